This is an optimization exercise on Yosys and OpenROAD, whose aim is small area, a short achievable clock period and few clock cycles, not a production implementation.
The RTL was checked by simulation tests, not by an equivalence proof against the original design.
Order is by start time. A run may have started before the one above it ended, and the first run may already hold edits.
The series may have gaps, and a smaller design here may also do less where the tests do not look.
Power and IR drop assume default switching activity.

==> design/flow/design.v <==
module CHIP (	clk,
                rst_n,
                mem_read_D,
                mem_write_D,
                mem_addr_D,
                mem_wdata_D,
                mem_rdata_D,
                mem_ready_D,
                mem_read_I,
                mem_write_I,
                mem_addr_I,
                mem_wdata_I,
                mem_rdata_I,
                mem_ready_I,
                DCACHE_addr,
                DCACHE_wdata,
                DCACHE_wen
            );
input			clk, rst_n;
output			mem_read_D;
output			mem_write_D;
output	[31:4]	mem_addr_D;
output	[127:0]	mem_wdata_D;
input	[127:0]	mem_rdata_D;
input			mem_ready_D;
output			mem_read_I;
output			mem_write_I;
output	[31:4]	mem_addr_I;
output	[127:0]	mem_wdata_I;
input	[127:0]	mem_rdata_I;
input			mem_ready_I;
output	[29:0]	DCACHE_addr;
output	[31:0]	DCACHE_wdata;
output			DCACHE_wen;
    integer i;
    function [31:0] swap;
        input [31:0] v;
        swap = {v[7:0], v[15:8], v[23:16], v[31:24]};
    endfunction
    reg  [29:0] pc;                  
    reg         d_valid;
    reg  [29:0] d_pc;
    reg  [31:0] d_ins;
    reg         e_we, e_load, e_store, e_br, e_bne, e_pred, e_jalr, e_link;
    reg  [4:0]  e_rd;
    reg  [31:0] e_a, e_b, e_sd;
    reg         e_fm1, e_fw1, e_fm2, e_fw2, e_sfm, e_sfw;
    reg         e_sub, e_sra;
    reg  [5:0]  e_fsel;              
    reg         e_sl;                
    reg  [29:0] e_alt;               
    reg  [29:0] e_pc4;               
    reg         m_we, m_load, m_store;
    reg  [4:0]  m_rd;
    reg  [31:0] m_res, m_sd;
    reg         w_we;
    reg  [4:0]  w_rd;
    reg  [31:0] w_data;
    reg  [31:0] regs [1:31];
    wire        freeze;              
    wire        ex_redirect;
    wire [29:0] ex_target;
    reg  [1:0]   iv [0:3];           
    reg  [25:0]  it0 [0:3], it1 [0:3];
    reg  [127:0] id0 [0:3], id1 [0:3];
    reg  [3:0]   ilru;               
    reg          ibusy;
    reg  [27:0]  ireq;
    wire [27:0] pc_line = pc[29:2];
    wire [1:0]  pset    = pc[3:2];
    wire        ih0 = iv[pset][0] & (it0[pset] == pc[29:4]);
    wire        ih1 = iv[pset][1] & (it1[pset] == pc[29:4]);
    wire        ifwd = mem_ready_I & (ireq == pc_line);
    wire [127:0] iline = ih0 ? id0[pset] : ih1 ? id1[pset] : mem_rdata_I;
    wire        if_ok = ih0 | ih1 | ifwd;
    wire [31:0] if_ins = swap(iline[pc[1:0]*32 +: 32]);
    wire [27:0] nl1 = pc_line + 28'd1;
    wire [27:0] nl2 = pc_line + 28'd2;
    wire        p1 = (iv[nl1[1:0]][0] & (it0[nl1[1:0]] == nl1[27:2])) |
                     (iv[nl1[1:0]][1] & (it1[nl1[1:0]] == nl1[27:2]));
    wire        p2 = (iv[nl2[1:0]][0] & (it0[nl2[1:0]] == nl2[27:2])) |
                     (iv[nl2[1:0]][1] & (it1[nl2[1:0]] == nl2[27:2]));
    wire        id_redirect;
    assign mem_read_I  = ibusy;
    assign mem_write_I = 1'b0;
    assign mem_addr_I  = ireq;
    assign mem_wdata_I = 128'b0;
    wire [1:0] fset = ireq[1:0];
    wire       fway = ~iv[fset][0] ? 1'b0 : ~iv[fset][1] ? 1'b1 : ilru[fset];
    always @(posedge clk) begin
        if (!rst_n) begin
            ibusy <= 1'b0;
            ilru  <= 4'b0;
            for (i = 0; i < 4; i = i + 1) iv[i] <= 2'b00;
        end else begin
            if (ibusy) begin
                if (mem_ready_I) begin
                    ibusy <= 1'b0;
                    if (fway) begin
                        iv[fset][1] <= 1'b1;
                        it1[fset]   <= ireq[27:2];
                        id1[fset]   <= mem_rdata_I;
                    end else begin
                        iv[fset][0] <= 1'b1;
                        it0[fset]   <= ireq[27:2];
                        id0[fset]   <= mem_rdata_I;
                    end
                    ilru[fset] <= ~fway;
                end
            end else if (!if_ok && !ex_redirect && !id_redirect) begin
                ibusy <= 1'b1;
                ireq  <= pc_line;
            end else if (!p1) begin
                ibusy <= 1'b1;
                ireq  <= nl1;
            end else if (!p2) begin
                ibusy <= 1'b1;
                ireq  <= nl2;
            end
            if (ih0 | ih1) ilru[pset] <= ih0;
        end
    end
    wire [4:0]  op  = d_ins[6:2];
    wire [2:0]  f3  = d_ins[14:12];
    wire [4:0]  rs1 = d_ins[19:15];
    wire [4:0]  rs2 = d_ins[24:20];
    wire [4:0]  rd  = d_ins[11:7];
    wire is_r   = op == 5'b01100;
    wire is_i   = op == 5'b00100;
    wire is_ld  = op == 5'b00000;
    wire is_st  = op == 5'b01000;
    wire is_br  = op == 5'b11000;
    wire is_jal = op == 5'b11011;
    wire is_jr  = op == 5'b11001;
    wire use1   = ~is_jal;
    wire use2   = is_r | is_st | is_br;
    wire wr     = is_r | is_i | is_ld | is_jal | is_jr;
    wire [31:0] imm_i = {{20{d_ins[31]}}, d_ins[31:20]};
    wire [31:0] imm_s = {{20{d_ins[31]}}, d_ins[31:25], d_ins[11:7]};
    wire [29:0] imm_b = {{20{d_ins[31]}}, d_ins[7], d_ins[30:25], d_ins[11:9]};
    wire [29:0] imm_j = {{12{d_ins[31]}}, d_ins[19:12], d_ins[20], d_ins[30:22]};
    wire [29:0] br_tgt = d_pc + imm_b;
    wire [29:0] j_tgt  = d_pc + imm_j;
    wire [29:0] pc4    = d_pc + 30'd1;
    wire [31:0] r1 = (rs1 == 5'd0) ? 32'd0 : (w_we && w_rd == rs1) ? w_data : regs[rs1];
    wire [31:0] r2 = (rs2 == 5'd0) ? 32'd0 : (w_we && w_rd == rs2) ? w_data : regs[rs2];
    wire ld_use = d_valid & e_load & (e_rd != 5'd0) &
                  ((use1 & (rs1 == e_rd)) | (use2 & (rs2 == e_rd)));
    wire pred   = is_br & d_ins[31];     
    assign id_redirect = d_valid & (is_jal | pred) & ~ld_use & ~freeze & ~ex_redirect;
    wire [29:0] id_target = is_jal ? j_tgt : br_tgt;
    wire m1 = e_we & (e_rd != 5'd0) & (e_rd == rs1);
    wire w1 = m_we & (m_rd != 5'd0) & (m_rd == rs1);
    wire m2 = e_we & (e_rd != 5'd0) & (e_rd == rs2);
    wire w2 = m_we & (m_rd != 5'd0) & (m_rd == rs2);
    wire useimm = is_i | is_ld | is_st | is_jr;
    wire [3:0] fn = is_r ? {d_ins[30], f3} : (is_i ? {f3 == 3'b101 && d_ins[30], f3} : 4'b0000);
    always @(posedge clk) begin
        if (!rst_n) begin
            e_we <= 1'b0; e_load <= 1'b0; e_store <= 1'b0; e_br <= 1'b0;
            e_jalr <= 1'b0; e_link <= 1'b0;
        end else if (!freeze) begin
            if (ex_redirect || ld_use || !d_valid) begin
                e_we <= 1'b0; e_load <= 1'b0; e_store <= 1'b0; e_br <= 1'b0;
                e_jalr <= 1'b0; e_link <= 1'b0;
            end else begin
                e_we <= wr; e_load <= is_ld; e_store <= is_st; e_br <= is_br;
                e_jalr <= is_jr; e_link <= is_jal | is_jr;
            end
            e_rd   <= rd;
            e_bne  <= f3[0];
            e_pred <= pred;
            e_a    <= r1;
            e_b    <= useimm ? (is_st ? imm_s : imm_i) : r2;
            e_sd   <= r2;
            e_fm1  <= m1;
            e_fw1  <= w1 & ~m1;
            e_fm2  <= m2 & ~useimm;
            e_fw2  <= w2 & ~m2 & ~useimm;
            e_sfm  <= m2;
            e_sfw  <= w2 & ~m2;
            e_sub  <= (fn == 4'b1000) | (fn[2:0] == 3'b010) | is_br;
            e_sra  <= fn[3];
            e_sl   <= fn[2:0] == 3'b001;
            e_fsel <= {fn[1:0] == 2'b01,                
                       fn[2:0] == 3'b010,               
                       fn[2:0] == 3'b100,               
                       fn[2:0] == 3'b110,               
                       fn[2:0] == 3'b111,               
                       fn[2:0] == 3'b000};              
            e_alt  <= pred ? pc4 : br_tgt;
            e_pc4  <= pc4;
        end
    end
    wire [31:0] opa = e_fm1 ? m_res : e_fw1 ? w_data : e_a;
    wire [31:0] opb = e_fm2 ? m_res : e_fw2 ? w_data : e_b;
    wire [31:0] sdv = e_sfm ? m_res : e_sfw ? w_data : e_sd;
    wire [31:0] sum = opa + (e_sub ? ~opb : opb) + {31'd0, e_sub};
    wire        lt  = (opa[31] ^ opb[31]) ? opa[31] : sum[31];
    wire [31:0] shr = $signed({e_sra & opa[31], opa}) >>> opb[4:0];
    wire [31:0] shl = opa << opb[4:0];
    wire [31:0] alu = ({32{e_fsel[0]}} & sum) |
                      ({32{e_fsel[1]}} & (opa & opb)) |
                      ({32{e_fsel[2]}} & (opa | opb)) |
                      ({32{e_fsel[3]}} & (opa ^ opb)) |
                      ({32{e_fsel[4]}} & {31'd0, lt}) |
                      ({32{e_fsel[5]}} & (e_sl ? shl : shr));
    wire        eq  = (opa == opb);
    assign ex_redirect = (e_br & ((eq ^ e_bne) ^ e_pred)) | e_jalr;
    assign ex_target   = e_jalr ? sum[31:2] : e_alt;
    always @(posedge clk) begin
        if (!rst_n) begin
            m_we <= 1'b0; m_load <= 1'b0; m_store <= 1'b0;
        end else if (!freeze) begin
            m_we    <= e_we;
            m_load  <= e_load;
            m_store <= e_store;
            m_rd    <= e_rd;
            m_res   <= e_link ? {e_pc4, 2'b00} : alu;
            m_sd    <= sdv;
        end
    end
    localparam ND = 8;
    localparam NB = 3;
    reg  [ND-1:0] dv, dd;
    reg  [3:0]    dm   [0:ND-1];
    reg  [27:0]   dtag [0:ND-1];
    reg  [127:0]  ddat [0:ND-1];
    reg  [NB-1:0] vptr;
    reg  [1:0]    est;               
    reg  [NB-1:0] eline;
    wire [27:0]   m_line = m_res[31:4];
    wire [1:0]    m_word = m_res[3:2];
    reg  [ND-1:0] dh, dwv;
    always @(*) for (i = 0; i < ND; i = i + 1) begin
        dh[i]  = dv[i] & (dtag[i] == m_line);
        dwv[i] = dm[i][m_word];
    end
    wire          taghit = |dh;
    wire          wvalid = |(dh & dwv);
    reg  [NB-1:0] hidx;
    always @(*) begin
        hidx = {NB{1'b0}};
        for (i = 0; i < ND; i = i + 1) if (dh[i]) hidx = hidx | i[NB-1:0];
    end
    wire          eng_idle  = est == 2'd0;
    wire          vdirty    = dv[vptr] & dd[vptr];
    wire          alloc_ok  = ~vdirty & (eng_idle | (eline != vptr));
    wire          st_wbhit  = (est == 2'd2) & dh[eline];
    assign freeze = (m_load & ~(taghit & wvalid)) |
                    (m_store & (taghit ? st_wbhit : ~alloc_ok));
    wire          st_hit    = m_store & taghit & ~st_wbhit;
    wire          st_alloc  = m_store & ~taghit & alloc_ok;
    wire          ld_alloc  = m_load & ~taghit & alloc_ok & eng_idle;
    wire          ld_fill   = m_load & taghit & ~wvalid & eng_idle;
    reg  [127:0] dline;
    always @(*) begin
        dline = 128'd0;
        for (i = 0; i < ND; i = i + 1) dline = dline | ({128{dh[i]}} & ddat[i]);
    end
    wire [31:0] ld_val = swap(dline[m_word*32 +: 32]);
    wire [31:0] st_val = swap(m_sd);
    assign mem_read_D  = est == 2'd1;
    assign mem_write_D = est == 2'd2;
    assign mem_addr_D  = dtag[eline];
    assign mem_wdata_D = ddat[eline];
    assign DCACHE_wen   = m_store;
    assign DCACHE_addr  = m_res[31:2];
    assign DCACHE_wdata = st_val;
    integer k;
    always @(posedge clk) begin
        if (!rst_n) begin
            dv <= {ND{1'b0}};
            dd <= {ND{1'b0}};
            vptr <= {NB{1'b0}};
            est <= 2'd0;
            eline <= {NB{1'b0}};
        end else begin
            case (est)
            2'd0: begin
                if (ld_fill) begin
                    est <= 2'd1; eline <= hidx;
                end else if (ld_alloc) begin
                    est <= 2'd1; eline <= vptr;
                end else if (vdirty) begin
                    est   <= (dm[vptr] == 4'hf) ? 2'd2 : 2'd1;
                    eline <= vptr;
                end
            end
            2'd1: if (mem_ready_D) begin
                est <= 2'd0;
                dm[eline] <= 4'hf;
                for (k = 0; k < 4; k = k + 1)
                    if (!dm[eline][k]) ddat[eline][k*32 +: 32] <= mem_rdata_D[k*32 +: 32];
            end
            default: if (mem_ready_D) begin
                est <= 2'd0;
                dd[eline] <= 1'b0;
            end
            endcase
            if (ld_alloc | st_alloc) begin
                dv[vptr]   <= 1'b1;
                dtag[vptr] <= m_line;
                dm[vptr]   <= st_alloc ? (4'b0001 << m_word) : 4'b0000;
                dd[vptr]   <= st_alloc;
                vptr <= vptr + 1'b1;
            end
            if (st_alloc) ddat[vptr][m_word*32 +: 32] <= st_val;
            if (st_hit) begin
                dd[hidx] <= 1'b1;
                dm[hidx][m_word] <= 1'b1;
                ddat[hidx][m_word*32 +: 32] <= st_val;
            end
        end
    end
    always @(posedge clk) begin
        if (!rst_n) begin
            w_we <= 1'b0;
        end else if (!freeze) begin
            w_we   <= m_we;
            w_rd   <= m_rd;
            w_data <= m_load ? ld_val : m_res;
        end
    end
    always @(posedge clk) begin
        if (!rst_n) begin
            for (i = 1; i < 32; i = i + 1) regs[i] <= 32'd0;
        end else if (w_we && w_rd != 5'd0) begin
            regs[w_rd] <= w_data;
        end
    end
    always @(posedge clk) begin
        if (!rst_n) begin
            pc <= 30'd0;
            d_valid <= 1'b0;
        end else if (!freeze) begin
            if (ex_redirect) begin
                pc <= ex_target;
                d_valid <= 1'b0;
            end else if (ld_use) begin
            end else if (id_redirect) begin
                pc <= id_target;
                d_valid <= 1'b0;
            end else begin
                d_valid <= if_ok;
                d_pc    <= pc;
                d_ins   <= if_ins;
                if (if_ok) pc <= pc + 30'd1;
            end
        end
    end
endmodule
==> design/flow/run.sh <==
#!/bin/bash
# synth_recipe.tcl (not shown) runs the flow's synth.tcl, then flattens the netlist and writes it again
# the make line also repeats each setting of config.mk as NAME=value (left out here)
make -C /OpenROAD-flow-scripts/flow DESIGN_CONFIG=/design/flow/config.mk WORK_HOME=/design/flow/orfs CLKGATE_MAP_FILE= SYNTH_SCRIPT=/design/flow/synth_recipe.tcl finish
==> design/flow/config.mk <==
export PLATFORM = sky130hd
export DESIGN_NAME = CHIP
export DESIGN_NICKNAME = CHIP
export VERILOG_FILES = /design/flow/design.v
export SDC_FILE = /design/flow/constraint.sdc
export NUM_CORES = 4
export LEC_CHECK = 0
export CAP_MARGIN = 20
export CORE_MARGIN = 2
export CORE_UTILIZATION = 45
export PLACE_DENSITY = 0.6
export SETUP_SLACK_MARGIN = 5
export SLEW_MARGIN = 20
==> design/flow/constraint.sdc <==
create_clock -name core_clock -period 12.0 [get_ports {clk}]
set_input_delay 2.4000 -clock core_clock [delete_from_list [all_inputs] [get_ports {clk}]]
set_output_delay 2.4000 -clock core_clock [all_outputs]
set_load 0.01 [all_outputs]
==> metrics.cfg, run 1 <==
[status]
outcome = finished clean

[finish]
design_area_um2 = 238000
area_delta_synth_final_pct = 12.55
fill_cells = 39280
fin_nets = 15160
drive_above_1_share_pct = 25.51

[timing]
clock-skew-final_ns = 0.1840
slew_violations = 0
tightest_slew_ns = 1.303
finalSetupViolations = 0
rsz0062_at_grt = yes
finalCritPeriodShare_pct = 58.11
timing.fmax_mhz = 143.4
period_minus_slack_ns = 6.973
slew_headroom_pct = 13.12
final_hold_viol_count = 0
setup_tns_ns = 0

[worst_setup_path]
crit_buf_inv = 5
crit_cells = 15
ff2ff_setup_slack_ns = 5.03
cp.required_ns = 12.65
crit_fanout = 48
arrival_ns = 7.62
crit_start = m_res[23]$_DFFE_PP_
worstSetupPathType = flop to flop
crit_family = simple AND/OR/NAND/NOR gates
reg2reg_from = m_res[23]$_DFFE_PP_
setup.worst_path.end = ddat[4][27]$_DFFE_PP_
cpMaxStageDelayCell = edfxtp_1
cpPeakStageDelay_ns = 0.71
r2r_cells = 15
critPathLaunchType = flop
crit_path_cell_trace = buf_4 > xor2_1 > nand4b_1 > nor2_2 > and3_4 > buf_6 > nor4_1 > nand2_1 > a31oi_2 > nor4_4 > buf_12 > buf_12 > nand2_4 > o21ai_4 > buf_4
worst_setup_path_end_kind = flop
r2r-end = ddat[4][27]$_DFFE_PP_

[cts]
clockBufferDepth = 4
numCtsBuffers = 435
clock_latency_ns = 1.09
cts_tree = done
cts_htree_levels = 5
clk_pin_slew_ns = 0.06
root_buffer = clkbuf_16
clock_sinks = 3937
cts_hold_buf = 0

[route]
routed_wl_um = 747000
firstDrtPassIters = 9
antenna_left = 0
viasPerCell = 6.538
drcViolationCount = 0
met1Wirelength_um = 294600
routed.top_layer = met5
wl_per_cell_um = 34.99
route.met2.wl_um = 337300
met3_length_um = 79010
vias = 139600
drtIter0Drc = 19490

[die]
io_pins = 639
dieArea_um2 = 475500
row_count = 251
die_h_um = 689.6
start_util_pct = 45.23
core_area_um2 = 467600
die_x_um = 689.6

[yosys]
netlist_area_um2 = 211500
synth_edf_count = 3852
synth.yosys.seq_area_share_pct = 55.50
synth.distinct_cells = 98
netlist_instances = 14630
yosysWarnings = 1
synth_ff_type = edfxtp_1
async_flop_share_pct = 0
syn_avg_cell_area_um2 = 14.46
yosys_register_bits = 3937

[run]
max-cap-violations = 0

[power]
powerDensity_nw_per_um2 = 142.5
p_leak_nw = 79.09
ir_worst_vdd_uv = 153.4

[global_routing]
antenna_found_initial = 107
overflow = 0
grt_pass1_wl_um = 1041000
grt_max_degree = 154
grt_use_total_pct = 30.62
grt_pass1_vias = 136100

[hold_path]
hold_class = flop to flop

[place]
gp_congestion = 0.9712
place_area_um2 = 223300
port_buffers = 501
place.detailed.hpwl_um = 460500

==> cells by family (layout without fill, tap and decap cells) <==
logic type | after synthesis | in the layout | synth area share [%]
simple gates | 3060 | 3062 | 7.752
fa+ha+maj | 165 | 165 | 0.9868
compound gates | 2050 | 2050 | 6.544
xor+xnor | 646 | 646 | 2.858
mux | 3158 | 3158 | 23.02
buf+inv | 1610 | 1926 | 3.341
flops | 3937 | 3937 | 55.50
other cells | 1 | 205 | 0.001773
==> where the power goes <==
group          leakage, nW  internal [W]  switching, W
clock                 6.94       0.00771       0.00586
combinational         35.1       0.00161       0.00298
sequential            37.1        0.0155      0.000252
==> Yosys cell counts (85+ instances only) <==
master	instances	area, um2
a211oi_1	130	975.9
a21oi_1	408	2042
a221oi_1	92	805.8
a222oi_1	124	1241
a22oi_1	346	2597
and2_1	964	6031
and3_1	104	650.6
buf_1	191	716.9
buf_2	110	550.5
buf_4	188	1411
clkbuf_1	944	3543
dfxtp_1	85	1702
edfxtp_1	3852	115700
ha_1	162	2027
inv_1	145	544.3
mux2_2	1251	14090
mux2_4	88	1321
mux2i_1	580	5806
mux4_2	1200	27030
nand2_1	655	2459
nand3_1	153	765.7
nand4_1	269	1683
nor2_1	439	1648
nor2b_1	92	575.6
nor3_1	85	425.4
o211ai_1	149	1119
o21ai_0	420	2102
xnor2_1	468	4099
xor2_1	150	1314
==> final cells by class <==
cell class	instances	area [um2]	area share [%]
clock inverter	293	2990	1.256
sequential	3937	117400	49.33
timing repair buffer	962	8931	3.752
antenna	44	110.1	0.04626
inverter	153	581.8	0.2444
clock buffer	518	11300	4.747
tap	6198	7755	3.258
multi-input combinational	9242	88940	37.36
==> worst register-to-register path, delay by kind of cell, from the launching register on <==
| family | cells | cell delay (ns) |
|---|---|---|
| AOI/OAI and AO/OA | 2 | 0.94 |
| buffers and inverters | 5 | 1.92 |
| xor gates and xnor gates | 1 | 0.22 |
| and+or+nand+nor | 7 | 2.84 |
| DFF | 1 | 0.71 |
==> cell usage in the layout (no fill, tap or decap), drive strengths merged, types with 162 or more instances in the layout <==
master,instances
nor2,439
clkdlybuf4s50,500
xnor2,468
nand4,271
a22oi,346
a21oi,408
clkinv,228
buf,461
mux4,1200
mux2,1375
mux2i,583
and2,966
o21ai,455
ha,162
clkbuf,518
nand2,663
edfxtp,3852
==> per-stage QoR <==
step / cells / hold slack, ns / utilization [%] / setup slack [ns] / power [W]
floorplan: 14790 / 0.4029 / - / 3.985 / 0.01872
global placement: 20480 / 0.4733 / 47.76 / 4.278 / 0.02048
detailed placement: 20480 / 0.4691 / 47.76 / 4.222 / 0.02050
CTS: 21300 / 0.4059 / 50.86 / 5.049 / 0.03393
global route: 21320 / 0.4059 / 50.89 / 4.952 / 0.03481
finish: 21350 / 0.4273 / 50.90 / 5.027 / 0.03391
==> how the worst min path moves through the flow <==
| stage | start | endpoint | slack (ns) | cells past startpoint |
|---|---|---|---|---|
| floorplan | pc[10]$_SDFFE_PN0N_ | d_pc[10]$_DFFE_PN_ | 0.40 | 0 |
| finish | m_we$_SDFFE_PN0N_ | w_we$_SDFFE_PN0N_ | 0.43 | 2 |
| global route | m_we$_SDFFE_PN0N_ | w_we$_SDFFE_PN0N_ | 0.41 | 2 |
| CTS | m_we$_SDFFE_PN0N_ | w_we$_SDFFE_PN0N_ | 0.41 | 2 |
| detailed placement | m_we$_SDFFE_PN0N_ | w_we$_SDFFE_PN0N_ | 0.47 | 2 |
| global placement | m_we$_SDFFE_PN0N_ | w_we$_SDFFE_PN0N_ | 0.47 | 2 |
==> metal layers <==
metal / GRT usage [%] / vias to the layer above
li1: - / 57700
met1: 42.40 / 72270
met2: 46.88 / 8026
met3: 6.575 / 1504
met4: 12.93 / 60
met5: 0 / -
==> sequential cells by signal, summed over array words and instances, names as in the netlist, 104 cells and up, named ones only <==
signal and count:
id1 480, regs 1024, dtag 224, it1 104
it0 104, id0 480, ddat 1024
==> repair_timing <==
item / 4_1_cts / 5_1_grt
cloned: 2 / 1
pin swaps: 1 / 3
setup buffers: 8 / 3
gates resized for setup: 10 / 8
endpoints found under the setup margin: 759 / 269
Testbench counts, summed over its fixed seeds: cycles 188,594.
==> inputs of run 2 (changes only) <==
--- a/design/flow/design.v
+++ b/design/flow/design.v
@@ -53,6 +53,7 @@
     reg         m_we, m_load, m_store;
     reg  [4:0]  m_rd;
     reg  [31:0] m_res, m_sd;
+    reg  [29:0] st_addr;             
     reg         w_we;
     reg  [4:0]  w_rd;
     reg  [31:0] w_data;
@@ -66,58 +67,72 @@
     reg  [3:0]   ilru;               
     reg          ibusy;
     reg  [27:0]  ireq;
+    reg          sbv;
+    reg  [27:0]  sbtag;
+    reg  [127:0] sbdat;
     wire [27:0] pc_line = pc[29:2];
     wire [1:0]  pset    = pc[3:2];
     wire        ih0 = iv[pset][0] & (it0[pset] == pc[29:4]);
     wire        ih1 = iv[pset][1] & (it1[pset] == pc[29:4]);
+    wire        ihs = sbv & (sbtag == pc_line);
     wire        ifwd = mem_ready_I & (ireq == pc_line);
-    wire [127:0] iline = ih0 ? id0[pset] : ih1 ? id1[pset] : mem_rdata_I;
-    wire        if_ok = ih0 | ih1 | ifwd;
+    wire [127:0] iline = ih0 ? id0[pset] : ih1 ? id1[pset] : ihs ? sbdat : mem_rdata_I;
+    wire        if_ok = ih0 | ih1 | ihs | ifwd;
     wire [31:0] if_ins = swap(iline[pc[1:0]*32 +: 32]);
     wire [27:0] nl1 = pc_line + 28'd1;
     wire [27:0] nl2 = pc_line + 28'd2;
-    wire        p1 = (iv[nl1[1:0]][0] & (it0[nl1[1:0]] == nl1[27:2])) |
+    wire        c1 = (iv[nl1[1:0]][0] & (it0[nl1[1:0]] == nl1[27:2])) |
                      (iv[nl1[1:0]][1] & (it1[nl1[1:0]] == nl1[27:2]));
-    wire        p2 = (iv[nl2[1:0]][0] & (it0[nl2[1:0]] == nl2[27:2])) |
+    wire        c2 = (iv[nl2[1:0]][0] & (it0[nl2[1:0]] == nl2[27:2])) |
                      (iv[nl2[1:0]][1] & (it1[nl2[1:0]] == nl2[27:2]));
+    wire        s1 = sbv & (sbtag == nl1);
+    wire        s2 = sbv & (sbtag == nl2);
     wire        id_redirect;
+    wire        id_jump;             
     assign mem_read_I  = ibusy;
     assign mem_write_I = 1'b0;
     assign mem_addr_I  = ireq;
     assign mem_wdata_I = 128'b0;
-    wire [1:0] fset = ireq[1:0];
-    wire       fway = ~iv[fset][0] ? 1'b0 : ~iv[fset][1] ? 1'b1 : ilru[fset];
+    wire        promote = (ihs & ~ih0 & ~ih1) | (ibusy & mem_ready_I & s1);
+    wire [1:0]  sset = sbtag[1:0];
+    wire        sway = ~iv[sset][0] ? 1'b0 : ~iv[sset][1] ? 1'b1 : ilru[sset];
     always @(posedge clk) begin
         if (!rst_n) begin
             ibusy <= 1'b0;
             ilru  <= 4'b0;
+            sbv   <= 1'b0;
             for (i = 0; i < 4; i = i + 1) iv[i] <= 2'b00;
         end else begin
+            if (ih0 | ih1) ilru[pset] <= ih0;
+            if (promote) begin
+                if (sway) begin
+                    iv[sset][1] <= 1'b1;
+                    it1[sset]   <= sbtag[27:2];
+                    id1[sset]   <= sbdat;
+                end else begin
+                    iv[sset][0] <= 1'b1;
+                    it0[sset]   <= sbtag[27:2];
+                    id0[sset]   <= sbdat;
+                end
+                ilru[sset] <= ~sway;
+            end
             if (ibusy) begin
                 if (mem_ready_I) begin
                     ibusy <= 1'b0;
-                    if (fway) begin
-                        iv[fset][1] <= 1'b1;
-                        it1[fset]   <= ireq[27:2];
-                        id1[fset]   <= mem_rdata_I;
-                    end else begin
-                        iv[fset][0] <= 1'b1;
-                        it0[fset]   <= ireq[27:2];
-                        id0[fset]   <= mem_rdata_I;
-                    end
-                    ilru[fset] <= ~fway;
+                    sbv   <= 1'b1;
+                    sbtag <= ireq;
+                    sbdat <= mem_rdata_I;
                 end
-            end else if (!if_ok && !ex_redirect && !id_redirect) begin
+            end else if (!if_ok && !e_br && !e_jalr && !id_jump) begin
                 ibusy <= 1'b1;
                 ireq  <= pc_line;
-            end else if (!p1) begin
+            end else if (!c1 && !s1) begin
                 ibusy <= 1'b1;
                 ireq  <= nl1;
-            end else if (!p2) begin
+            end else if ((c1 || s1) && !c2 && !s2) begin
                 ibusy <= 1'b1;
                 ireq  <= nl2;
             end
-            if (ih0 | ih1) ilru[pset] <= ih0;
         end
     end
     wire [4:0]  op  = d_ins[6:2];
@@ -147,6 +162,7 @@
     wire ld_use = d_valid & e_load & (e_rd != 5'd0) &
                   ((use1 & (rs1 == e_rd)) | (use2 & (rs2 == e_rd)));
     wire pred   = is_br & d_ins[31];     
+    assign id_jump = d_valid & (is_jal | pred);
     assign id_redirect = d_valid & (is_jal | pred) & ~ld_use & ~freeze & ~ex_redirect;
     wire [29:0] id_target = is_jal ? j_tgt : br_tgt;
     wire m1 = e_we & (e_rd != 5'd0) & (e_rd == rs1);
@@ -218,6 +234,7 @@
             m_rd    <= e_rd;
             m_res   <= e_link ? {e_pc4, 2'b00} : alu;
             m_sd    <= sdv;
+            if (e_store) st_addr <= sum[31:2];
         end
     end
     localparam ND = 8;
@@ -245,9 +262,21 @@
     end
     wire          eng_idle  = est == 2'd0;
     wire          vdirty    = dv[vptr] & dd[vptr];
+    wire [NB-1:0] vptr1     = vptr + 1'b1;
+    wire          cln_sel   = ~vdirty;
+    reg  [NB-1:0] cptr;
+    integer j;
+    always @(*) begin
+        cptr = vptr;
+        for (j = ND-1; j >= 0; j = j - 1)
+            if (dv[vptr + j[NB-1:0]] & dd[vptr + j[NB-1:0]]) cptr = vptr + j[NB-1:0];
+    end
+    wire          cdirty    = dv[cptr] & dd[cptr];
     wire          alloc_ok  = ~vdirty & (eng_idle | (eline != vptr));
-    wire          st_wbhit  = (est == 2'd2) & dh[eline];
-    assign freeze = (m_load & ~(taghit & wvalid)) |
+    wire          fill_now  = (est == 2'd1) & mem_ready_D;
+    wire          st_wbhit  = ((est == 2'd2) | fill_now) & dh[eline];
+    wire          ld_fwd    = (est == 2'd1) & mem_ready_D & dh[eline] & ~wvalid;
+    assign freeze = (m_load & ~(taghit & wvalid) & ~ld_fwd) |
                     (m_store & (taghit ? st_wbhit : ~alloc_ok));
     wire          st_hit    = m_store & taghit & ~st_wbhit;
     wire          st_alloc  = m_store & ~taghit & alloc_ok;
@@ -258,14 +287,16 @@
         dline = 128'd0;
         for (i = 0; i < ND; i = i + 1) dline = dline | ({128{dh[i]}} & ddat[i]);
     end
-    wire [31:0] ld_val = swap(dline[m_word*32 +: 32]);
+    wire [31:0] ld_val = swap(ld_fwd ? mem_rdata_D[m_word*32 +: 32] : dline[m_word*32 +: 32]);
     wire [31:0] st_val = swap(m_sd);
     assign mem_read_D  = est == 2'd1;
     assign mem_write_D = est == 2'd2;
-    assign mem_addr_D  = dtag[eline];
-    assign mem_wdata_D = ddat[eline];
+    reg  [27:0]  eaddr;
+    reg  [127:0] ewdata;
+    assign mem_addr_D  = eaddr;
+    assign mem_wdata_D = ewdata;
     assign DCACHE_wen   = m_store;
-    assign DCACHE_addr  = m_res[31:2];
+    assign DCACHE_addr  = st_addr;
     assign DCACHE_wdata = st_val;
     integer k;
     always @(posedge clk) begin
@@ -279,19 +310,19 @@
             case (est)
             2'd0: begin
                 if (ld_fill) begin
-                    est <= 2'd1; eline <= hidx;
+                    est <= 2'd1; eline <= hidx; eaddr <= m_line;
                 end else if (ld_alloc) begin
-                    est <= 2'd1; eline <= vptr;
-                end else if (vdirty) begin
-                    est   <= (dm[vptr] == 4'hf) ? 2'd2 : 2'd1;
-                    eline <= vptr;
+                    est <= 2'd1; eline <= vptr; eaddr <= m_line;
+                end else if (cdirty & ~(m_store & dh[cptr]) & ~(st_alloc & cln_sel)) begin
+                    est    <= (dm[cptr] == 4'hf) ? 2'd2 : 2'd1;
+                    eline  <= cptr;
+                    eaddr  <= dtag[cptr];
+                    ewdata <= ddat[cptr];
                 end
             end
             2'd1: if (mem_ready_D) begin
                 est <= 2'd0;
                 dm[eline] <= 4'hf;
-                for (k = 0; k < 4; k = k + 1)
-                    if (!dm[eline][k]) ddat[eline][k*32 +: 32] <= mem_rdata_D[k*32 +: 32];
             end
             default: if (mem_ready_D) begin
                 est <= 2'd0;
@@ -305,14 +336,19 @@
                 dd[vptr]   <= st_alloc;
                 vptr <= vptr + 1'b1;
             end
-            if (st_alloc) ddat[vptr][m_word*32 +: 32] <= st_val;
             if (st_hit) begin
                 dd[hidx] <= 1'b1;
                 dm[hidx][m_word] <= 1'b1;
-                ddat[hidx][m_word*32 +: 32] <= st_val;
             end
         end
     end
+    wire [ND-1:0] st_line = ({ND{st_hit}} & dh) | ({ND{st_alloc}} & ({{(ND-1){1'b0}}, 1'b1} << vptr));
+    always @(posedge clk) begin
+        for (i = 0; i < ND; i = i + 1)
+            for (k = 0; k < 4; k = k + 1)
+                if ((fill_now & (eline == i) & ~dm[i][k]) | (st_line[i] & (m_word == k)))
+                    ddat[i][k*32 +: 32] <= (fill_now & (eline == i)) ? mem_rdata_D[k*32 +: 32] : st_val;
+    end
     always @(posedge clk) begin
         if (!rst_n) begin
             w_we <= 1'b0;
==> design/flow/flow/run.sh (new file) <==
#!/bin/bash
set -euo pipefail
cd "$(dirname "$0")/.."
echo "export SETUP_SLACK_MARGIN = 7.5" >> config.mk
bash standard.sh > standard.log 2>&1
==> design/flow/standard.sh (new file) <==
#!/bin/bash
# synth_recipe.tcl (not shown) runs the flow's synth.tcl, then flattens the netlist and writes it again
# the make line also repeats each setting of config.mk as NAME=value (left out here)
make -C /OpenROAD-flow-scripts/flow DESIGN_CONFIG=/design/flow/config.mk WORK_HOME=/design/flow/orfs CLKGATE_MAP_FILE= SYNTH_SCRIPT=/design/flow/synth_recipe.tcl "${@:-finish}"
--- a/design/flow/config.mk
+++ b/design/flow/config.mk
@@ -9,5 +9,5 @@
 export CORE_MARGIN = 2
 export CORE_UTILIZATION = 45
 export PLACE_DENSITY = 0.6
-export SETUP_SLACK_MARGIN = 5
 export SLEW_MARGIN = 20
+export SETUP_SLACK_MARGIN = 7.5
removed: design/flow/run.sh
==> run 2 against run 1 <==
Flip-flop and latch count rose by 329; combinational power rose by 24%; area after synthesis rose by 5.2%; highest routed layer unchanged; maximum frequency rose by 42%; critical path depth rose by 4; largest cell class unchanged; largest power group unchanged; critical endpoint is now m_res[23]$_DFFE_PN_; sequential share of layout area fell by 0.51 points.
==> metrics.cfg, run 2 <==
[die]
die_h_um = 707.1  ; was 689.6 um
row_count = 258  ; was 251
start_util_pct = 45.13  ; was 45.23%
die_x_um = 707.1  ; was 689.6 um
dieArea_um2 = 499900  ; was 475500 um2
io_pins = 639  ; unchanged
core_area_um2 = 492900  ; was 467600 um2

[worst_setup_path]
crit_start = e_fw2$_DFFE_PN_  ; was m_res[23]$_DFFE_PP_
setup.worst_path.end = m_res[23]$_DFFE_PN_  ; was ddat[4][27]$_DFFE_PP_
r2r-end = m_res[23]$_DFFE_PN_  ; was ddat[4][27]$_DFFE_PP_
crit_path_cell_trace = buf_6 > buf_12 > mux2i_4 > nor2_4 > a21oi_4 > buf_6 > xnor2_2 > ha_1 > a21o_1 > a21o_1 > a221o_1 > a221o_2 > o21ai_2 > or4b_4 > a31oi_4 > xor2_2 > inv_2 > a221oi_4 > a21oi_2  ; was buf_4 > xor2_1 > nand4b_1 > nor2_2 > and3_4 > buf_6 > nor4_1 > nand2_1 > a31oi_2 > nor4_4 > buf_12 > buf_12 > nand2_4 > o21ai_4 > buf_4
crit_fanout = 5  ; was 48
cp.required_ns = 12.77  ; was 12.65 ns
worstSetupPathType = flop to flop  ; unchanged
r2r_cells = 19  ; was 15
worst_setup_path_end_kind = flop  ; unchanged
cpPeakStageDelay_ns = 0.49  ; was 0.71 ns
arrival_ns = 5.69  ; was 7.62 ns
ff2ff_setup_slack_ns = 7.08  ; was 5.03 ns
crit_buf_inv = 4  ; was 5
crit_cells = 19  ; was 15
cpMaxStageDelayCell = or4b_4  ; was edfxtp_1
critPathLaunchType = flop  ; unchanged
crit_family = compound AO/OA/AOI/OAI gates  ; was simple AND/OR/NAND/NOR gates
reg2reg_from = e_fw2$_DFFE_PN_  ; was m_res[23]$_DFFE_PP_

[power]
seq_power_share_pct = 46.1  ; was 46.5%
switching_share_pct = 27.54  ; was 26.80%
powerDensity_nw_per_um2 = 141.4  ; was 142.5 nW/um2
ir_worst_vdd_uv = 143.5  ; was 153.4 uV
switchingPower_w = 0.01016  ; was 0.009089 W
combPwrFrac_pct = 15.4  ; was 13.5%
p_total_w = 0.03689  ; was 0.03391 W
p_int_w = 0.02673  ; was 0.02482 W
p_leak_nw = 90.88  ; was 79.09 nW
clock_power_share_pct = 38.5  ; was 40.0%

[timing]
finalSetupViolations = 0  ; unchanged
setup_tns_ns = 0  ; unchanged
slew_violations = 0  ; unchanged
final_hold_viol_count = 0  ; unchanged
slew_headroom_pct = 8.402  ; was 13.12%
tightest_slew_ns = 1.374  ; was 1.303 ns
timing.fmax_mhz = 203.3  ; was 143.4 MHz
rsz0062_at_grt = yes  ; unchanged
worst_hold_slack_ns = 0.4743  ; was 0.4273 ns
clock-skew-final_ns = 0.1479  ; was 0.1840 ns
finalCritPeriodShare_pct = 40.98  ; was 58.11%
period_minus_slack_ns = 4.918  ; was 6.973 ns
setup_ws_ns = 7.082  ; was 5.027 ns

[cts]
cts_tree = done  ; unchanged
cts_hold_buf = 0  ; unchanged
clockBufferDepth = 4  ; unchanged
root_buffer = clkbuf_16  ; unchanged
cts_htree_levels = 5  ; unchanged
clock_latency_ns = 1.12  ; was 1.09 ns
clk_pin_slew_ns = 0.06  ; about the same
numCtsBuffers = 460  ; was 435
clock_sinks = 4266  ; was 3937

[yosys]
synth_edf_count = 4186  ; was 3852
netlist_instances = 17540  ; was 14.63k
synth_ff_type = edfxtp_1  ; unchanged
synth.distinct_cells = 98  ; unchanged
netlist_top_cells_area = edfxtp_1 57%, mux4_2 12%, nand2_1 6.3%  ; was edfxtp_1 55%, mux4_2 13%, mux2_2 6.7%
yosys_register_bits = 4266  ; was 3937
async_flop_share_pct = 0  ; unchanged
yosys.cell_count.top_type = edfxtp_1  ; unchanged
synth.yosys.seq_area_share_pct = 57.23  ; was 55.50%
netlist_area_um2 = 222400  ; was 211500 um2
yosysTopAreaCell = edfxtp_1  ; unchanged
syn_avg_cell_area_um2 = 12.68  ; was 14.46 um2
yosysWarnings = 2  ; was 1
synth_top_area_share_pct = 56.51  ; was 54.69%
ys_top_cells_by_count = 4186 x edfxtp_1, 3721 x nand2_1, 1197 x mux4_2  ; was 3852 x edfxtp_1, 1251 x mux2_2, 1200 x mux4_2

[place]
dp.cells = 23500  ; was 20.48k
port_buffers = 501  ; unchanged
place.detailed.hpwl_um = 516300  ; was 460500 um
dp_worst_setup_slack_ns = 4.594  ; was 4.222 ns
gp_congestion = 0.9541  ; was 0.9712

[hold_path]
whs_path_depth = 0  ; was 2
hold_class = flop to flop  ; unchanged

[status]
outcome = finished clean  ; unchanged

[finish]
multi_input_area_um2 = 92880  ; was 88940 um2
fill_cells = 40980  ; was 39.28k
largestRegisters = ddat (1024), regs (1024)  ; unchanged
fin_nets = 18450  ; was 15.16k
layout_commonest_cell = edfxtp_1  ; unchanged
area_delta_synth_final_pct = 17.29  ; was 12.55%
final_cell_mix = 4186 x edfxtp_1, 3692 x nand2_1, 1197 x mux4_2  ; was 3852 x edfxtp_1, 1246 x mux2_2, 1200 x mux4_2
instances_no_fill = 24990  ; was 21.35k
regArea_um2 = 127400  ; was 117400 um2
drive_above_1_share_pct = 20.28  ; was 25.51%

[route]
drcViolationCount = 0  ; unchanged
routed_wl_um = 898400  ; was 747000 um
wl_per_cell_um = 35.95  ; was 34.99 um
antenna_left = 0  ; unchanged
viasPerCell = 6.622  ; was 6.538
vias = 165500  ; was 139.6k
drtIter0Drc = 28810  ; was 19.49k
firstDrtPassIters = 10  ; was 9

[run]
max-cap-violations = 0  ; unchanged

[global_routing]
antenna_found_initial = 124  ; was 107
grt_max_degree = 107  ; was 154
overflow = 0  ; unchanged
grt_pass1_vias = 156000  ; was 136.1k
grt_use_total_pct = 34.35  ; was 30.62%
grt_pass1_wl_um = 1216000  ; was 1041000 um

## run 2: logic make-up (layout without fill, tap and decap cells)
group	count (synthesis)	after routing	share of synthesized area, %
AND/OR/NAND/NOR	6471	6494	13.26
flip-flops	4266	4266	57.23
AO/OA/AOI/OAI	2223	2228	6.965
buffers and inverters	1850	2509	3.517
multiplexers	1807	1807	14.99
XOR/XNOR	750	750	3.040
adder cells (fa/ha/maj)	175	175	0.9945
other	1	260	0.001686
## run 2: stage by stage
stage	area (um2)	util (%)
global route	260800	52.91
global placement	234300	47.53
finish	260900	52.93
CTS	257300	52.20
floorplan	223300	-
detailed placement	234300	47.54
## run 2: worst min-delay path by stage
stage / start / slack (ns) / endpoint
global placement: e_we$_SDFFE_PN0N_ / 0.46 / e_we$_SDFFE_PN0N_
finish: d_ins[8]$_DFFE_PP_ / 0.47 / e_rd[1]$_DFFE_PN_
detailed placement: d_ins[8]$_DFFE_PP_ / 0.47 / e_rd[1]$_DFFE_PN_
floorplan: pc[13]$_SDFFE_PN0P_ / 0.40 / d_pc[13]$_DFFE_PP_
global route: d_ins[8]$_DFFE_PP_ / 0.49 / e_rd[1]$_DFFE_PN_
CTS: d_ins[8]$_DFFE_PP_ / 0.48 / e_rd[1]$_DFFE_PN_
## run 2: metal layers
| layer | vias to the layer above | wire length [um] | part of all wire [%] | global-route usage, % |
|---|---|---|---|---|
| met5 | - | 541 | 0.060 | 0 |
| met4 | 70 | 66770 | 7.4 | 20.88 |
| met3 | 3025 | 128900 | 14 | 10.58 |
| met2 | 13340 | 385900 | 43 | 50.27 |
| met1 | 82300 | 316300 | 35 | 44.91 |
| li1 | 66750 | - | - | - |
## run 2: power groups by stage
stage / Clock, W / Sequential, W / Combinational [W]
3_5_place_dp: 0 / 0.0174 / 0.00472
4_1_cts: 0.0142 / 0.0170 / 0.00531
6_report: 0.0142 / 0.0170 / 0.00567
3_3_place_gp: 0 / 0.0174 / 0.00470
2_1_floorplan: 0 / 0.0173 / 0.00287
5_1_grt: 0.0148 / 0.0170 / 0.00586
## run 2: timing repair
action | in CTS | in global routing
gates cloned | 79 | 43
setup endpoints to repair | 3859 | 3076
gates resized for setup | 990 | 298
buffers inserted | 324 | 107
pin swaps | 150 | 99
## run 2: area by class of cell
| cell class | instances | share of cell area [%] |
|---|---|---|
| Clock inverter | 254 | 0.9495 |
| Tap cell | 6500 | 3.117 |
| Sequential cell | 4266 | 48.82 |
| Inverter | 201 | 0.3141 |
| Multi-Input combinational cell | 11620 | 35.60 |
| Clock buffer | 581 | 4.689 |
| Antenna cell | 99 | 0.09495 |
| Timing Repair Buffer | 1473 | 6.417 |
Testbench counts for the RTL of run 2, summed over its fixed seeds: cycles 161,696.
==> inputs of run 3 (changes only) <==
--- a/design/flow/design.v
+++ b/design/flow/design.v
@@ -37,6 +37,17 @@
         input [31:0] v;
         swap = {v[7:0], v[15:8], v[23:16], v[31:24]};
     endfunction
+    function [119:0] ipack;
+        input [127:0] l;
+        integer n;
+        reg [31:0] w;
+        begin
+            for (n = 0; n < 4; n = n + 1) begin
+                w = swap(l[n*32 +: 32]);
+                ipack[n*30 +: 30] = w[31:2];
+            end
+        end
+    endfunction
     reg  [29:0] pc;                  
     reg         d_valid;
     reg  [29:0] d_pc;
@@ -49,7 +60,6 @@
     reg  [5:0]  e_fsel;              
     reg         e_sl;                
     reg  [29:0] e_alt;               
-    reg  [29:0] e_pc4;               
     reg         m_we, m_load, m_store;
     reg  [4:0]  m_rd;
     reg  [31:0] m_res, m_sd;
@@ -63,22 +73,22 @@
     wire [29:0] ex_target;
     reg  [1:0]   iv [0:3];           
     reg  [25:0]  it0 [0:3], it1 [0:3];
-    reg  [127:0] id0 [0:3], id1 [0:3];
+    reg  [119:0] id0 [0:3], id1 [0:3];
     reg  [3:0]   ilru;               
     reg          ibusy;
     reg  [27:0]  ireq;
     reg          sbv;
     reg  [27:0]  sbtag;
-    reg  [127:0] sbdat;
+    reg  [119:0] sbdat;
     wire [27:0] pc_line = pc[29:2];
     wire [1:0]  pset    = pc[3:2];
     wire        ih0 = iv[pset][0] & (it0[pset] == pc[29:4]);
     wire        ih1 = iv[pset][1] & (it1[pset] == pc[29:4]);
     wire        ihs = sbv & (sbtag == pc_line);
     wire        ifwd = mem_ready_I & (ireq == pc_line);
-    wire [127:0] iline = ih0 ? id0[pset] : ih1 ? id1[pset] : ihs ? sbdat : mem_rdata_I;
+    wire [119:0] iline = ih0 ? id0[pset] : ih1 ? id1[pset] : ihs ? sbdat : ipack(mem_rdata_I);
     wire        if_ok = ih0 | ih1 | ihs | ifwd;
-    wire [31:0] if_ins = swap(iline[pc[1:0]*32 +: 32]);
+    wire [31:0] if_ins = {iline[pc[1:0]*30 +: 30], 2'b11};
     wire [27:0] nl1 = pc_line + 28'd1;
     wire [27:0] nl2 = pc_line + 28'd2;
     wire        c1 = (iv[nl1[1:0]][0] & (it0[nl1[1:0]] == nl1[27:2])) |
@@ -121,11 +131,12 @@
                     ibusy <= 1'b0;
                     sbv   <= 1'b1;
                     sbtag <= ireq;
-                    sbdat <= mem_rdata_I;
+                    sbdat <= ipack(mem_rdata_I);
                 end
             end else if (!if_ok && !e_br && !e_jalr && !id_jump) begin
                 ibusy <= 1'b1;
                 ireq  <= pc_line;
+            end else if (e_br || e_jalr || id_jump || (d_valid && (is_br || is_jr))) begin
             end else if (!c1 && !s1) begin
                 ibusy <= 1'b1;
                 ireq  <= nl1;
@@ -204,8 +215,7 @@
                        fn[2:0] == 3'b110,               
                        fn[2:0] == 3'b111,               
                        fn[2:0] == 3'b000};              
-            e_alt  <= pred ? pc4 : br_tgt;
-            e_pc4  <= pc4;
+            e_alt  <= (pred | ~is_br) ? pc4 : br_tgt;    
         end
     end
     wire [31:0] opa = e_fm1 ? m_res : e_fw1 ? w_data : e_a;
@@ -232,7 +242,7 @@
             m_load  <= e_load;
             m_store <= e_store;
             m_rd    <= e_rd;
-            m_res   <= e_link ? {e_pc4, 2'b00} : alu;
+            m_res   <= e_link ? {e_alt, 2'b00} : alu;
             m_sd    <= sdv;
             if (e_store) st_addr <= sum[31:2];
         end
@@ -260,7 +270,7 @@
         hidx = {NB{1'b0}};
         for (i = 0; i < ND; i = i + 1) if (dh[i]) hidx = hidx | i[NB-1:0];
     end
-    wire          eng_idle  = est == 2'd0;
+    wire          eng_idle  = ~est[0] & ~est[1];
     wire          vdirty    = dv[vptr] & dd[vptr];
     wire [NB-1:0] vptr1     = vptr + 1'b1;
     wire          cln_sel   = ~vdirty;
@@ -273,9 +283,9 @@
     end
     wire          cdirty    = dv[cptr] & dd[cptr];
     wire          alloc_ok  = ~vdirty & (eng_idle | (eline != vptr));
-    wire          fill_now  = (est == 2'd1) & mem_ready_D;
-    wire          st_wbhit  = ((est == 2'd2) | fill_now) & dh[eline];
-    wire          ld_fwd    = (est == 2'd1) & mem_ready_D & dh[eline] & ~wvalid;
+    wire          fill_now  = est[0] & mem_ready_D;
+    wire          st_wbhit  = (est[1] | fill_now) & dh[eline];
+    wire          ld_fwd    = est[0] & mem_ready_D & dh[eline] & ~wvalid;
     assign freeze = (m_load & ~(taghit & wvalid) & ~ld_fwd) |
                     (m_store & (taghit ? st_wbhit : ~alloc_ok));
     wire          st_hit    = m_store & taghit & ~st_wbhit;
@@ -289,8 +299,8 @@
     end
     wire [31:0] ld_val = swap(ld_fwd ? mem_rdata_D[m_word*32 +: 32] : dline[m_word*32 +: 32]);
     wire [31:0] st_val = swap(m_sd);
-    assign mem_read_D  = est == 2'd1;
-    assign mem_write_D = est == 2'd2;
+    assign mem_read_D  = est[0];
+    assign mem_write_D = est[1];
     reg  [27:0]  eaddr;
     reg  [127:0] ewdata;
     assign mem_addr_D  = eaddr;
==> run 3 against run 2 <==
Non-clock buffer count rose by 188; first-iteration DRC count rose by 0.24%; area after synthesis fell by 0.57%; utilization rose by 0.60 points; combinational power rose by 7.1%; power rose by 0.55%; via count rose by 0.70%.
==> metrics.cfg, run 3 <==
[route]
firstDrtPassIters = 13  ; was 10
viasPerCell = 6.662  ; was 6.622
antenna_left = 0  ; unchanged
drcViolationCount = 0  ; unchanged
drtIter0Drc = 28880  ; was 28.81k
vias = 166600  ; was 165.5k
routed_wl_um = 920500  ; was 898400 um
wl_per_cell_um = 36.79  ; was 35.95 um

[status]
outcome = finished clean  ; unchanged

[cts]
cts_tree = done  ; unchanged
cts_htree_levels = 5  ; unchanged
numCtsBuffers = 458  ; was 460
clk_pin_slew_ns = 0.06  ; about the same
clock_sinks = 4236  ; was 4266
root_buffer = clkbuf_16  ; unchanged
clockBufferDepth = 4  ; unchanged
clock_latency_ns = 1.13  ; was 1.12 ns

[yosys]
synth.distinct_cells = 115  ; was 98
synth_mux_area_share_pct = 14.81  ; was 14.99%
yosys.cell_count.top_type = edfxtp_1  ; unchanged
synth.yosys.seq_area_share_pct = 57.15  ; was 57.23%
synth_compound_area_share_pct = 7.448  ; was 6.965%
yosysWarnings = 2  ; unchanged
synth_ff_type = edfxtp_1  ; unchanged
synth_edf_count = 4156  ; was 4186
synth_top_area_share_pct = 56.42  ; was 56.51%
netlist_top_cells_area = edfxtp_1 56%, mux4_2 12%, nand2_1 6.2%  ; was edfxtp_1 57%, mux4_2 12%, nand2_1 6.3%
synth_fa_ha_area_share_pct = 1.000  ; was 0.9945%
yosysTopAreaCell = edfxtp_1  ; unchanged
synth_top_family_by_area = multiplexers  ; unchanged
async_flop_share_pct = 0  ; unchanged
netlist_area_um2 = 221200  ; was 222400 um2
synthXorXnorAreaFrac_pct = 3.063  ; was 3.040%
yosys_register_bits = 4236  ; was 4266
syn_avg_cell_area_um2 = 12.70  ; was 12.68 um2
netlist_instances = 17420  ; was 17.54k
ys_top_cells_by_count = 4156 x edfxtp_1, 3660 x nand2_1, 1188 x mux4_2  ; was 4186 x edfxtp_1, 3721 x nand2_1, 1197 x mux4_2
yosys.area_share.simple_pct = 12.92  ; was 13.26%

[global_routing]
antenna_found_initial = 144  ; was 124
top_usage_layer = met2  ; unchanged
overflow = 0  ; unchanged
grt_pass1_vias = 156400  ; was 156.0k
grt_max_degree = 129  ; was 107
grt_use_met2_pct = 52.18  ; was 50.27%
grt_pass1_wl_um = 1239000  ; was 1216000 um
grt_use_total_pct = 35.30  ; was 34.35%
grtUsageMet3_pct = 12.25  ; was 10.58%
grt_use_met1_pct = 43.83  ; was 44.91%

[worst_setup_path]
crit_path_cell_trace = buf_12 > clkinvlp_4 > buf_12 > ha_4 > mux4_2 > o31a_1 > o311ai_4 > and3_4 > or2_4 > buf_12 > buf_16 > o21ai_2 > mux2i_2 > nand2_1 > a2111oi_4 > buf_12 > buf_16 > buf_16  ; was buf_6 > buf_12 > mux2i_4 > nor2_4 > a21oi_4 > buf_6 > xnor2_2 > ha_1 > a21o_1 > a21o_1 > a221o_1 > a221o_2 > o21ai_2 > or4b_4 > a31oi_4 > xor2_2 > inv_2 > a221oi_4 > a21oi_2
crit_path_frequent_cell = buf_12
worstSetupPathType = flop to flop  ; unchanged
crit_family = buffers and inverters  ; was compound AO/OA/AOI/OAI gates
cpPeakStageDelay_ns = 0.43  ; was 0.49 ns
crit_buf_inv = 8  ; was 4
cp.required_ns = 12.73  ; was 12.77 ns
crit_fanout = 6  ; was 5
cpMaxStageDelayCell = a2111oi_4  ; was or4b_4
critPathLaunchType = flop  ; unchanged
arrival_ns = 5.46  ; was 5.69 ns
worst_setup_path_end_kind = flop  ; unchanged

[place]
place.detailed.hpwl_um = 520200  ; was 516300 um
port_buffers = 501  ; unchanged
gp_congestion = 0.9776  ; was 0.9541
dp.cells = 23360  ; was 23.50k

[die]
row_count = 257  ; was 258
die_h_um = 705.1  ; was 707.1 um
core_area_um2 = 489700  ; was 492900 um2
start_util_pct = 45.16  ; was 45.13%
die_x_um = 705.1  ; was 707.1 um
dieArea_um2 = 497100  ; was 499900 um2
io_pins = 639  ; unchanged

[timing]
finalSetupViolations = 0  ; unchanged
slew_headroom_pct = 10.94  ; was 8.402%
slew_violations = 0  ; unchanged
period_minus_slack_ns = 4.732  ; was 4.918 ns
final_hold_viol_count = 0  ; unchanged
timing.fmax_mhz = 211.3  ; was 203.3 MHz
rsz0062_at_grt = yes  ; unchanged
setup_tns_ns = 0  ; unchanged
worst_hold_slack_ns = 0.4733  ; was 0.4743 ns
clock-skew-final_ns = 0.09020  ; was 0.1479 ns
tightest_slew_ns = 1.336  ; was 1.374 ns
finalCritPeriodShare_pct = 39.43  ; was 40.98%

[finish]
final_cell_mix = 4156 x edfxtp_1, 3644 x nand2_1, 1188 x mux4_2  ; was 4186 x edfxtp_1, 3692 x nand2_1, 1197 x mux4_2
drive_above_1_share_pct = 20.70  ; was 20.28%
instances_no_fill = 25020  ; was 24.99k
largestRegisters = ddat (1024), regs (1024)  ; unchanged
area_delta_synth_final_pct = 18.53  ; was 17.29%
fin_nets = 18500  ; was 18.45k
layout_commonest_cell = edfxtp_1  ; unchanged

[hold_path]
hold_class = flop to flop  ; unchanged

[power]
p_leak_nw = 91.57  ; was 90.88 nW
ir_worst_vdd_uv = 136.4  ; was 143.5 uV
powerDensity_nw_per_um2 = 141.5  ; was 141.4 nW/um2

[run]
max-cap-violations = 0  ; unchanged

-- run 3: cell count changes after synthesis, moves of 36 or more --
cell / delta
and2_1: -36
a21oi_1: +36
a22o_1: +43
nor2_1: -107
mux2_2: -45
o21ai_1: +39
a31oi_1: +47
a311oi_1: -71
nand2_1: -61
clkbuf_1: -50
a22oi_1: +68
nand4_1: -43
-- run 3: layout make-up --
| type | instances | area, um2 |
|---|---|---|
| fill | 40290 | 227600 |
| sequential | 4236 | 126500 |
| multi-input combinational | 11510 | 91990 |
| timing repair buffer | 1661 | 20030 |
| clock buffer | 564 | 11930 |
| tap | 6475 | 8102 |
| clock inverter | 278 | 2633 |
| inverter | 199 | 782.0 |
| antenna | 91 | 227.7 |
-- run 3: logic make-up (layout without fill, tap and decap cells) --
kind of cell / after synthesis / count (layout)
compound gates: 2392 / 2393
simple gates: 6249 / 6269
fa+ha+maj: 175 / 175
flops: 4236 / 4236
buf+inv: 1852 / 2702
mux: 1766 / 1766
other cells: 1 / 252
xor+xnor: 748 / 748
-- run 3: final timing paths --
check	startpoint	to	slack, ns	cells past startpoint
worst max-delay path	vptr[2]$_SDFFE_PN0N_	ewdata[28]$_DFFE_PP_	7.27	18
worst min-delay path	e_store$_SDFFE_PN0N_	e_store$_SDFFE_PN0N_	0.47	2
worst min register to register	e_store$_SDFFE_PN0N_	e_store$_SDFFE_PN0N_	0.47	2
worst max register to register	vptr[2]$_SDFFE_PN0N_	ewdata[28]$_DFFE_PP_	7.27	18
-- run 3: layer usage --
layer	share of wire [%]	wire length [um]	vias up
met4	8.6	79230	112
met5	0.086	791	-
met1	34	312800	82500
met2	43	394700	13750
li1	-	-	66740
met3	14	133000	3540
-- run 3: what timing repair did --
item                                    in CTS  in global routing
endpoints found under the setup margin    4221               2885
hold buffers                                 0                  0
gates resized for setup                    850                366
hold endpoints to repair                     0                  0
buffers inserted                           387                168
pin swaps                                  130                103
cloned                                      94                 68
-- run 3: per-stage QoR --
stage,instance area [um2],setup WS (ns),power [W],util [%]
2_1_floorplan,222100,2.689,0.02017,-
6_report,262200,7.268,0.03710,53.53
3_5_place_dp,233300,4.717,0.02233,47.63
5_1_grt,262000,7.317,0.03786,53.50
3_3_place_gp,233100,4.750,0.02230,47.60
4_1_cts,257100,7.318,0.03660,52.50
-- run 3: report_power, final --
group	leakage (nW)	internal [W]	switching (W)	total (W)
Sequential	39.8	0.0167	0.000233	0.0169
Clock	7.07	0.00781	0.00628	0.0141
Combinational	44.7	0.00218	0.00390	0.00607
Total	91.6	0.0267	0.0104	0.0371
-- run 3: worst register-to-register path, delay by kind of cell, from the launching register on --
kind | cells | cell delay [ns]
buffers and inverters | 8 | 1.39
AOI/OAI and AO/OA | 4 | 1.13
and+or+nand+nor | 3 | 0.66
muxes | 2 | 0.59
DFF | 1 | 0.34
adders and majority gates | 1 | 0.29
Testbench counts for the RTL of run 3, summed over its fixed seeds: cycles 158,834.
==> inputs of run 4 (changes only) <==
--- a/design/flow/design.v
+++ b/design/flow/design.v
@@ -68,6 +68,11 @@
     reg  [4:0]  w_rd;
     reg  [31:0] w_data;
     reg  [31:0] regs [1:31];
+    reg         pv, pdone;
+    reg  [4:0]  prd;
+    reg  [1:0]  pword;
+    reg  [31:0] pdata;
+    wire        go_pend;
     wire        freeze;              
     wire        ex_redirect;
     wire [29:0] ex_target;
@@ -170,9 +175,11 @@
     wire [29:0] pc4    = d_pc + 30'd1;
     wire [31:0] r1 = (rs1 == 5'd0) ? 32'd0 : (w_we && w_rd == rs1) ? w_data : regs[rs1];
     wire [31:0] r2 = (rs2 == 5'd0) ? 32'd0 : (w_we && w_rd == rs2) ? w_data : regs[rs2];
-    wire ld_use = d_valid & e_load & (e_rd != 5'd0) &
-                  ((use1 & (rs1 == e_rd)) | (use2 & (rs2 == e_rd)));
-    wire pred   = is_br & d_ins[31];     
+    wire ld_use = d_valid & (
+                  (e_load & (e_rd != 5'd0) & ((use1 & (rs1 == e_rd)) | (use2 & (rs2 == e_rd)))) |
+                  (m_load & (m_rd != 5'd0) & ((use1 & (rs1 == m_rd)) | (use2 & (rs2 == m_rd)))) |
+                  (pv & (prd != 5'd0) & ((use1 & (rs1 == prd)) | (use2 & (rs2 == prd)))));
+    wire pred   = is_br & ((rs1 == rs2) ? ~f3[0] : (d_ins[31] | f3[0]));
     assign id_jump = d_valid & (is_jal | pred);
     assign id_redirect = d_valid & (is_jal | pred) & ~ld_use & ~freeze & ~ex_redirect;
     wire [29:0] id_target = is_jal ? j_tgt : br_tgt;
@@ -274,24 +281,27 @@
     wire          vdirty    = dv[vptr] & dd[vptr];
     wire [NB-1:0] vptr1     = vptr + 1'b1;
     wire          cln_sel   = ~vdirty;
-    reg  [NB-1:0] cptr;
+    reg  [NB-1:0] cfind, cptr;
     integer j;
     always @(*) begin
-        cptr = vptr;
+        cfind = vptr;
         for (j = ND-1; j >= 0; j = j - 1)
-            if (dv[vptr + j[NB-1:0]] & dd[vptr + j[NB-1:0]]) cptr = vptr + j[NB-1:0];
+            if (dv[vptr + j[NB-1:0]] & dd[vptr + j[NB-1:0]]) cfind = vptr + j[NB-1:0];
     end
+    always @(posedge clk) cptr <= cfind;
     wire          cdirty    = dv[cptr] & dd[cptr];
+    reg           blk;
     wire          alloc_ok  = ~vdirty & (eng_idle | (eline != vptr));
     wire          fill_now  = est[0] & mem_ready_D;
-    wire          st_wbhit  = (est[1] | fill_now) & dh[eline];
+    wire          st_wbhit  = (est[1] & dh[eline]) | fill_now;
     wire          ld_fwd    = est[0] & mem_ready_D & dh[eline] & ~wvalid;
-    assign freeze = (m_load & ~(taghit & wvalid) & ~ld_fwd) |
-                    (m_store & (taghit ? st_wbhit : ~alloc_ok));
+    assign freeze = (m_load & ~(taghit & wvalid) & ~ld_fwd & ~go_pend) |
+                    (m_store & (taghit ? st_wbhit : (~alloc_ok | fill_now)));
     wire          st_hit    = m_store & taghit & ~st_wbhit;
-    wire          st_alloc  = m_store & ~taghit & alloc_ok;
+    wire          st_alloc  = m_store & ~taghit & alloc_ok & ~fill_now;
     wire          ld_alloc  = m_load & ~taghit & alloc_ok & eng_idle;
     wire          ld_fill   = m_load & taghit & ~wvalid & eng_idle;
+    assign        go_pend   = (ld_alloc | ld_fill) & ~pv;
     reg  [127:0] dline;
     always @(*) begin
         dline = 128'd0;
@@ -308,6 +318,7 @@
     assign DCACHE_wen   = m_store;
     assign DCACHE_addr  = st_addr;
     assign DCACHE_wdata = st_val;
+    always @(posedge clk) blk <= rst_n & freeze & (m_load | m_store) & ~taghit & vdirty;
     integer k;
     always @(posedge clk) begin
         if (!rst_n) begin
@@ -320,15 +331,15 @@
             case (est)
             2'd0: begin
                 if (ld_fill) begin
-                    est <= 2'd1; eline <= hidx; eaddr <= m_line;
+                    est <= 2'd1; eline <= hidx;
                 end else if (ld_alloc) begin
-                    est <= 2'd1; eline <= vptr; eaddr <= m_line;
-                end else if (cdirty & ~(m_store & dh[cptr]) & ~(st_alloc & cln_sel)) begin
+                    est <= 2'd1; eline <= vptr;
+                end else if (cdirty & ((~m_load & ~m_store) | (blk & vdirty))) begin
                     est    <= (dm[cptr] == 4'hf) ? 2'd2 : 2'd1;
                     eline  <= cptr;
-                    eaddr  <= dtag[cptr];
-                    ewdata <= ddat[cptr];
                 end
+                eaddr  <= (m_load & ~(blk & vdirty)) ? m_line : dtag[cptr];
+                ewdata <= ddat[cptr];
             end
             2'd1: if (mem_ready_D) begin
                 est <= 2'd0;
@@ -357,20 +368,39 @@
         for (i = 0; i < ND; i = i + 1)
             for (k = 0; k < 4; k = k + 1)
                 if ((fill_now & (eline == i) & ~dm[i][k]) | (st_line[i] & (m_word == k)))
-                    ddat[i][k*32 +: 32] <= (fill_now & (eline == i)) ? mem_rdata_D[k*32 +: 32] : st_val;
+                    ddat[i][k*32 +: 32] <= fill_now ? mem_rdata_D[k*32 +: 32] : st_val;
     end
     always @(posedge clk) begin
         if (!rst_n) begin
             w_we <= 1'b0;
         end else if (!freeze) begin
-            w_we   <= m_we;
+            w_we   <= m_we & ~go_pend;
             w_rd   <= m_rd;
             w_data <= m_load ? ld_val : m_res;
         end
     end
+    wire p_kill = pv & w_we & (w_rd == prd);
+    wire p_wr   = pv & pdone & ~w_we;
+    always @(posedge clk) begin
+        if (!rst_n) begin
+            pv <= 1'b0;
+            pdone <= 1'b0;
+        end else begin
+            if (go_pend) begin
+                pv <= 1'b1; pdone <= 1'b0; prd <= m_rd; pword <= m_word;
+            end else if (p_kill | p_wr) begin
+                pv <= 1'b0; pdone <= 1'b0;
+            end else if (pv & ~pdone & fill_now) begin
+                pdone <= 1'b1;
+                pdata <= swap(mem_rdata_D[pword*32 +: 32]);
+            end
+        end
+    end
     always @(posedge clk) begin
         if (!rst_n) begin
             for (i = 1; i < 32; i = i + 1) regs[i] <= 32'd0;
+        end else if (p_wr) begin
+            if (prd != 5'd0) regs[prd] <= pdata;
         end else if (w_we && w_rd != 5'd0) begin
             regs[w_rd] <= w_data;
         end
==> run 4 against run 3 <==
Still clean; combinational power fell by 16%; sequential share of layout area rose by 4.0 points; die area down 4.3%; critical path depth down 9; power is 1.2% lower; critical path type unchanged; largest power group unchanged.
==> metrics.cfg, run 4 <==
[yosys]
synth_top_area_share_pct = 60.01  ; was 56.42%
synth_edf_count = 4228  ; was 4156
yosys_register_bits = 4314  ; was 4236
synthXorXnorAreaFrac_pct = 3.214  ; was 3.063%
yosysTopAreaCell = edfxtp_1  ; unchanged
synth_top_family_by_area = multiplexers  ; unchanged
synth.yosys.seq_area_share_pct = 60.82  ; was 57.15%
synth_compound_area_share_pct = 7.666  ; was 7.448%
yosys.area_share.simple_pct = 7.172  ; was 12.92%
yosys.cell_count.top_type = edfxtp_1  ; unchanged
synth_mux_area_share_pct = 16.97  ; was 14.81%
synth.distinct_cells = 106  ; was 115
netlist_area_um2 = 211600  ; was 221200 um2
ys_top_cells_by_count = 4228 x edfxtp_1, 1642 x nor2_1, 1184 x mux4_2  ; was 4156 x edfxtp_1, 3660 x nand2_1, 1188 x mux4_2
async_flop_share_pct = 0  ; unchanged
yosysWarnings = 2  ; unchanged
synth_ff_type = edfxtp_1  ; unchanged
netlist_top_cells_area = edfxtp_1 60%, mux4_2 13%, mux2i_1 3.2%  ; was edfxtp_1 56%, mux4_2 12%, nand2_1 6.2%
netlist_instances = 14740  ; was 17.42k
syn_avg_cell_area_um2 = 14.35  ; was 12.70 um2
synth_fa_ha_area_share_pct = 1.056  ; was 1.000%

[route]
antenna_left = 0  ; unchanged
vias = 145300  ; was 166.6k
wl_per_cell_um = 36.07  ; was 36.79 um
viasPerCell = 6.634  ; was 6.662
drcViolationCount = 0  ; unchanged
firstDrtPassIters = 10  ; was 13
drtIter0Drc = 22170  ; was 28.88k
routed_wl_um = 790200  ; was 920500 um

[cts]
root_buffer = clkbuf_16  ; unchanged
numCtsBuffers = 456  ; was 458
cts_htree_levels = 5  ; unchanged
clock_sinks = 4314  ; was 4236
clk_pin_slew_ns = 0.07  ; was 0.06 ns
clock_latency_ns = 1.10  ; was 1.13 ns
cts_hold_buf = 0  ; unchanged
cts_tree = done  ; unchanged
clockBufferDepth = 4  ; unchanged

[timing]
final_hold_viol_count = 0  ; unchanged
slew_headroom_pct = 13.10  ; was 10.94%
worst_hold_slack_ns = 0.4740  ; was 0.4733 ns
setup_tns_ns = 0  ; unchanged
finalSetupViolations = 0  ; unchanged
tightest_slew_ns = 1.290  ; was 1.336 ns
timing.fmax_mhz = 208.6  ; was 211.3 MHz
rsz0062_at_grt = yes  ; unchanged
finalCritPeriodShare_pct = 39.94  ; was 39.43%
period_minus_slack_ns = 4.793  ; was 4.732 ns
clock-skew-final_ns = 0.1090  ; was 0.09020 ns
setup_ws_ns = 7.207  ; was 7.268 ns
slew_violations = 0  ; unchanged

[place]
gp_congestion = 0.9747  ; was 0.9776
place_area_um2 = 224400  ; was 233300 um2
dp_worst_setup_slack_ns = 5.064  ; was 4.717 ns
place.detailed.hpwl_um = 486200  ; was 520200 um
dp.cells = 20730  ; was 23.36k
port_buffers = 501  ; unchanged

[finish]
final_cell_mix = 4228 x edfxtp_1, 1611 x nor2_1, 1184 x mux4_2  ; was 4156 x edfxtp_1, 3644 x nand2_1, 1188 x mux4_2
fill_cells = 38500  ; was 40.29k
drive_above_1_share_pct = 21.55  ; was 20.70%
largestRegisters = ddat (1024), regs (1024)  ; unchanged
design_area_um2 = 246600  ; was 262200 um2
area_delta_synth_final_pct = 16.58  ; was 18.53%
fin_nets = 15730  ; was 18.50k
instances_no_fill = 21910  ; was 25.02k
layout_commonest_cell = edfxtp_1  ; unchanged

[hold_path]
hp-start = sbv$_SDFFE_PN0P_  ; was e_store$_SDFFE_PN0N_
whs_path_depth = 2  ; unchanged
min_to = sbv$_SDFFE_PN0P_  ; was e_store$_SDFFE_PN0N_
hold_class = flop to flop  ; unchanged

[die]
die_x_um = 689.7  ; was 705.1 um
core_area_um2 = 467600  ; was 489700 um2
row_count = 251  ; was 257
dieArea_um2 = 475700  ; was 497100 um2
io_pins = 639  ; unchanged
die_h_um = 689.7  ; was 705.1 um
start_util_pct = 45.24  ; was 45.16%

[worst_setup_path]
crit_path_frequent_cell = buf_6  ; was buf_12
r2r-end = w_data[23]$_DFFE_PN_  ; was ewdata[28]$_DFFE_PP_
arrival_ns = 5.57  ; was 5.46 ns
critPathLaunchType = flop  ; unchanged
cpPeakStageDelay_ns = 0.84  ; was 0.43 ns
reg2reg_from = m_res[3]$_DFFE_PN_  ; was vptr[2]$_SDFFE_PN0N_
crit_family = buffers and inverters  ; unchanged
crit_fanout = 47  ; was 6
crit_path_cell_trace = buf_4 > buf_6 > mux4_2 > a222oi_1 > and4_1 > nor3b_2 > buf_6 > mux2i_2 > o21ai_0  ; was buf_12 > clkinvlp_4 > buf_12 > ha_4 > mux4_2 > o31a_1 > o311ai_4 > and3_4 > or2_4 > buf_12 > buf_16 > o21ai_2 > mux2i_2 > nand2_1 > a2111oi_4 > buf_12 > buf_16 > buf_16
worst_setup_path_end_kind = flop  ; unchanged
ff2ff_setup_slack_ns = 7.21  ; was 7.27 ns
worstSetupPathType = flop to flop  ; unchanged
cpMaxStageDelayCell = mux2i_2  ; was a2111oi_4
cp.required_ns = 12.78  ; was 12.73 ns
crit_buf_inv = 3  ; was 8
r2r_cells = 9  ; was 18

[global_routing]
top_usage_layer = met2  ; unchanged
grt_use_total_pct = 32.28  ; was 35.30%
grt_pass1_wl_um = 1081000  ; was 1239000 um
antenna_found_initial = 68  ; was 144
overflow = 0  ; unchanged
grt_use_met1_pct = 42.74  ; was 43.83%
grt_use_met2_pct = 49.36  ; was 52.18%
grt_max_degree = 114  ; was 129
grtUsageMet3_pct = 8.337  ; was 12.25%
grt_pass1_vias = 138600  ; was 156.4k

[run]
max-cap-violations = 0  ; unchanged

[power]
ir_worst_vdd_uv = 138.5  ; was 136.4 uV
p_leak_nw = 82.94  ; was 91.57 nW
powerDensity_nw_per_um2 = 148.6  ; was 141.5 nW/um2

[status]
outcome = finished clean  ; unchanged

run 4: per-layer routing:
| metal | vias to the layer above | share of wire, % |
|---|---|---|
| met1 | 74260 | 36 |
| met5 | - | 0.045 |
| met4 | 34 | 6.2 |
| li1 | 58800 | - |
| met3 | 1812 | 13 |
| met2 | 10420 | 45 |
run 4: power by group:
part | internal [W] | switching [W] | total [W] | leakage, nW
Combinational | 0.00183 | 0.00328 | 0.00511 | 35.2
Sequential | 0.0170 | 0.000300 | 0.0173 | 40.5
Clock | 0.00802 | 0.00620 | 0.0142 | 7.18
run 4: cell type report:
cell class	instances	area (um2)	share of cell area [%]
Sequential cell	4314	128700	52.20
Timing Repair Buffer	1231	13580	5.505
Clock buffer	554	11920	4.834
Antenna cell	27	67.56	0.02739
Clock inverter	286	2883	1.169
Tap cell	6198	7755	3.144
Multi-Input combinational cell	9063	80760	32.74
Inverter	232	939.7	0.3810
run 4: worst max path at each step:
stage,startpoint,endpoint,cells after the start
final,m_res[3]$_DFFE_PN_,w_data[23]$_DFFE_PN_,9
after global routing,m_res[3]$_DFFE_PN_,w_data[22]$_DFFE_PN_,9
after global placement,mem_ready_D,m_res[15]$_DFFE_PN_,9
after detailed placement,mem_ready_D,m_res[12]$_DFFE_PN_,9
after floorplan,mem_ready_D,d_ins[10]$_DFFE_PP_,9
after CTS,rst_n,regs[18][25]$_SDFFCE_PN0P_,10
run 4: worst min-delay path: stages (launching register included):
cell and delay (ns):
dfxtp_1 0.33, nand2_1 0.06, nand2_1 0.04
run 4: through the flow:
stage / util (%) / total power, W
2_1_floorplan: - / 0.02004
3_3_place_gp: 47.93 / 0.02205
3_5_place_dp: 47.99 / 0.02207
4_1_cts: 52.29 / 0.03646
5_1_grt: 52.73 / 0.03750
6_report: 52.75 / 0.03665
run 4: cells by family (layout without fill, tap and decap cells):
logic type / after synthesis / count (layout)
AOI/OAI and AO/OA: 2335 / 2338
xor gates and xnor gates: 765 / 765
adders and majority gates: 177 / 177
buffers and inverters: 1539 / 2303
DFF: 4314 / 4314
muxes: 2079 / 2081
other: 1 / 188
and+or+nand+nor: 3529 / 3541
run 4: timing repair:
action | in CTS | in global routing
setup endpoints to repair | 4029 | 2423
buffers inserted | 192 | 57
resized for setup | 625 | 238
pin swaps | 55 | 60
cloned | 42 | 14
Testbench counts for the RTL of run 4, summed over its fixed seeds: cycles 155,788.
==> inputs of run 5 (changes only) <==
--- a/design/flow/design.v
+++ b/design/flow/design.v
@@ -68,11 +68,6 @@
     reg  [4:0]  w_rd;
     reg  [31:0] w_data;
     reg  [31:0] regs [1:31];
-    reg         pv, pdone;
-    reg  [4:0]  prd;
-    reg  [1:0]  pword;
-    reg  [31:0] pdata;
-    wire        go_pend;
     wire        freeze;              
     wire        ex_redirect;
     wire [29:0] ex_target;
@@ -175,11 +170,9 @@
     wire [29:0] pc4    = d_pc + 30'd1;
     wire [31:0] r1 = (rs1 == 5'd0) ? 32'd0 : (w_we && w_rd == rs1) ? w_data : regs[rs1];
     wire [31:0] r2 = (rs2 == 5'd0) ? 32'd0 : (w_we && w_rd == rs2) ? w_data : regs[rs2];
-    wire ld_use = d_valid & (
-                  (e_load & (e_rd != 5'd0) & ((use1 & (rs1 == e_rd)) | (use2 & (rs2 == e_rd)))) |
-                  (m_load & (m_rd != 5'd0) & ((use1 & (rs1 == m_rd)) | (use2 & (rs2 == m_rd)))) |
-                  (pv & (prd != 5'd0) & ((use1 & (rs1 == prd)) | (use2 & (rs2 == prd)))));
-    wire pred   = is_br & ((rs1 == rs2) ? ~f3[0] : (d_ins[31] | f3[0]));
+    wire ld_use = d_valid & e_load & (e_rd != 5'd0) &
+                  ((use1 & (rs1 == e_rd)) | (use2 & (rs2 == e_rd)));
+    wire pred   = is_br & ((rs1 == rs2) ? ~f3[0] : (d_ins[31] | f3[0]));    
     assign id_jump = d_valid & (is_jal | pred);
     assign id_redirect = d_valid & (is_jal | pred) & ~ld_use & ~freeze & ~ex_redirect;
     wire [29:0] id_target = is_jal ? j_tgt : br_tgt;
@@ -295,13 +288,12 @@
     wire          fill_now  = est[0] & mem_ready_D;
     wire          st_wbhit  = (est[1] & dh[eline]) | fill_now;
     wire          ld_fwd    = est[0] & mem_ready_D & dh[eline] & ~wvalid;
-    assign freeze = (m_load & ~(taghit & wvalid) & ~ld_fwd & ~go_pend) |
+    assign freeze = (m_load & ~(taghit & wvalid) & ~ld_fwd) |
                     (m_store & (taghit ? st_wbhit : (~alloc_ok | fill_now)));
     wire          st_hit    = m_store & taghit & ~st_wbhit;
     wire          st_alloc  = m_store & ~taghit & alloc_ok & ~fill_now;
     wire          ld_alloc  = m_load & ~taghit & alloc_ok & eng_idle;
     wire          ld_fill   = m_load & taghit & ~wvalid & eng_idle;
-    assign        go_pend   = (ld_alloc | ld_fill) & ~pv;
     reg  [127:0] dline;
     always @(*) begin
         dline = 128'd0;
@@ -374,33 +366,14 @@
         if (!rst_n) begin
             w_we <= 1'b0;
         end else if (!freeze) begin
-            w_we   <= m_we & ~go_pend;
+            w_we   <= m_we;
             w_rd   <= m_rd;
             w_data <= m_load ? ld_val : m_res;
         end
     end
-    wire p_kill = pv & w_we & (w_rd == prd);
-    wire p_wr   = pv & pdone & ~w_we;
-    always @(posedge clk) begin
-        if (!rst_n) begin
-            pv <= 1'b0;
-            pdone <= 1'b0;
-        end else begin
-            if (go_pend) begin
-                pv <= 1'b1; pdone <= 1'b0; prd <= m_rd; pword <= m_word;
-            end else if (p_kill | p_wr) begin
-                pv <= 1'b0; pdone <= 1'b0;
-            end else if (pv & ~pdone & fill_now) begin
-                pdone <= 1'b1;
-                pdata <= swap(mem_rdata_D[pword*32 +: 32]);
-            end
-        end
-    end
     always @(posedge clk) begin
         if (!rst_n) begin
             for (i = 1; i < 32; i = i + 1) regs[i] <= 32'd0;
-        end else if (p_wr) begin
-            if (prd != 5'd0) regs[prd] <= pdata;
         end else if (w_we && w_rd != 5'd0) begin
             regs[w_rd] <= w_data;
         end
==> run 5 against run 4 <==
Worst setup slack improved by 0.027 ns; non-clock buffer count increased by 192; critical path depth increased by 11; combinational power increased by 16%; final area increased by 1.2%; critical endpoint is now pc[22]$_SDFFE_PN0P_; largest cell class unchanged.
==> metrics.cfg, run 5 <==
[status]
outcome = finished clean  ; unchanged

[yosys]
yosys_register_bits = 4240  ; was 4314
synth_compound_area_share_pct = 7.734  ; was 7.666%
yosys.area_share.simple_pct = 8.278  ; was 7.172%
synth.distinct_cells = 113  ; was 106
synth_fa_ha_area_share_pct = 1.051  ; was 1.056%
yosys.cell_count.top_type = edfxtp_1  ; unchanged
ys_top_cells_by_count = 4156 x edfxtp_1, 1197 x mux4_2, 1029 x and2_1  ; was 4228 x edfxtp_1, 1642 x nor2_1, 1184 x mux4_2
syn_avg_cell_area_um2 = 14.55  ; was 14.35 um2
synth.yosys.seq_area_share_pct = 59.76  ; was 60.82%
netlist_area_um2 = 211700  ; was 211600 um2
synth_ff_type = edfxtp_1  ; unchanged
synth_top_area_share_pct = 58.96  ; was 60.01%
synth_mux_area_share_pct = 16.89  ; was 16.97%
synth_edf_count = 4156  ; was 4228
yosysWarnings = 2  ; unchanged
synth_top_family_by_area = multiplexers  ; unchanged
synthXorXnorAreaFrac_pct = 3.180  ; was 3.214%
async_flop_share_pct = 0  ; unchanged
netlist_top_cells_area = edfxtp_1 59%, mux4_2 13%, and2_1 3.0%  ; was edfxtp_1 60%, mux4_2 13%, mux2i_1 3.2%
yosysTopAreaCell = edfxtp_1  ; unchanged
netlist_instances = 14550  ; was 14.74k

[timing]
setup_ws_ns = 7.234  ; was 7.207 ns
finalCritPeriodShare_pct = 39.71  ; was 39.94%
final_hold_viol_count = 0  ; unchanged
slew_headroom_pct = 4.023  ; was 13.10%
rsz0062_at_grt = yes  ; unchanged
timing.fmax_mhz = 209.8  ; was 208.6 MHz
slew_violations = 0  ; unchanged
setup_tns_ns = 0  ; unchanged
period_minus_slack_ns = 4.766  ; was 4.793 ns
clock-skew-final_ns = 0.1354  ; was 0.1090 ns
finalSetupViolations = 0  ; unchanged
tightest_slew_ns = 1.440  ; was 1.290 ns

[route]
antenna_left = 0  ; unchanged
wl_per_cell_um = 36.76  ; was 36.07 um
viasPerCell = 6.596  ; was 6.634
routed_wl_um = 805800  ; was 790200 um
drtIter0Drc = 22200  ; was 22.17k
firstDrtPassIters = 8  ; was 10
vias = 144600  ; was 145.3k
drcViolationCount = 0  ; unchanged

[cts]
cts_htree_levels = 5  ; unchanged
root_buffer = clkbuf_16  ; unchanged
clockBufferDepth = 4  ; unchanged
clock_sinks = 4240  ; was 4314
cts_tree = done  ; unchanged
clk_pin_slew_ns = 0.06  ; was 0.07 ns
clock_latency_ns = 1.09  ; was 1.10 ns
numCtsBuffers = 451  ; was 456
cts_hold_buf = 0  ; unchanged

[global_routing]
grt_use_total_pct = 32.48  ; was 32.28%
grt_pass1_vias = 136500  ; was 138.6k
overflow = 0  ; unchanged
grt_pass1_wl_um = 1083000  ; was 1081000 um
antenna_found_initial = 96  ; was 68
grt_max_degree = 118  ; was 114

[die]
io_pins = 639  ; unchanged
die_x_um = 689.8  ; was 689.7 um
start_util_pct = 45.23  ; was 45.24%
row_count = 251  ; unchanged
core_area_um2 = 467900  ; was 467600 um2
dieArea_um2 = 475800  ; was 475700 um2
die_h_um = 689.8  ; was 689.7 um

[finish]
fill_cells = 38000  ; was 38.50k
drive_above_1_share_pct = 23.45  ; was 21.55%
regArea_um2 = 126600  ; was 128700 um2
area_delta_synth_final_pct = 17.91  ; was 16.58%
layout_commonest_cell = edfxtp_1  ; unchanged
final_core_util_pct = 53.33  ; was 52.75%
fin_nets = 15730  ; about the same
instances_no_fill = 21920  ; was 21.91k
largestRegisters = ddat (1024), regs (1024)  ; unchanged
final_cell_mix = 4156 x edfxtp_1, 1197 x mux4_2, 1023 x and2_1  ; was 4228 x edfxtp_1, 1611 x nor2_1, 1184 x mux4_2
multi_input_area_um2 = 83590  ; was 80760 um2

[place]
gp_congestion = 0.9550  ; was 0.9747
place.detailed.hpwl_um = 478600  ; was 486200 um
dp.cells = 20520  ; was 20.73k
port_buffers = 501  ; unchanged
dp_worst_setup_slack_ns = 4.958  ; was 5.064 ns

[worst_setup_path]
critPathLaunchType = flop  ; unchanged
cpPeakStageDelay_ns = 0.47  ; was 0.84 ns
worstSetupPathType = flop to flop  ; unchanged
worst_setup_path_end_kind = flop  ; unchanged
cp.required_ns = 12.90  ; was 12.78 ns
arrival_ns = 5.67  ; was 5.57 ns
crit_path_cell_trace = buf_12 > buf_12 > buf_16 > mux2i_1 > nor2_1 > a21oi_2 > ha_1 > nor4_1 > nand4_1 > or3_4 > a31oi_4 > buf_6 > nand2b_4 > or2_4 > nand4b_4 > buf_12 > buf_4 > mux2i_1 > a221oi_1 > a21oi_1  ; was buf_4 > buf_6 > mux4_2 > a222oi_1 > and4_1 > nor3b_2 > buf_6 > mux2i_2 > o21ai_0
cpMaxStageDelayCell = a21oi_2  ; was mux2i_2
crit_path_frequent_cell = buf_12  ; was buf_6
crit_fanout = 16  ; was 47

[power]
powerDensity_nw_per_um2 = 148.1  ; was 148.6 nW/um2
p_leak_nw = 84.05  ; was 82.94 nW
ir_worst_vdd_uv = 156.8  ; was 138.5 uV

[run]
max-cap-violations = 0  ; unchanged

[hold_path]
hold_class = flop to flop  ; unchanged

[run 5: changes by cell type after synthesis, moves of 72 or more]
cell      change
o211ai_1     -73
a22oi_1     +195
a221o_1      +87
mux2i_1     -116
o21ai_0     -157
edfxtp_1     -72
nand2_1      -84
and2_1      +986
a222oi_1    -229
a221oi_1     +77
nor2_1     -1016
[run 5: through the flow]
| step | instance area, um2 | power [W] | hold WS, ns |
|---|---|---|---|
| after floorplan | 212500 | 0.02015 | 0.4029 |
| after global placement | 224300 | 0.02237 | 0.4169 |
| after detailed placement | 224300 | 0.02238 | 0.4260 |
| after CTS | 245800 | 0.03671 | 0.4448 |
| after global routing | 249500 | 0.03780 | 0.4545 |
| final | 249600 | 0.03697 | 0.4395 |
[run 5: power breakdown]
group	switching, W	internal, W	leakage (nW)
Clock	0.00611	0.00797	7.14
Combinational	0.00387	0.00206	37.0
Sequential	0.000221	0.0167	39.9
Total	0.0102	0.0268	84.0
[run 5: layer usage]
| layer | GRT usage [%] | routed length [um] | share of wire, % |
|---|---|---|---|
| met5 | 0 | 409 | 0.051 |
| met4 | 16.71 | 52280 | 6.5 |
| met3 | 8.701 | 103800 | 13 |
| met2 | 48.52 | 353400 | 44 |
| met1 | 43.77 | 296000 | 37 |
[run 5: cell type report]
cell class              count  share of cell area [%]
flip-flops and latches   4240                   50.71
multi-input cells        8961                   33.49
repair buffers           1423                   6.416
clock buffers             553                   4.734
well taps                6198                   3.107
clock inverters           283                   1.149
inverters                 217                  0.3439
diodes                     46                 0.04612
[run 5: logic make-up (layout without fill, tap and decap cells)]
| kind of cell | Yosys count | after routing |
|---|---|---|
| muxes | 2039 | 2039 |
| buffers and inverters | 1537 | 2476 |
| xor gates and xnor gates | 732 | 732 |
| DFF | 4240 | 4240 |
| other | 1 | 207 |
| AOI/OAI and AO/OA | 2366 | 2366 |
| adders and majority gates | 176 | 176 |
| and+or+nand+nor | 3455 | 3487 |
[run 5: path summary, 6_finish.rpt]
check / startpoint / end / slack, ns / depth (start not counted)
worst max-delay path: e_fw2$_DFFE_PN_ / pc[22]$_SDFFE_PN0P_ / 7.23 / 20
worst min register to register: pc[23]$_SDFFE_PN0P_ / d_pc[23]$_DFFE_PP_ / 0.44 / 0
worst min-delay path: pc[23]$_SDFFE_PN0P_ / d_pc[23]$_DFFE_PP_ / 0.44 / 0
worst max register to register: e_fw2$_DFFE_PN_ / pc[22]$_SDFFE_PN0P_ / 7.23 / 20
[run 5: repair_timing]
item	CTS	global route
gates resized for setup	760	262
buffers inserted	269	117
pin swaps	140	94
endpoints found under the setup margin	4770	3570
gates cloned	60	71
endpoints found under the hold margin	0	0
[run 5: worst max-delay path, delay by kind of cell, from the launching register on]
kind | cells | cell delay, ns
AND/OR/NAND/NOR | 7 | 1.62
multiplexers | 2 | 0.31
AO/OA/AOI/OAI | 4 | 0.98
buffers and inverters | 6 | 0.94
flip-flops | 1 | 0.41
adder cells (fa/ha/maj) | 1 | 0.35
Testbench counts for the RTL of run 5, summed over its fixed seeds: cycles 158,552.
==> inputs of run 6 (changes only) <==
--- a/design/flow/design.v
+++ b/design/flow/design.v
@@ -68,6 +68,11 @@
     reg  [4:0]  w_rd;
     reg  [31:0] w_data;
     reg  [31:0] regs [1:31];
+    reg         pv, pdone;
+    reg  [4:0]  prd;
+    reg  [1:0]  pword;
+    reg  [31:0] pdata;
+    wire        go_pend;
     wire        freeze;              
     wire        ex_redirect;
     wire [29:0] ex_target;
@@ -170,9 +175,11 @@
     wire [29:0] pc4    = d_pc + 30'd1;
     wire [31:0] r1 = (rs1 == 5'd0) ? 32'd0 : (w_we && w_rd == rs1) ? w_data : regs[rs1];
     wire [31:0] r2 = (rs2 == 5'd0) ? 32'd0 : (w_we && w_rd == rs2) ? w_data : regs[rs2];
-    wire ld_use = d_valid & e_load & (e_rd != 5'd0) &
-                  ((use1 & (rs1 == e_rd)) | (use2 & (rs2 == e_rd)));
-    wire pred   = is_br & ((rs1 == rs2) ? ~f3[0] : (d_ins[31] | f3[0]));    
+    wire ld_use = d_valid & (
+                  (e_load & (e_rd != 5'd0) & ((use1 & (rs1 == e_rd)) | (use2 & (rs2 == e_rd)))) |
+                  (m_load & (m_rd != 5'd0) & ((use1 & (rs1 == m_rd)) | (use2 & (rs2 == m_rd)))) |
+                  (pv & (prd != 5'd0) & ((use1 & (rs1 == prd)) | (use2 & (rs2 == prd)))));
+    wire pred   = is_br & ((rs1 == rs2) ? ~f3[0] : (d_ins[31] | f3[0]));
     assign id_jump = d_valid & (is_jal | pred);
     assign id_redirect = d_valid & (is_jal | pred) & ~ld_use & ~freeze & ~ex_redirect;
     wire [29:0] id_target = is_jal ? j_tgt : br_tgt;
@@ -288,12 +295,13 @@
     wire          fill_now  = est[0] & mem_ready_D;
     wire          st_wbhit  = (est[1] & dh[eline]) | fill_now;
     wire          ld_fwd    = est[0] & mem_ready_D & dh[eline] & ~wvalid;
-    assign freeze = (m_load & ~(taghit & wvalid) & ~ld_fwd) |
+    assign freeze = (m_load & ~(taghit & wvalid) & ~ld_fwd & ~go_pend) |
                     (m_store & (taghit ? st_wbhit : (~alloc_ok | fill_now)));
     wire          st_hit    = m_store & taghit & ~st_wbhit;
     wire          st_alloc  = m_store & ~taghit & alloc_ok & ~fill_now;
     wire          ld_alloc  = m_load & ~taghit & alloc_ok & eng_idle;
     wire          ld_fill   = m_load & taghit & ~wvalid & eng_idle;
+    assign        go_pend   = (ld_alloc | ld_fill) & ~pv;
     reg  [127:0] dline;
     always @(*) begin
         dline = 128'd0;
@@ -366,14 +374,35 @@
         if (!rst_n) begin
             w_we <= 1'b0;
         end else if (!freeze) begin
-            w_we   <= m_we;
+            w_we   <= m_we & ~go_pend;
             w_rd   <= m_rd;
             w_data <= m_load ? ld_val : m_res;
         end
     end
+    wire p_kill = pv & w_we & (w_rd == prd);
+    wire p_wr   = pv & pdone & ~w_we;
     always @(posedge clk) begin
         if (!rst_n) begin
+            pv <= 1'b0;
+            pdone <= 1'b0;
+        end else begin
+            if (go_pend) begin
+                pv <= 1'b1; pdone <= 1'b0; prd <= m_rd; pword <= m_word;
+            end else if (p_kill | p_wr) begin
+                pv <= 1'b0; pdone <= 1'b0;
+            end else if (pv & ~pdone & fill_now) begin
+                pdone <= 1'b1;
+                pdata <= swap(mem_rdata_D[pword*32 +: 32]);
+            end
+        end
+    end
+    reg rst_q;
+    always @(posedge clk) rst_q <= rst_n;
+    always @(posedge clk) begin
+        if (!rst_q) begin
             for (i = 1; i < 32; i = i + 1) regs[i] <= 32'd0;
+        end else if (p_wr) begin
+            if (prd != 5'd0) regs[prd] <= pdata;
         end else if (w_we && w_rd != 5'd0) begin
             regs[w_rd] <= w_data;
         end
==> run 6 against run 5 <==
Critical endpoint is now pc[12]$_SDFFE_PN0N_; power shrank 0.98%; first-iteration DRC count grew 2.5%; clock power is essentially flat; area after synthesis grew 0.17%; combinational power shrank 9.1%.
==> metrics.cfg, run 6 <==
[status]
outcome = finished clean  ; unchanged

[route]
drcViolationCount = 0  ; unchanged
firstDrtPassIters = 9  ; was 8
viasPerCell = 6.633  ; was 6.596
vias = 145400  ; was 144.6k
drtIter0Drc = 22740  ; was 22.20k
antenna_left = 0  ; unchanged
routed_wl_um = 804700  ; was 805800 um
wl_per_cell_um = 36.71  ; was 36.76 um

[cts]
clock_latency_ns = 1.07  ; was 1.09 ns
clock_sinks = 4287  ; was 4240
clk_pin_slew_ns = 0.06  ; about the same
root_buffer = clkbuf_16  ; unchanged
cts_htree_levels = 5  ; unchanged
cts_tree = done  ; unchanged
numCtsBuffers = 451  ; unchanged
clockBufferDepth = 4  ; unchanged

[timing]
finalCritPeriodShare_pct = 40.42  ; was 39.71%
tightest_slew_ns = 1.190  ; was 1.440 ns
slew_violations = 0  ; unchanged
clock-skew-final_ns = 0.07840  ; was 0.1354 ns
final_hold_viol_count = 0  ; unchanged
setup_tns_ns = 0  ; unchanged
slew_headroom_pct = 20.42  ; was 4.023%
period_minus_slack_ns = 4.851  ; was 4.766 ns
rsz0062_at_grt = yes  ; unchanged
finalSetupViolations = 0  ; unchanged
timing.fmax_mhz = 206.1  ; was 209.8 MHz

[global_routing]
overflow = 0  ; unchanged
grt_pass1_vias = 138900  ; was 136.5k
grt_use_total_pct = 32.54  ; was 32.48%
grt_pass1_wl_um = 1094000  ; was 1083000 um
antenna_found_initial = 112  ; was 96
grt_max_degree = 121  ; was 118

[worst_setup_path]
crit_fanout = 5  ; was 16
ff2ff_setup_slack_ns = 7.15  ; was 7.23 ns
worst_setup_path_end_kind = flop  ; unchanged
crit_buf_inv = 8  ; was 6
crit_path_cell_trace = buf_12 > buf_16 > buf_12 > buf_12 > mux2i_4 > nor2_2 > a21oi_2 > ha_4 > nor4_4 > nand4_1 > nor2_2 > xnor2_2 > and2_4 > nor2_4 > buf_12 > nand4_1 > buf_4 > nor4_4 > buf_4 > buf_8 > nor2_2 > a211oi_1 > a32o_1  ; was buf_12 > buf_12 > buf_16 > mux2i_1 > nor2_1 > a21oi_2 > ha_1 > nor4_1 > nand4_1 > or3_4 > a31oi_4 > buf_6 > nand2b_4 > or2_4 > nand4b_4 > buf_12 > buf_4 > mux2i_1 > a221oi_1 > a21oi_1
r2r_cells = 23  ; was 20
crit_family = simple AND/OR/NAND/NOR gates  ; unchanged
cpPeakStageDelay_ns = 0.41  ; was 0.47 ns
arrival_ns = 5.76  ; was 5.67 ns
r2r-end = pc[12]$_SDFFE_PN0N_  ; was pc[22]$_SDFFE_PN0P_
cpMaxStageDelayCell = edfxtp_1  ; was a21oi_2
cp.required_ns = 12.91  ; was 12.90 ns
worstSetupPathType = flop to flop  ; unchanged
critPathLaunchType = flop  ; unchanged
crit_path_frequent_cell = buf_12  ; unchanged
reg2reg_from = e_fw2$_DFFE_PN_  ; unchanged

[yosys]
syn_avg_cell_area_um2 = 14.56  ; was 14.55 um2
netlist_area_um2 = 212000  ; was 211700 um2
synth_top_area_share_pct = 59.42  ; was 58.96%
yosysWarnings = 2  ; unchanged
netlist_top_cells_area = edfxtp_1 59%, mux4_2 14%, nor2_1 2.7%  ; was edfxtp_1 59%, mux4_2 13%, and2_1 3.0%
synth.distinct_cells = 102  ; was 113
netlist_instances = 14570  ; was 14.55k
yosys.cell_count.top_type = edfxtp_1  ; unchanged
yosysTopAreaCell = edfxtp_1  ; unchanged
synth.yosys.seq_area_share_pct = 60.29  ; was 59.76%
async_flop_share_pct = 0  ; unchanged
ys_top_cells_by_count = 4195 x edfxtp_1, 1547 x nor2_1, 1335 x mux4_2  ; was 4156 x edfxtp_1, 1197 x mux4_2, 1029 x and2_1
yosys_register_bits = 4287  ; was 4240
synth_edf_count = 4195  ; was 4156
synth_ff_type = edfxtp_1  ; unchanged

[die]
dieArea_um2 = 476600  ; was 475800 um2
io_pins = 639  ; unchanged
row_count = 252  ; was 251
die_h_um = 690.4  ; was 689.8 um
start_util_pct = 45.10  ; was 45.23%
core_area_um2 = 470100  ; was 467900 um2
die_x_um = 690.4  ; was 689.8 um

[power]
ir_worst_vdd_uv = 154.2  ; was 156.8 uV
powerDensity_nw_per_um2 = 146.6  ; was 148.1 nW/um2
p_leak_nw = 83.66  ; was 84.05 nW

[hold_path]
min_to = d_pc[22]$_DFFE_PP_  ; was d_pc[23]$_DFFE_PP_
whs_path_depth = 0  ; unchanged
hp-start = pc[22]$_SDFFE_PN0N_  ; was pc[23]$_SDFFE_PN0P_
hold_class = flop to flop  ; unchanged

[finish]
final_core_util_pct = 53.11  ; was 53.33%
layout_commonest_cell = edfxtp_1  ; unchanged
fill_cells = 38390  ; was 38.00k
largestRegisters = ddat (1024), regs (1024)  ; unchanged
fin_nets = 15710  ; was 15.73k
drive_above_1_share_pct = 24.16  ; was 23.45%
area_delta_synth_final_pct = 17.78  ; was 17.91%
final_cell_mix = 4195 x edfxtp_1, 1504 x nor2_1, 1336 x mux4_2  ; was 4156 x edfxtp_1, 1197 x mux4_2, 1023 x and2_1

[place]
port_buffers = 501  ; unchanged
place.detailed.hpwl_um = 475400  ; was 478600 um
gp_congestion = 0.9793  ; was 0.9550

[run]
max-cap-violations = 0  ; unchanged

-- run 6: cell count changes after synthesis, sizes merged, moves of 153 or more --
cell / change
a22oi: -167
and2: -992
nor2: +921
a21oi: -153
nand2: +299
a222oi: +169
-- run 6: cell type report --
| cell class | count | area (um2) | share of cell area (%) |
|---|---|---|---|
| Antenna cell | 60 | 150.1 | 0.06013 |
| Inverter | 199 | 789.5 | 0.3162 |
| Tap cell | 6223 | 7786 | 3.118 |
| Sequential cell | 4287 | 127900 | 51.22 |
| Multi-Input combinational cell | 8964 | 83010 | 33.24 |
| Clock inverter | 261 | 2572 | 1.030 |
| Timing Repair Buffer | 1366 | 15640 | 6.265 |
| Clock buffer | 559 | 11850 | 4.745 |
-- run 6: per-stage QoR --
| stage | cell area [um2] | power (W) | cells | worst slack, ns | hold slack, ns |
|---|---|---|---|---|---|
| 6_report | 249700 | 0.03661 | 21920 | 7.149 | 0.4396 |
| 4_1_cts | 246700 | 0.03639 | 21710 | 7.239 | 0.4405 |
| 5_1_grt | 249600 | 0.03745 | 21900 | 7.033 | 0.4617 |
| 3_5_place_dp | 224400 | 0.02214 | 20520 | 4.416 | 0.4250 |
| 3_3_place_gp | 224400 | 0.02212 | 20520 | 4.406 | 0.4169 |
| 2_1_floorplan | 212900 | 0.02010 | 14730 | 3.390 | 0.4029 |
-- run 6: per-layer routing --
| layer | track usage, % | share of wire, % | vias to the layer above |
|---|---|---|---|
| li1 | - | - | 58570 |
| met2 | 50.10 | 45 | 10240 |
| met1 | 42.04 | 36 | 74330 |
| met3 | 8.323 | 12 | 2164 |
| met5 | 0.1700 | 0.079 | - |
| met4 | 18.62 | 6.8 | 88 |
-- run 6: cell families after synthesis --
| logic type | synth area share, % |
|---|---|
| other | 0.001769 |
| buffers and inverters | 2.992 |
| DFF | 60.29 |
| muxes | 18.33 |
| AOI/OAI and AO/OA | 6.574 |
| xor gates and xnor gates | 3.247 |
| adders and majority gates | 1.055 |
| and+or+nand+nor | 7.512 |
-- run 6: timing repair --
item / CTS / global route
setup endpoints to repair: 3686 / 2795
pin swaps: 173 / 116
resized for setup: 724 / 264
gates cloned: 73 / 22
setup buffers: 299 / 109
hold buffers: 0 / 0
-- run 6: how the worst max path moves through the flow --
stage,end,from,cells after the start,slack (ns)
after floorplan,st_addr[0]$_DFFE_PP_,mem_ready_D,10,3.39
after global placement,id1[0][18]$_DFFE_PP_,pc[3]$_SDFFE_PN0N_,12,4.41
after detailed placement,id1[0][44]$_DFFE_PP_,pc[3]$_SDFFE_PN0N_,12,4.42
after CTS,regs[19][13]$_SDFFCE_PN0P_,rst_q$_DFF_P_,6,7.24
after global routing,pc[15]$_SDFFE_PN0N_,e_fw2$_DFFE_PN_,24,7.03
final,pc[12]$_SDFFE_PN0N_,e_fw2$_DFFE_PN_,23,7.15
-- run 6: power breakdown --
part | switching (W) | leakage (nW) | total [W] | internal [W]
registers | 0.000369 | 40.4 | 0.0173 | 0.0170
clock network | 0.00608 | 6.99 | 0.0139 | 0.00781
logic | 0.00333 | 36.3 | 0.00539 | 0.00206
Testbench counts for the RTL of run 6, summed over its fixed seeds: cycles 155,788.
==> inputs of run 7 (changes only) <==
--- a/design/flow/design.v
+++ b/design/flow/design.v
@@ -302,12 +302,12 @@
     wire          ld_alloc  = m_load & ~taghit & alloc_ok & eng_idle;
     wire          ld_fill   = m_load & taghit & ~wvalid & eng_idle;
     assign        go_pend   = (ld_alloc | ld_fill) & ~pv;
-    reg  [127:0] dline;
+    reg  [31:0] dword;
     always @(*) begin
-        dline = 128'd0;
-        for (i = 0; i < ND; i = i + 1) dline = dline | ({128{dh[i]}} & ddat[i]);
+        dword = 32'd0;
+        for (i = 0; i < ND; i = i + 1) dword = dword | ({32{dh[i]}} & ddat[i][m_word*32 +: 32]);
     end
-    wire [31:0] ld_val = swap(ld_fwd ? mem_rdata_D[m_word*32 +: 32] : dline[m_word*32 +: 32]);
+    wire [31:0] ld_val = swap(ld_fwd ? mem_rdata_D[m_word*32 +: 32] : dword);
     wire [31:0] st_val = swap(m_sd);
     assign mem_read_D  = est[0];
     assign mem_write_D = est[1];
==> run 7 against run 6 <==
Power up 2.7%; sequential power barely moved; maximum frequency grew 2.5%; combinational power up 15%; still clean on timing, DRC and antenna; die area rose by 1.0%; clock skew increased by 0.014 ns; area after synthesis grew 1.0%; synthesized cell count is 0.83% lower; critical path depth down 1.
==> metrics.cfg, run 7 <==
[yosys]
ys_top_cells_by_count = 4195 x edfxtp_1, 1582 x nor2_1, 1572 x mux4_2  ; was 4195 x edfxtp_1, 1547 x nor2_1, 1335 x mux4_2
yosys.cell_count.top_type = edfxtp_1  ; unchanged
yosys_register_bits = 4287  ; unchanged
synth_ff_type = edfxtp_1  ; unchanged
yosysWarnings = 2  ; unchanged
synth.yosys.seq_area_share_pct = 59.68  ; was 60.29%
netlist_top_cells_area = edfxtp_1 59%, mux4_2 17%, nor2_1 2.8%  ; was edfxtp_1 59%, mux4_2 14%, nor2_1 2.7%
syn_avg_cell_area_um2 = 14.83  ; was 14.56 um2
synth_edf_count = 4195  ; unchanged
netlist_instances = 14440  ; was 14.57k
synth_top_area_share_pct = 58.82  ; was 59.42%
netlist_area_um2 = 214200  ; was 212000 um2
yosysTopAreaCell = edfxtp_1  ; unchanged
synth.distinct_cells = 106  ; was 102
async_flop_share_pct = 0  ; unchanged

[global_routing]
grt_pass1_vias = 137700  ; was 138.9k
grt_pass1_wl_um = 1086000  ; was 1094000 um
antenna_found_initial = 88  ; was 112
grt_use_total_pct = 31.96  ; was 32.54%
overflow = 0  ; unchanged
grt_max_degree = 119  ; was 121

[die]
start_util_pct = 45.13  ; was 45.10%
row_count = 253  ; was 252
die_h_um = 693.9  ; was 690.4 um
core_area_um2 = 474500  ; was 470100 um2
die_x_um = 693.9  ; was 690.4 um
dieArea_um2 = 481500  ; was 476600 um2
io_pins = 639  ; unchanged

[cts]
clk_pin_slew_ns = 0.06  ; about the same
clock_latency_ns = 1.06  ; was 1.07 ns
root_buffer = clkbuf_16  ; unchanged
clock_sinks = 4287  ; unchanged
cts_tree = done  ; unchanged
cts_htree_levels = 5  ; unchanged
numCtsBuffers = 454  ; was 451
clockBufferDepth = 4  ; unchanged

[finish]
multi_input_area_um2 = 84460  ; was 83010 um2
final_core_util_pct = 53.03  ; was 53.11%
largestRegisters = ddat (1024), regs (1024)  ; unchanged
area_delta_synth_final_pct = 17.50  ; was 17.78%
fin_nets = 15600  ; was 15.71k
layout_commonest_cell = edfxtp_1  ; unchanged
final_cell_mix = 4195 x edfxtp_1, 1572 x mux4_2, 1553 x nor2_1  ; was 4195 x edfxtp_1, 1504 x nor2_1, 1336 x mux4_2
fill_cells = 38420  ; was 38.39k
regArea_um2 = 127900  ; about the same
instances_no_fill = 21840  ; was 21.92k
drive_above_1_share_pct = 25.74  ; was 24.16%

[worst_setup_path]
crit_path_frequent_cell = buf_6  ; was buf_12
crit_path_cell_trace = buf_6 > buf_16 > mux2i_4 > nor2_1 > a21oi_4 > ha_4 > nor4_4 > nand4_1 > buf_4 > o21a_1 > nor3_4 > buf_6 > nor2_4 > and2_4 > nand2_4 > a211oi_4 > buf_12 > buf_12 > buf_6 > nor3_1 > a21o_1 > o32ai_2  ; was buf_12 > buf_16 > buf_12 > buf_12 > mux2i_4 > nor2_2 > a21oi_2 > ha_4 > nor4_4 > nand4_1 > nor2_2 > xnor2_2 > and2_4 > nor2_4 > buf_12 > nand4_1 > buf_4 > nor4_4 > buf_4 > buf_8 > nor2_2 > a211oi_1 > a32o_1
worstSetupPathType = flop to flop  ; unchanged
cpMaxStageDelayCell = nor4_4  ; was edfxtp_1
cpPeakStageDelay_ns = 0.50  ; was 0.41 ns
arrival_ns = 5.65  ; was 5.76 ns
crit_buf_inv = 7  ; was 8
crit_family = simple AND/OR/NAND/NOR gates  ; unchanged
worst_setup_path_end_kind = flop  ; unchanged
crit_fanout = 8  ; was 5
cp.required_ns = 12.91  ; about the same
critPathLaunchType = flop  ; unchanged

[route]
vias = 143900  ; was 145.4k
antenna_left = 0  ; unchanged
firstDrtPassIters = 9  ; unchanged
drtIter0Drc = 21880  ; was 22.74k
routed_wl_um = 795300  ; was 804700 um
drcViolationCount = 0  ; unchanged
viasPerCell = 6.586  ; was 6.633
wl_per_cell_um = 36.41  ; was 36.71 um

[power]
switching_share_pct = 27.35  ; was 26.70%
p_int_w = 0.02732  ; was 0.02684 W
powerDensity_nw_per_um2 = 149.4  ; was 146.6 nW/um2
switchingPower_w = 0.01029  ; was 0.009774 W
seq_power_share_pct = 45.8  ; was 47.3%
p_leak_nw = 84.44  ; was 83.66 nW
combPwrFrac_pct = 16.5  ; was 14.7%
ir_worst_vdd_uv = 247.7  ; was 154.2 uV
clock_power_share_pct = 37.6  ; was 38.0%

[place]
dp.cells = 20490  ; was 20.52k
port_buffers = 501  ; unchanged
place.detailed.hpwl_um = 481900  ; was 475400 um
gp_congestion = 0.9626  ; was 0.9793

[timing]
finalSetupViolations = 0  ; unchanged
tightest_slew_ns = 1.231  ; was 1.190 ns
slew_headroom_pct = 17.35  ; was 20.42%
setup_tns_ns = 0  ; unchanged
timing.fmax_mhz = 211.2  ; was 206.1 MHz
period_minus_slack_ns = 4.734  ; was 4.851 ns
clock-skew-final_ns = 0.09287  ; was 0.07840 ns
rsz0062_at_grt = yes  ; unchanged
final_hold_viol_count = 0  ; unchanged
finalCritPeriodShare_pct = 39.45  ; was 40.42%
slew_violations = 0  ; unchanged

[run]
max-cap-violations = 0  ; unchanged

[status]
outcome = finished clean  ; unchanged

[hold_path]
hold_class = flop to flop  ; unchanged

-- run 7: cell types whose count changed in the layout (fill, tap and decap cells not counted), moves of 42 or more --
| cell | change |
|---|---|
| nand3_1 | +87 |
| nand4_1 | -72 |
| nand2_1 | -191 |
| a222oi_1 | -186 |
| a22oi_1 | -115 |
| buf_6 | -47 |
| a21oi_1 | +126 |
| xor2_1 | -61 |
| inv_1 | +72 |
| o21ai_0 | -62 |
| nand2b_1 | +42 |
| mux4_2 | +236 |
| xnor2_1 | +49 |
| nor2_1 | +49 |
-- run 7: power by group through the flow --
stage | Combinational [W] | Clock (W) | Sequential [W]
final | 0.00622 | 0.0141 | 0.0172
after global routing | 0.00641 | 0.0147 | 0.0173
after CTS | 0.00589 | 0.0142 | 0.0172
after detailed placement | 0.00537 | 0 | 0.0176
after global placement | 0.00535 | 0 | 0.0176
after floorplan | 0.00335 | 0 | 0.0174
-- run 7: path summary, 6_finish.rpt --
path | from | to | slack [ns] | cells past startpoint
min | pc[7]$_SDFFE_PN0P_ | d_pc[7]$_DFFE_PP_ | 0.47 | 0
min reg2reg | pc[7]$_SDFFE_PN0P_ | d_pc[7]$_DFFE_PP_ | 0.47 | 0
max reg2reg | e_fw2$_DFFE_PN_ | pc[27]$_SDFFE_PN0P_ | 7.27 | 22
max | e_fw2$_DFFE_PN_ | pc[27]$_SDFFE_PN0P_ | 7.27 | 22
-- run 7: cells by family (layout without fill, tap and decap cells) --
logic type / after synthesis / after routing / share of synthesized area, %
compound gates: 1714 / 1714 / 5.222
xor+xnor: 741 / 741 / 3.096
fa+ha+maj: 177 / 177 / 1.045
buf+inv: 1533 / 2466 / 3.046
flops: 4287 / 4287 / 59.68
mux: 2401 / 2401 / 20.60
other cells: 1 / 211 / 0.001751
simple gates: 3590 / 3599 / 7.310
-- run 7: routing by layer --
layer	global-route usage [%]	vias to the layer above	wire length (um)
met5	0.05001	-	450
met4	17.12	70	53380
met3	7.620	2267	93130
met2	49.39	9973	361400
met1	42.01	73830	286900
li1	-	57720	-
-- run 7: final cells by class --
type	instances	share of cell area, %
inverter	271	0.4301
clock buffer	562	4.734
clock inverter	279	1.080
antenna	50	0.04972
timing repair buffer	1354	6.206
sequential	4287	50.83
tap	6247	3.106
multi-input combinational	8793	33.56
-- run 7: what timing repair did --
| item | 4_1_cts | 5_1_grt |
|---|---|---|
| setup endpoints to repair | 3159 | 2669 |
| gates resized for setup | 726 | 236 |
| cloned | 65 | 23 |
| buffers inserted | 225 | 133 |
| hold buffers | 0 | 0 |
| pin swaps | 85 | 70 |
-- run 7: through the flow --
| stage | total power, W | instance area (um2) | setup slack [ns] | hold WS [ns] |
|---|---|---|---|---|
| 5_1_grt | 0.03841 | 251600 | 7.237 | 0.4861 |
| 3_3_place_gp | 0.02291 | 226600 | 4.016 | 0.4172 |
| 2_1_floorplan | 0.02076 | 215100 | 4.909 | 0.4029 |
| 6_report | 0.03760 | 251700 | 7.266 | 0.4725 |
| 3_5_place_dp | 0.02294 | 226900 | 3.978 | 0.4397 |
| 4_1_cts | 0.03734 | 248400 | 7.326 | 0.5070 |
Testbench counts for the RTL of run 7, summed over its fixed seeds: cycles 155,788.

-- separate check: timing with driven ports --
In the flow no input, the clock included, has a driving cell. The finished layouts below were timed again as built, in two steps.
Step 1 assumes that a clkbuf_16 drives the clock port and a buf_2 every other input.
Step 2 also shifts input and output timing later by t, the mid clock arrival at the registers, as if the neighbouring blocks saw the same clock.
Slacks: no drivers / after step 1 / after step 2; pairs: no drivers / after step 1.
| run | t, ns | setup WS [ns] | clock arrival spread, ns | worst register clock-pin slew, ns |
|---|---|---|---|---|
| run 1 | 1.130 | 5.027 / 4.934 / 5.027 | 0.184 / 0.184 | 0.07 / 0.07 |
| run 2 | 1.166 | 7.082 / 7.082 / 6.281 | 0.154 / 0.154 | 0.07 / 0.07 |
| run 3 | 1.198 | 7.268 / 7.268 / 6.134 | 0.115 / 0.114 | 0.08 / 0.08 |
| run 4 | 1.158 | 7.207 / 7.207 / 6.312 | 0.124 / 0.124 | 0.07 / 0.07 |
| run 5 | 1.151 | 7.234 / 7.234 / 6.275 | 0.144 / 0.145 | 0.07 / 0.07 |
| run 6 | 1.164 | 7.149 / 7.149 / 6.321 | 0.080 / 0.080 | 0.07 / 0.07 |
| run 7 | 1.151 | 7.266 / 7.266 / 6.338 | 0.102 / 0.102 | 0.08 / 0.08 |
After both steps setup and hold are still met in every run listed. For run 3, which loses most, drivers alone change the setup slack by 0.000 ns; drivers and shift together by -1.134 ns.
